Context: an optimization exercise on an open-source flow, tuned for small area. The choices shown serve that exercise and are no tape-out recipe.
Where RTL was checked, it was by simulation tests only, not by an equivalence proof against the original.
Order is by start time. A run may have started before the one above it ended, and the first run may already hold edits.
Some runs may be left out. An edit can pass the tests and still lose a function that they never use.
Function not checked in runs 3 to 7: the RTL went through the layout flow alone.
Power and IR drop assume default switching activity.

==> design.v <==
`timescale 1ns / 1ps
module act_n_weight_ctrlr #(
    parameter ADDR_IN           = 20,            
    parameter ADDR_W            = 18,            
    parameter ACT_PER_CORE      = 11,
    parameter WEIGHT_PER_CORE   = 9,
    parameter NUM_DENSE_CORE    = 8,
    parameter NUM_SPARSE_CORE   = 4,
    parameter INPUT_BW          = 8,             
    parameter OUTPUT_BW         = 8              
)(
    input                       clk,
    input                       resetn,
    input  wire start,           
    output wire done,            
    input  wire [9:0] TOTAL_IC,
    input  wire [5:0] OC,
    input  wire [5:0] IMG_H,
    input  wire [5:0] IMG_W,
    input  wire [2:0] K,
    input  wire signed [INPUT_BW-1:0]   input_mem_data,
    output wire [ADDR_IN-1:0]           input_mem_addr,
    output                              input_mem_en,
    input  wire signed [INPUT_BW-1:0]   weight_mem_data,
    output wire [ADDR_W-1:0]            weight_mem_addr,
    output                              weight_mem_en,
    output wire signed [INPUT_BW-1:0]   act_row_mem_data,
    output wire [ACT_PER_CORE-1:0]      act_row_mem_addr,
    output wire signed [INPUT_BW-1:0]       weight_row_mem_data,
    output wire [WEIGHT_PER_CORE-1:0]       weight_row_mem_addr,
    input wire [NUM_DENSE_CORE-1:0]     which_dense_core_done,
    input wire [NUM_SPARSE_CORE-1:0]    which_sparse_core_done,
    output wire [NUM_DENSE_CORE-1:0]        which_dense_core_start,
    output wire [NUM_SPARSE_CORE-1:0]       which_sparse_core_start
    );
    wire [5:0] input_img_h        = IMG_H + K - 1;
    wire [5:0] input_img_w        = IMG_W + K - 1;
    wire [ADDR_IN-1:0] max_elems_input_mem    = input_img_h * input_img_w * TOTAL_IC; 
    wire [ADDR_W-1:0]  max_elems_weight_mem   = K * K * TOTAL_IC * OC; 
    wire [12:0] weight_ic_offset   = K * K * (TOTAL_IC);
    wire [10:0] act_per_core       = (input_img_h * input_img_w);  
    wire [8:0]  weight_per_core    = (K * K * OC);                 
    reg [1:0] ic_per_core_cnt;
    reg       was_dense_core_q;   
    localparam LOG2_NUM_DENSE_CORE  = $clog2(NUM_DENSE_CORE);
    localparam LOG2_NUM_SPARSE_CORE = $clog2(NUM_SPARSE_CORE);
    reg [NUM_DENSE_CORE-1:0]        dense_core_ready;
    reg [NUM_SPARSE_CORE-1:0]       sparse_core_ready;
    reg [LOG2_NUM_DENSE_CORE-1:0]   dense_core_check_cnt;
    reg [LOG2_NUM_SPARSE_CORE-1:0]  sparse_core_check_cnt;
    reg get_core;
    reg [5:0] sparsity_cnt;
    reg [5:0] sparse_amount;
    reg [ADDR_IN-1:0] input_mem_addr_reg;
    reg [ADDR_W-1:0]  weight_mem_addr_reg;
    reg [10:0]  input_per_core_cnt;
    reg [10:0]  weight_per_core_cnt;
    reg [2:0] state, n_state;
    localparam IDLE                 = 3'd0;
    localparam SPARSE_CHECK         = 3'd1;
    localparam DENSE_CORE_CHECK     = 3'd2;
    localparam SPARSE_CORE_CHECK    = 3'd3;
    localparam LOAD_DENSE_DATA      = 3'd4;
    localparam LOAD_SPARSE_DATA     = 3'd5;
    localparam IS_DONE              = 3'd6;
    localparam DONE                 = 3'd7;
    wire was_dense_core = (state == LOAD_DENSE_DATA)  ? 1'b1 :
                          (state == LOAD_SPARSE_DATA) ? 1'b0 : was_dense_core_q;
    always @(posedge clk or negedge resetn) begin
        if(~resetn) was_dense_core_q <= 1'b0;
        else        was_dense_core_q <= was_dense_core;
    end
    assign input_mem_addr   = (state == SPARSE_CHECK) ? (input_mem_addr_reg + sparsity_cnt) : input_mem_addr_reg;
    assign input_mem_en     = (state != IDLE);
    reg [8:0]     weight_oc_iter;     
    reg [9:0]     weight_current_ic;
    reg [3:0]     weight_ic_cnt;
    assign weight_mem_addr  = weight_oc_iter * weight_ic_offset + weight_current_ic * K * K + weight_ic_cnt;
    assign weight_mem_en    = (state != IDLE);
    reg [10:0]  input_per_core_cnt_delay;
    reg [10:0]  weight_per_core_cnt_delay;
    always @(posedge clk or negedge resetn) begin
        if(~resetn) begin
            input_per_core_cnt_delay    <= 0;
            weight_per_core_cnt_delay   <= 0;
        end
        else begin 
            input_per_core_cnt_delay    <= input_per_core_cnt;
            weight_per_core_cnt_delay   <= weight_per_core_cnt;
        end
    end
    assign act_row_mem_data = input_mem_data;
    assign act_row_mem_addr = input_per_core_cnt_delay;
    assign weight_row_mem_data  = weight_mem_data;
    assign weight_row_mem_addr  = weight_per_core_cnt_delay;
    assign done = (state==DONE);
    always @(posedge clk or negedge resetn) begin
        if(~resetn) state <= IDLE;
        else state <= n_state;
    end
     always @(*) begin
        case (state)
        IDLE : begin 
            if(start) begin
                n_state = SPARSE_CHECK;
            end               
            else n_state = IDLE;
        end
        SPARSE_CHECK : begin
            if(ic_per_core_cnt > 0) begin
                if(was_dense_core)  n_state = LOAD_DENSE_DATA;
                else                n_state = LOAD_SPARSE_DATA;
            end
            else if(sparsity_cnt >= (input_img_w-1)) begin
                if(2*sparse_amount >= (input_img_w-1))   n_state = SPARSE_CORE_CHECK;    
                else                                     n_state = DENSE_CORE_CHECK;
            end
            else                                         n_state = SPARSE_CHECK;
        end
        DENSE_CORE_CHECK : begin
            if(get_core == 1)                              n_state = LOAD_DENSE_DATA;
            else                                           n_state = DENSE_CORE_CHECK;
        end
        SPARSE_CORE_CHECK : begin
            if(get_core == 1)                              n_state = LOAD_SPARSE_DATA;
            else                                           n_state = SPARSE_CORE_CHECK;
        end
        LOAD_DENSE_DATA : begin
            if(input_per_core_cnt >= (act_per_core - 1) && weight_per_core_cnt >= (weight_per_core - 1)) n_state = IS_DONE;
            else n_state = LOAD_DENSE_DATA;
        end
        LOAD_SPARSE_DATA : begin
            if(input_per_core_cnt >= (act_per_core - 1) && weight_per_core_cnt >= (weight_per_core - 1)) n_state = IS_DONE;
            else n_state = LOAD_SPARSE_DATA;
        end
        IS_DONE : begin
            if(input_mem_addr_reg >= (max_elems_input_mem-1) && weight_mem_addr_reg >=( max_elems_weight_mem-1))    n_state = DONE;
            else                                                                                                    n_state = SPARSE_CHECK;
        end
        DONE : begin
            n_state = IDLE;
        end
        default :  n_state = IDLE;
        endcase
    end
    always @(posedge clk or negedge resetn) begin
        if(~resetn) begin
            sparsity_cnt    <= 0;
            sparse_amount   <= 0;
        end
        else begin
            case (state)
                IDLE : begin
                    sparsity_cnt    <= 0;
                    sparse_amount   <= 0;      
                end
                SPARSE_CHECK : begin
                    sparsity_cnt    <= sparsity_cnt + 1;
                    if (input_mem_data == 0) begin
                        sparse_amount <= sparse_amount + 1;
                    end
                end
                default :  begin
                    sparsity_cnt    <= 0;
                    sparse_amount   <= 0;
                end
            endcase
        end
    end
    always @(posedge clk or negedge resetn) begin
        if(~resetn) begin
            dense_core_ready        <= 0;
            sparse_core_ready       <= 0;
            get_core                <= 0;
        end
        else begin
            case (state)
                IDLE : begin
                    dense_core_ready        <= dense_core_ready;
                    sparse_core_ready       <= sparse_core_ready;
                    get_core                <= 0;
                end
                DENSE_CORE_CHECK : begin
                    if(which_dense_core_done[dense_core_check_cnt] == 1) begin
                        dense_core_ready[dense_core_check_cnt] <= 0;
                    end
                    if(dense_core_ready[dense_core_check_cnt] == 0 && get_core == 0) begin
                        get_core    <= 1;
                        dense_core_ready[dense_core_check_cnt] <= 1;
                    end
                    else get_core    <= 0;
                end
                SPARSE_CORE_CHECK : begin
                    if(which_sparse_core_done[sparse_core_check_cnt] == 1) begin
                        sparse_core_ready[sparse_core_check_cnt] <= 0;
                    end
                    if(sparse_core_ready[sparse_core_check_cnt] == 0 && get_core == 0) begin
                        get_core    <= 1;
                        sparse_core_ready[sparse_core_check_cnt] <= 1;
                    end
                    else get_core    <= 0;
                end
                default :  begin
                    dense_core_ready        <= dense_core_ready;
                    sparse_core_ready       <= sparse_core_ready;
                    get_core                <= 0;
                end
            endcase
        end
    end
    always @(posedge clk or negedge resetn) begin
        if(~resetn) begin
            dense_core_check_cnt    <= 0;
            sparse_core_check_cnt   <= 0;
        end
        else begin
            case (state)
                IDLE : begin
                    dense_core_check_cnt    <= 0;
                    sparse_core_check_cnt   <= 0;        
                end
                DENSE_CORE_CHECK : begin
                    if(dense_core_check_cnt >= NUM_DENSE_CORE-1)    dense_core_check_cnt    <= 0;
                    else if (get_core == 1)                         dense_core_check_cnt    <= dense_core_check_cnt;
                    else                                            dense_core_check_cnt    <= dense_core_check_cnt + 1;
                end
                SPARSE_CORE_CHECK : begin
                    if(sparse_core_check_cnt >= NUM_SPARSE_CORE-1)  sparse_core_check_cnt    <= 0;
                    else if (get_core == 1)                         dense_core_check_cnt    <= dense_core_check_cnt;
                    else                                            sparse_core_check_cnt    <= sparse_core_check_cnt + 1;
                end
                default :  begin
                    dense_core_check_cnt    <= dense_core_check_cnt;
                    sparse_core_check_cnt   <= sparse_core_check_cnt;
                end
            endcase
        end
    end
    always @(posedge clk or negedge resetn) begin
        if(~resetn) begin
            input_mem_addr_reg    <= 0;
            input_per_core_cnt    <= 0;
            weight_mem_addr_reg   <= 0;
            weight_per_core_cnt   <= 0;
            weight_ic_cnt         <= 0;
            weight_oc_iter        <= 0;
        end
        else begin
            case (state)
                IDLE : begin
                    input_mem_addr_reg     <= 0;
                    weight_mem_addr_reg    <= 0;
                    input_per_core_cnt     <= 0;
                    weight_per_core_cnt    <= 0;
                    weight_ic_cnt          <= 0;
                    weight_oc_iter  <= 0;
                end
                LOAD_DENSE_DATA : begin
                    input_mem_addr_reg   <= input_mem_addr_reg + 1;
                    input_per_core_cnt   <= input_per_core_cnt + 1;
                    if(weight_per_core_cnt == weight_per_core) begin
                        weight_mem_addr_reg  <= weight_mem_addr_reg;
                        weight_per_core_cnt  <= weight_per_core_cnt; 
                    end
                    else begin
                        weight_mem_addr_reg  <= weight_mem_addr_reg + 1;
                        weight_per_core_cnt  <= weight_per_core_cnt + 1;
                        if(weight_ic_cnt == K*K-1) begin
                            weight_ic_cnt           <= 0;
                            weight_oc_iter   <= weight_oc_iter + 1;
                        end
                        else begin
                            weight_ic_cnt <= weight_ic_cnt + 1;
                        end
                    end
                end
                LOAD_SPARSE_DATA : begin
                    input_mem_addr_reg   <= input_mem_addr_reg + 1;
                    input_per_core_cnt   <= input_per_core_cnt + 1;
                    if(weight_per_core_cnt == weight_per_core) begin
                        weight_mem_addr_reg  <= weight_mem_addr_reg;
                        weight_per_core_cnt  <= weight_per_core_cnt; 
                    end
                    else begin
                        weight_mem_addr_reg  <= weight_mem_addr_reg + 1;
                        weight_per_core_cnt  <= weight_per_core_cnt + 1;
                        if(weight_ic_cnt == K*K-1) begin
                            weight_ic_cnt           <= 0;
                            weight_oc_iter   <= weight_oc_iter + 1;
                        end
                        else begin
                            weight_ic_cnt <= weight_ic_cnt + 1;
                        end
                    end
                end
                default :  begin
                    input_mem_addr_reg     <= input_mem_addr_reg;
                    input_per_core_cnt     <= 0;
                    weight_mem_addr_reg    <= weight_mem_addr_reg;
                    weight_per_core_cnt    <= 0;
                    weight_ic_cnt          <= 0;
                    weight_oc_iter  <= 0;
                end
            endcase
        end
    end
    always @(posedge clk or negedge resetn) begin
        if(~resetn) begin
            weight_current_ic    <= 0;
            ic_per_core_cnt      <= 0;
        end
        else begin
            case (state)
                IDLE : begin
                    weight_current_ic      <= 0;
                    ic_per_core_cnt        <= 0;
                end
                IS_DONE : begin
                    weight_current_ic    <= weight_current_ic + 1;
                    if(K!=3 && (ic_per_core_cnt < 2)) ic_per_core_cnt <= ic_per_core_cnt + 1;
                    else                              ic_per_core_cnt <= 0;
                end
                default :  begin
                    weight_current_ic    <= weight_current_ic;
                    ic_per_core_cnt      <= ic_per_core_cnt;
                end
            endcase
        end
    end
    reg [NUM_DENSE_CORE-1:0]        which_dense_core_start_reg;
    reg [NUM_SPARSE_CORE-1:0]       which_sparse_core_start_reg;
    assign which_dense_core_start   = which_dense_core_start_reg;
    assign which_sparse_core_start  = which_sparse_core_start_reg;
    reg get_core_delay;
    reg [LOG2_NUM_DENSE_CORE-1:0]   dense_core_check_cnt_delay, dense_core_check_cnt_delay2;
    reg [LOG2_NUM_SPARSE_CORE-1:0]  sparse_core_check_cnt_delay, sparse_core_check_cnt_delay2;
    always @(posedge clk or negedge resetn) begin
        if(~resetn) begin
            get_core_delay <= 0;
            dense_core_check_cnt_delay  <= 0; dense_core_check_cnt_delay2  <= 0;
            sparse_core_check_cnt_delay <= 0; sparse_core_check_cnt_delay2 <= 0;
        end
        else begin
            get_core_delay <= get_core;
            dense_core_check_cnt_delay  <= dense_core_check_cnt;  dense_core_check_cnt_delay2  <= dense_core_check_cnt_delay;
            sparse_core_check_cnt_delay <= sparse_core_check_cnt; sparse_core_check_cnt_delay2 <= sparse_core_check_cnt_delay;
        end
    end
    always @(posedge clk or negedge resetn) begin
        if(~resetn) begin
            which_dense_core_start_reg        <= 0;
            which_sparse_core_start_reg       <= 0;
        end
        else begin
            if(get_core_delay && was_dense_core) begin
                which_dense_core_start_reg[dense_core_check_cnt_delay2] <= 1;  
            end
            else if(get_core_delay && !was_dense_core) begin
                which_sparse_core_start_reg[sparse_core_check_cnt_delay2] <= 1;  
            end
            else begin
                which_dense_core_start_reg  <= 0;
                which_sparse_core_start_reg <= 0;
            end
        end
    end
endmodule
==> run.sh <==
#!/bin/bash
# synth_recipe.tcl (not shown) runs the flow's synth.tcl, then flattens the netlist and writes it again
# the make line also repeats each setting of config.mk as NAME=value (left out here)
make -C /OpenROAD-flow-scripts/flow DESIGN_CONFIG=/design/flow/config.mk WORK_HOME=/design/flow/orfs CLKGATE_MAP_FILE= SYNTH_SCRIPT=/design/flow/synth_recipe.tcl finish
==> config.mk <==
export PLATFORM = sky130hd
export DESIGN_NAME = act_n_weight_ctrlr
export DESIGN_NICKNAME = act_n_weight_ctrlr
export VERILOG_FILES = /design/flow/design.v
export SDC_FILE = /design/flow/constraint.sdc
export NUM_CORES = 4
export LEC_CHECK = 0
export CAP_MARGIN = 20
export CORE_MARGIN = 2
export CORE_UTILIZATION = 40
export SLEW_MARGIN = 20
==> constraint.sdc <==
create_clock -name core_clock -period 15.0 [get_ports {clk}]
set_input_delay 3.0000 -clock core_clock [delete_from_list [all_inputs] [get_ports {clk}]]
set_output_delay 3.0000 -clock core_clock [all_outputs]
set_load 0.01 [all_outputs]
==> results.txt, run 1 <==
outcome - complete, no violations
vias per cell - 5.087
Worst Setup End Kind - output pin
endpoints failing hold - 0
Mapped Area - 0.02624 sq mm
Max Slew Vio Count - 0
# IOs - 151
Worst-Margin Slew - 941.6 ps
hold depth - 0
drt pass-1 iters - 5
Post-route DRC - 0
number of antenna violations at the first check in global routing - 2
Slowest-stage cell, CP - fa_1
Starting Density - 40.55%
HPWL after detailed placement - 50760 um
Worst Hold Endpoint - dense_core_check_cnt_delay2[0]
Max Fanout on Critical Path - 10
CTS sink cnt - 162
crit path launch type - primary input
Hold Crit Class - flop to flop
synthesized instance count - 2998
final WL - 63060 um
RSZ-0062 raised after global routing - false
Setup TNS - 0 ps
WL/cell - 15.84 um
vias in the first global route - 21220
Avg Inst Size Synth - 8.752 sq um
die width - 260.1 um
CTS tree - yes
FFs w/ async S/R, synth - 100.0%
via count - 20250
yosys warns - 1
Area growth, synth to finish - 12.19%
Site Rows - 93
most numerous cell on the critical path - fa_1
crit path time final - 14510 ps
Crit path arrival time - 11510 ps
Final GP Congestion - 0.8173
number of flops mapped to enable cells by yosys - 0
first-pass GRT wire length - 108900 um
r2r startpoint - weight_per_core_cnt[0]
Die H - 260.1 um
register area - 0.004054 sq mm
Clock Path Buffers - 2
Worst Setup SP - K[2]
starting DRC count in detailed routing - 969
min-delay src - dense_core_check_cnt_delay[0]
sequential area share after synthesis - 15.45%
Clock transition at path regs - 80 ps
WP data required - 12000 ps
H-tree depth - 4
Post-DRT Antenna Nets - 0
syn_nets - 3681
Port Buffer Count - 134
Core Footprint - 0.06470 sq mm
Tcrit/Tclk final - 96.73%
worst setup path class - primary input to output pin
Reg2Reg Setup Slack - 11820 ps
Rel. slew slack - 37.22%
Die ar. - 0.06766 sq mm
# fillers - 6417
Clock Latency Late Sink - 490 ps
GR Overflow Total - 0
R2R depth - 10
layout cell share with drive strength beyond 1 - 5.760%
Unique masters post-synth - 92
reg-to-reg endpoint - weight_mem_addr_reg[5]
FMAX - 68.92 MHz
endpoints failing setup - 0
max reg flops - 20
Max-Cap Viols - 0
CP peak stage delay - 560 ps
multi-input logic area - 0.02002 sq mm
clk_skew - 12.58 ps
Root Driver - clkbuf_16
Num CTS Buffers - 17
largest net degree at the start of global routing - 94
Final #Nets - 3795
Top FF cell, synth - dfrtp_1
total track usage - 20.02%
Synth Register Bits - 162
-- per-stage QoR --
step           std cells  hold WS (ps)  setup WS [ps]  cell area (sq um)  utilization (%)
4_1_cts             3971         353.8          68.52              29320            45.31
2_1_floorplan       2998         331.2          714.6              26240                -
5_1_grt             3981         359.8          22.17              29440            45.50
3_5_place_dp        3939         334.7          16.32              28690            44.34
6_report            3981         351.9          490.8              29440            45.50
3_3_place_gp        3939         333.0          88.31              28690            44.34
-- worst max-delay path: cells and delay by family --
family | cells | cell delay, ps
and+or+nand+nor | 5 | 770
xor gates and xnor gates | 2 | 350
AOI/OAI and AO/OA | 6 | 910
adders and majority gates | 11 | 4990
buffers and inverters | 7 | 1480
-- kinds of logic after synthesis --
family / synth area share [%]
AND/OR/NAND/NOR: 19.49
XOR/XNOR: 7.701
buffers and inverters: 8.503
multiplexers: 0.9967
adder cells (fa/ha/maj): 38.34
AO/OA/AOI/OAI: 9.514
flip-flops: 15.45
-- worst max-delay path by stage --
stage / endpoint / slack, ps / cells past startpoint
after global routing: weight_mem_addr[16] / 20 / 31
final: weight_mem_addr[16] / 490 / 31
after global placement: weight_mem_addr[17] / 90 / 33
after detailed placement: weight_mem_addr[17] / 20 / 33
after floorplan: weight_mem_addr[17] / 710 / 35
after CTS: weight_mem_addr[17] / 70 / 32
-- cell usage after synthesis (all sizes together), types with 9 or more instances --
library cell | number | area (sq um)
nand2b | 29 | 188.9
nor4 | 14 | 106.4
and3 | 76 | 475.5
inv | 450 | 1689
buf | 23 | 155.2
a22o | 14 | 122.6
nand3 | 64 | 320.3
a21o | 49 | 367.9
clkbuf | 101 | 379.1
fa | 305 | 6106
a21oi | 79 | 421.7
nor3 | 34 | 180.2
a31oi | 21 | 131.4
nand4 | 27 | 168.9
xor2 | 88 | 770.7
o31ai | 14 | 105.1
xnor2 | 128 | 1136
o21a | 13 | 97.59
nor2b | 42 | 270.3
o211ai | 15 | 117.6
a211oi | 9 | 77.57
and2 | 152 | 952.2
o21ai | 94 | 474.2
nor3b | 10 | 85.08
ha | 316 | 3954
nand2 | 379 | 1423
nor2 | 153 | 574.3
or3 | 18 | 112.6
o2111ai | 9 | 85.08
dfrtp | 162 | 4054
-- layer usage --
| layer | wire length (um) | track usage (%) | share of wire, % |
|---|---|---|---|
| met1 | 29900 | 27.37 | 47 |
| met3 | 2106 | 2.710 | 3.3 |
| met2 | 29920 | 33.53 | 47 |
| met4 | 1116 | 4.825 | 1.8 |
| met5 | 13 | 0 | 0.021 |
-- cell usage in the layout (no fill, tap or decap), drive strengths merged, types with 7 or more instances in the layout --
master,n
a21oi,79
a21o,49
o31ai,14
a22o,14
and2,152
o211ai,15
dfrtp,162
clkdlybuf4s50,130
nand3,64
or3,18
xor2,88
nor2,153
a211oi,9
nor4,14
nand2b,29
o21ai,94
xnor2,128
nor3,34
nand2,379
clkinv,11
a31oi,21
o21a,13
mux2i,7
clkbuf,17
buf,86
ha,316
inv,456
and3,76
o21bai,8
nor3b,10
fa,305
o2111ai,9
nand4,27
nor2b,42
-- repair_timing --
action | 4_1_cts | 5_1_grt
endpoints found under the setup margin | 1 | 8
pin swaps | 0 | 3
hold endpoints to repair | 0 | 0
resized for setup | 2 | 13
cloned | 0 | 1
hold buffers | 0 | 0
buffers inserted | 0 | 8
-- layout make-up --
class	instances	share of cell area, %
well taps	855	3.634
multi-input cells	2260	68.01
repair buffers	219	6.741
clock inverters	15	0.6248
inverters	452	5.764
flip-flops and latches	162	13.77
diodes	1	0.008501
clock buffers	17	1.445
Power of run 1 is left out: the tool's default activity adds up to more than one toggle a clock period on the data nets, which glitch-free logic cannot reach.
==> run 2: changes to the inputs <==
==> design.v (replaced) <==
`timescale 1ns / 1ps
module act_n_weight_ctrlr #(
    parameter ADDR_IN           = 20,
    parameter ADDR_W            = 18,
    parameter ACT_PER_CORE      = 11,
    parameter WEIGHT_PER_CORE   = 9,
    parameter NUM_DENSE_CORE    = 8,
    parameter NUM_SPARSE_CORE   = 4,
    parameter INPUT_BW          = 8,
    parameter OUTPUT_BW         = 8
)(
    input                       clk,
    input                       resetn,
    input  wire start,
    output wire done,
    input  wire [9:0] TOTAL_IC,
    input  wire [5:0] OC,
    input  wire [5:0] IMG_H,
    input  wire [5:0] IMG_W,
    input  wire [2:0] K,
    input  wire signed [INPUT_BW-1:0]   input_mem_data,
    output wire [ADDR_IN-1:0]           input_mem_addr,
    output                              input_mem_en,
    input  wire signed [INPUT_BW-1:0]   weight_mem_data,
    output wire [ADDR_W-1:0]            weight_mem_addr,
    output                              weight_mem_en,
    output wire signed [INPUT_BW-1:0]   act_row_mem_data,
    output wire [ACT_PER_CORE-1:0]      act_row_mem_addr,
    output wire signed [INPUT_BW-1:0]       weight_row_mem_data,
    output wire [WEIGHT_PER_CORE-1:0]       weight_row_mem_addr,
    input wire [NUM_DENSE_CORE-1:0]     which_dense_core_done,
    input wire [NUM_SPARSE_CORE-1:0]    which_sparse_core_done,
    output wire [NUM_DENSE_CORE-1:0]        which_dense_core_start,
    output wire [NUM_SPARSE_CORE-1:0]       which_sparse_core_start
    );
    localparam IDLE                 = 3'd0;
    localparam SPARSE_CHECK         = 3'd1;
    localparam DENSE_CORE_CHECK     = 3'd2;
    localparam SPARSE_CORE_CHECK    = 3'd3;
    localparam LOAD_DENSE_DATA      = 3'd4;
    localparam LOAD_SPARSE_DATA     = 3'd5;
    localparam IS_DONE              = 3'd6;
    localparam DONE                 = 3'd7;
    reg [2:0] state;
    wire st_idle  = (state == IDLE);
    wire st_sc    = (state == SPARSE_CHECK);
    wire st_dcc   = (state == DENSE_CORE_CHECK);
    wire st_scc   = (state == SPARSE_CORE_CHECK);
    wire st_load  = (state == LOAD_DENSE_DATA) || (state == LOAD_SPARSE_DATA);
    wire st_isd   = (state == IS_DONE);
    wire        k3   = K[1];
    wire [5:0]  wm1  = IMG_W + {{5{~k3}}, 1'b1};            
    wire [5:0]  hm1  = IMG_H + {{5{~k3}}, 1'b1};            
    wire [9:0]  tm1  = TOTAL_IC - 1'b1;
    wire [12:0] kkt1 = {3'b0, tm1} + (k3 ? {tm1, 3'b0} : 13'd0);    
    wire [8:0]  wpc  = {3'b0, OC} + (k3 ? {OC, 3'b0} : 9'd0);       
    wire        one_one = ~k3 & (OC == 6'd1) & (IMG_H == 6'd1) & (IMG_W == 6'd1);
    reg        was_dense_core_q;
    reg [1:0]  ic_per_core_cnt;
    reg [5:0]  sparsity_cnt;         
    reg [5:0]  sparse_amount;        
    reg [19:0] input_mem_addr_reg;
    reg [17:0] weight_addr;
    reg [12:0] weight_base;          
    reg [3:0]  weight_ic_cnt;
    reg [8:0]  weight_per_core_cnt;
    reg        weight_full;          
    reg        load_q;               
    reg [10:0] input_per_core_cnt_delay;
    reg [8:0]  weight_per_core_cnt_delay;
    reg [NUM_DENSE_CORE-1:0]   dense_core_ready;
    reg [NUM_SPARSE_CORE-1:0]  sparse_core_ready;
    reg [2:0]  dense_core_check_cnt;
    reg [1:0]  sparse_core_check_cnt;
    reg        get_core, get_core_delay, start_pulse;
    reg [2:0]  granted_core;
    wire col_last = (sparsity_cnt == wm1);
    wire row_last = (sparse_amount == hm1);
    wire act_last = col_last & row_last;
    wire [8:0] wpc_inc   = weight_per_core_cnt + 1'b1;
    wire       w_last    = weight_full | (wpc_inc == wpc);
    wire       w_step    = st_load & ~weight_full;
    wire       ic_wrap   = ~k3 | weight_ic_cnt[3];
    wire [12:0] base_next = weight_base + {k3, 2'b00, 1'b1};
    wire        tile_last = (weight_base == kkt1) | (one_one & (base_next == kkt1));
    wire [10:0] input_per_core_cnt = load_q ? input_per_core_cnt_delay + 1'b1 : 11'd0;
    assign done             = (state == DONE);
    assign input_mem_en     = ~st_idle;
    assign weight_mem_en    = ~st_idle;
    assign input_mem_addr   = st_sc ? (input_mem_addr_reg + sparsity_cnt) : input_mem_addr_reg;
    assign weight_mem_addr  = weight_addr;
    assign act_row_mem_data    = input_mem_data;
    assign act_row_mem_addr    = input_per_core_cnt_delay;
    assign weight_row_mem_data = weight_mem_data;
    assign weight_row_mem_addr = weight_per_core_cnt_delay;
    assign which_dense_core_start  = (start_pulse &  was_dense_core_q) ? (8'd1 << granted_core) : 8'd0;
    assign which_sparse_core_start = (start_pulse & ~was_dense_core_q) ? (4'd1 << granted_core[1:0]) : 4'd0;
    reg [2:0] n_state;
    always @(*) begin
        case (state)
        IDLE              : n_state = start ? SPARSE_CHECK : IDLE;
        SPARSE_CHECK      : begin
            if (ic_per_core_cnt != 2'd0)
                n_state = was_dense_core_q ? LOAD_DENSE_DATA : LOAD_SPARSE_DATA;
            else if (col_last)
                n_state = ({sparse_amount, 1'b0} >= {1'b0, wm1}) ? SPARSE_CORE_CHECK : DENSE_CORE_CHECK;
            else
                n_state = SPARSE_CHECK;
        end
        DENSE_CORE_CHECK  : n_state = get_core ? LOAD_DENSE_DATA : DENSE_CORE_CHECK;
        SPARSE_CORE_CHECK : n_state = get_core ? LOAD_SPARSE_DATA : SPARSE_CORE_CHECK;
        LOAD_DENSE_DATA   : n_state = (act_last & w_last) ? IS_DONE : LOAD_DENSE_DATA;
        LOAD_SPARSE_DATA  : n_state = (act_last & w_last) ? IS_DONE : LOAD_SPARSE_DATA;
        IS_DONE           : n_state = tile_last ? DONE : SPARSE_CHECK;
        default           : n_state = IDLE;
        endcase
    end
    always @(posedge clk or negedge resetn) begin
        if (~resetn) state <= IDLE;
        else         state <= n_state;
    end
    always @(posedge clk) begin
        if (st_sc & (ic_per_core_cnt == 2'd0)) begin
            sparsity_cnt  <= sparsity_cnt + 1'b1;
            sparse_amount <= sparse_amount + (input_mem_data == 0);
        end
        else if (st_load) begin
            if (~col_last)
                sparsity_cnt <= sparsity_cnt + 1'b1;
            else if (~row_last) begin
                sparsity_cnt  <= 6'd0;
                sparse_amount <= sparse_amount + 1'b1;
            end
        end
        else begin
            sparsity_cnt  <= 6'd0;
            sparse_amount <= 6'd0;
        end
    end
    always @(posedge clk) begin
        if (st_idle) begin
            input_mem_addr_reg <= 20'd0;
            weight_addr        <= 18'd0;
            weight_base        <= 13'd0;
        end
        else begin
            if (st_load) input_mem_addr_reg <= input_mem_addr_reg + 1'b1;
            if (w_step)
                weight_addr <= weight_addr + (ic_wrap ? {5'd0, kkt1} : 18'd0) + 1'b1;
            else if (st_isd)
                weight_addr <= {5'd0, base_next};
            if (st_isd) weight_base <= base_next;
        end
        weight_ic_cnt <= (w_step & ~ic_wrap) ? weight_ic_cnt + 1'b1 : 4'd0;
    end
    always @(posedge clk or negedge resetn) begin
        if (~resetn) begin
            weight_per_core_cnt       <= 9'd0;
            weight_full               <= 1'b0;
            load_q                    <= 1'b0;
            input_per_core_cnt_delay  <= 11'd0;
            weight_per_core_cnt_delay <= 9'd0;
        end
        else begin
            weight_per_core_cnt       <= st_load ? (weight_full ? weight_per_core_cnt : wpc_inc) : 9'd0;
            weight_full               <= st_load & w_last;
            load_q                    <= st_load;
            input_per_core_cnt_delay  <= input_per_core_cnt;
            weight_per_core_cnt_delay <= weight_per_core_cnt;
        end
    end
    always @(posedge clk) begin
        if (state == LOAD_DENSE_DATA)       was_dense_core_q <= 1'b1;
        else if (state == LOAD_SPARSE_DATA) was_dense_core_q <= 1'b0;
        if (st_idle)     ic_per_core_cnt <= 2'd0;
        else if (st_isd) ic_per_core_cnt <= (~k3 & ~ic_per_core_cnt[1]) ? ic_per_core_cnt + 1'b1 : 2'd0;
    end
    wire dense_busy  = dense_core_ready[dense_core_check_cnt];
    wire sparse_busy = sparse_core_ready[sparse_core_check_cnt];
    always @(posedge clk or negedge resetn) begin
        if (~resetn) begin
            dense_core_ready  <= 0;
            sparse_core_ready <= 0;
            get_core          <= 1'b0;
            get_core_delay    <= 1'b0;
            start_pulse       <= 1'b0;
        end
        else begin
            get_core_delay <= get_core;
            start_pulse    <= get_core_delay;
            if (st_dcc) begin
                if (which_dense_core_done[dense_core_check_cnt])
                    dense_core_ready[dense_core_check_cnt] <= 1'b0;
                if (~dense_busy & ~get_core) begin
                    get_core <= 1'b1;
                    dense_core_ready[dense_core_check_cnt] <= 1'b1;
                end
                else get_core <= 1'b0;
            end
            else if (st_scc) begin
                if (which_sparse_core_done[sparse_core_check_cnt])
                    sparse_core_ready[sparse_core_check_cnt] <= 1'b0;
                if (~sparse_busy & ~get_core) begin
                    get_core <= 1'b1;
                    sparse_core_ready[sparse_core_check_cnt] <= 1'b1;
                end
                else get_core <= 1'b0;
            end
            else get_core <= 1'b0;
        end
    end
    always @(posedge clk) begin
        if (st_idle) begin
            dense_core_check_cnt  <= 3'd0;
            sparse_core_check_cnt <= 2'd0;
        end
        else if (st_dcc) begin
            if (~get_core | (dense_core_check_cnt == 3'd7))
                dense_core_check_cnt <= dense_core_check_cnt + 1'b1;
        end
        else if (st_scc) begin
            if (~get_core | (sparse_core_check_cnt == 2'd3))
                sparse_core_check_cnt <= sparse_core_check_cnt + 1'b1;
        end
        if ((st_dcc & ~dense_busy & ~get_core) | (st_scc & ~sparse_busy & ~get_core))
            granted_core <= st_dcc ? dense_core_check_cnt : {1'b0, sparse_core_check_cnt};
    end
endmodule
==> run 2 against run 1 <==
Still clean on timing, DRC and antenna. Global-route usage decreased by 0.53 points. Sequential cell count decreased by 35. Worst setup slack improved by 6500 ps. Hold slack got worse by 3.6 ps. Fmax increased by 80%. Synthesized area decreased by 64%. Synthesized cell count decreased by 63%. Core utilization increased by 4.5 points. Register-to-register slack got worse by 320 ps. Non-clock buffer count decreased by 81.
==> results.txt, run 2 <==
Psw - 0.5397 mW
Final GP Congestion - 0.8726 (+6.8%)
top cell type's share of synthesized area - 13.46% (-9.8 points)
endpoints failing hold - 0 (unchanged)
most frequent cells in the layout - 131 x clkdlybuf4s50_1, 120 x nor2_1, 80 x xnor2_1
Rel. slew slack - 37.78% (+0.55 points)
Pint - 0.8927 mW
Clk pwr share - 28.7%
RSZ-0062 raised after global routing - false
CTS tree - yes
Core Footprint - 0.02285 sq mm (-65%)
vias per cell - 5.267 (+3.5%)
Setup TNS - 0 ps (unchanged)
max reg flops - 20 (unchanged)
r2r startpoint - weight_ic_cnt[3]
Yosys top cell by area - dfxtp_1
Top FF cell, synth - dfxtp_1
post-CTS setup buffer count - 0 (unchanged)
Synth area leaders - dfxtp_1 13%, dfrtp_1 13%, ha_1 8.5%
sequential area share after synthesis - 31.36% (+16 points)
R2R depth - 12 (+2)
Clock Latency Late Sink - 430 ps (-60 ps)
Post-route DRC - 0 (unchanged)
crit path launch type - primary input
# hold bufs at CTS - 0 (unchanged)
Sequential Power Share - 33.7%
Post-DRT Antenna Nets - 0 (unchanged)
Starting Density - 41.00% (+0.45 points)
number of antenna violations at the first check in global routing - 0 (-2)
total track usage - 19.49% (-0.53 points)
Hold Crit Class - flop to flop
Mapped Area - 0.009368 sq mm (-64%)
drt pass-1 iters - 5 (unchanged)
starting DRC count in detailed routing - 303 (-69%)
reg-to-reg endpoint - weight_addr[16]
most frequent cells after synthesis - 120 x nor2_1, 80 x xnor2_1, 77 x nand2_1
Max-Cap Viols - 0 (unchanged)
CTS sink cnt - 127 (-22%)
yosys warns - 1 (unchanged)
Area growth, synth to finish - 21.82%
via count - 8022 (-60%)
Clock transition at path regs - 60 ps (-20 ps)
power density of the placed cells - 125.5 mW/mm^2
# fillers - 2205 (-66%)
clk_skew - 8.815 ps (-3.762 ps)
H-tree depth - 4 (unchanged)
outcome - complete, no violations
Port Buffer Count - 132 (-1.5%)
FFs w/ async S/R, synth - 38.58% (-61 points)
Worst-Margin Slew - 923.6 ps (-18.08 ps)
WL/cell - 15.36 um (-3.0%)
WP data required - 15360 ps (+3360 ps)
number of flops mapped to enable cells by yosys - 15 (+15)
Clock Path Buffers - 2 (unchanged)
VDD IR max - 0.08343 mV
most common cell after layout, fill and taps aside - clkdlybuf4s50_1
hold depth - 0 (unchanged)
combinational cell fraction of total power - 37.6%
Worst Setup End Kind - flop
Root Driver - clkbuf_16
Site Rows - 55 (-41%)
Max Fanout on Critical Path - 19 (+9)
die width - 157.0 um (-40%)
setup ws final - 6941 ps (+6450 ps)
Num CTS Buffers - 17 (unchanged)
Die ar. - 0.02466 sq mm (-64%)
Crit path arrival time - 8420 ps (-3090 ps)
leakage - 4.556 nW
GR Overflow Total - 0 (unchanged)
final WL - 23390 um (-63%)
first-pass GRT wire length - 38520 um (-65%)
switching part of the total - 37.68%
Avg Inst Size Synth - 8.508 sq um (-2.8%)
Final #Nets - 1329 (-65%)
HPWL after detailed placement - 17410 um (-66%)
Max Slew Vio Count - 0 (unchanged)
endpoints failing setup - 0 (unchanged)
# IOs - 151 (unchanged)
vias in the first global route - 7699 (-64%)
FMAX - 124.1 MHz (+80%)
Tcrit/Tclk final - 53.73% (-43 points)
crit path time final - 8059 ps (-6450 ps)
Reg2Reg Setup Slack - 11500 ps (-320 ps)
largest net degree at the start of global routing - 50 (-47%)
post-place setup slack - 6624 ps (+6607 ps)
worst setup path class - primary input to flop
number of diodes - 0 (-1)
Unique masters post-synth - 78 (-15%)
synthesized instance count - 1101 (-63%)
Worst Setup SP - K[1]
Post-CTS Resized - 0 (-2)
layout cell share with drive strength beyond 1 - 5.537% (-0.22 points)
CP endpoint - weight_addr[16]
Die H - 157.0 um (-40%)
syn_nets - 1233 (-67%)
most common cell in the netlist - nor2_1
Synth Register Bits - 127 (-22%)
==> run 2: metrics by stage <==
| step | cells | total power, mW | hold slack, ps | instance area (sq um) | utilization (%) |
|---|---|---|---|---|---|
| 3_5_place_dp | 1491 | 1.028 | 337.0 | 10830 | 47.41 |
| 5_1_grt | 1523 | 1.532 | 361.4 | 11410 | 49.95 |
| 4_1_cts | 1523 | 1.447 | 350.2 | 11410 | 49.95 |
| 2_1_floorplan | 1101 | 0.8448 | 331.2 | 9368 | - |
| 3_3_place_gp | 1491 | 1.023 | 333.9 | 10830 | 47.41 |
| 6_report | 1523 | 1.432 | 348.3 | 11410 | 49.95 |
==> run 2: kinds of logic (layout without fill, tap and decap cells) <==
logic type                 Yosys count  after routing  share of synthesized area [%]
xor gates and xnor gates           145            145                          14.01
and+or+nand+nor                    415            415                          21.98
DFF                                127            127                          31.36
AOI/OAI and AO/OA                  226            226                          15.77
muxes                               12             12                          2.097
adders and majority gates           70             70                          9.830
buffers and inverters              106            215                          4.942
==> run 2: power groups by stage <==
stage | Sequential, mW | Combinational (mW) | Clock [mW]
after detailed placement | 0.489 | 0.539 | 0
after global placement | 0.488 | 0.535 | 0
after CTS | 0.483 | 0.544 | 0.420
after floorplan | 0.462 | 0.383 | 0
final | 0.483 | 0.539 | 0.410
after global routing | 0.494 | 0.603 | 0.435
==> run 2: critical path, cell delays in order <==
cell and delay, ps:
clkdlybuf4s50_1 940, inv_1 550, nor2_1 270, ha_1 260, a211oi_1 370, nor2_1 190
o21ai_0 380, xor2_1 440, nor2b_1 220, ha_1 280, and3_1 190, a31o_2 260
o41ai_1 650, o21a_1 180, o21ai_0 70, a21oi_1 150
==> run 2: per-layer routing <==
layer	vias to the layer above	routed length (um)	GRT usage, %
met5	-	0	0
met4	0	311	5.152
met3	25	881	3.607
met2	141	11600	34.31
met1	3786	10600	24.50
li1	4070	-	-
==> run 2: area by class of cell <==
class	count	area (sq um)	area share [%]
timing repair buffer	138	1361	11.93
tap	313	391.6	3.432
clock inverter	14	130.1	1.140
multi-input combinational	868	5972	52.33
clock buffer	18	450.4	3.947
sequential	127	2938	25.74
inverter	45	168.9	1.480
==> run 2: worst min-delay path by stage <==
stage,end,slack [ps],startpoint
final,start_pulse,350,get_core_delay
after global routing,start_pulse,360,get_core_delay
after CTS,start_pulse,350,get_core_delay
after detailed placement,start_pulse,340,get_core_delay
after global placement,start_pulse,330,get_core_delay
after floorplan,start_pulse,330,get_core_delay
==> run 3: changes to the inputs <==
--- a/design.v
+++ b/design.v
@@ -35,2 +35,17 @@
     );
+    function [20:0] radd;
+        input [19:0] a;
+        input [19:0] b;
+        input        ci;
+        integer i;
+        reg c;
+        begin
+            c = ci;
+            for (i = 0; i < 20; i = i + 1) begin
+                radd[i] = a[i] ^ b[i] ^ c;
+                c = (a[i] & b[i]) | (c & (a[i] ^ b[i]));
+            end
+            radd[20] = c;
+        end
+    endfunction
     localparam IDLE                 = 3'd0;
@@ -51,7 +66,12 @@
     wire        k3   = K[1];
-    wire [5:0]  wm1  = IMG_W + {{5{~k3}}, 1'b1};            
-    wire [5:0]  hm1  = IMG_H + {{5{~k3}}, 1'b1};            
-    wire [9:0]  tm1  = TOTAL_IC - 1'b1;
-    wire [12:0] kkt1 = {3'b0, tm1} + (k3 ? {tm1, 3'b0} : 13'd0);    
-    wire [8:0]  wpc  = {3'b0, OC} + (k3 ? {OC, 3'b0} : 9'd0);       
+    wire [20:0] wm1_s  = radd({14'd0, IMG_W}, {14'd0, {5{~k3}}, 1'b1}, 1'b0);
+    wire [20:0] hm1_s  = radd({14'd0, IMG_H}, {14'd0, {5{~k3}}, 1'b1}, 1'b0);
+    wire [5:0]  wm1  = wm1_s[5:0];                                   
+    wire [5:0]  hm1  = hm1_s[5:0];                                   
+    wire [20:0] tm1_s  = radd({10'd0, TOTAL_IC}, {10'd0, 10'h3ff}, 1'b0);
+    wire [9:0]  tm1  = tm1_s[9:0];                                   
+    wire [20:0] kkt1_s = radd({10'd0, tm1}, {7'd0, k3 ? {tm1, 3'b0} : 13'd0}, 1'b0);
+    wire [12:0] kkt1 = kkt1_s[12:0];                                 
+    wire [20:0] wpc_s  = radd({14'd0, OC}, {11'd0, k3 ? {OC, 3'b0} : 9'd0}, 1'b0);
+    wire [8:0]  wpc  = wpc_s[8:0];                                   
     wire        one_one = ~k3 & (OC == 6'd1) & (IMG_H == 6'd1) & (IMG_W == 6'd1);
@@ -79,3 +99,10 @@
     wire act_last = col_last & row_last;
-    wire [8:0] wpc_inc   = weight_per_core_cnt + 1'b1;
+    wire [20:0] scnt_inc_s = radd({14'd0, sparsity_cnt}, 20'd0, 1'b1);
+    wire [5:0]  scnt_inc   = scnt_inc_s[5:0];
+    wire [20:0] amt_inc_s  = radd({14'd0, sparse_amount}, 20'd0, st_load | (input_mem_data == 0));
+    wire [5:0]  amt_inc    = amt_inc_s[5:0];
+    wire [20:0] dec_s      = radd({13'd0, sparse_amount, 1'b0}, {13'd0, 1'b1, ~wm1}, 1'b1);
+    wire        go_sparse  = dec_s[7];
+    wire [20:0] wpc_inc_s = radd({11'd0, weight_per_core_cnt}, 20'd0, 1'b1);
+    wire [8:0]  wpc_inc   = wpc_inc_s[8:0];
     wire       w_last    = weight_full | (wpc_inc == wpc);
@@ -83,5 +110,13 @@
     wire       ic_wrap   = ~k3 | weight_ic_cnt[3];
-    wire [12:0] base_next = weight_base + {k3, 2'b00, 1'b1};
-    wire        tile_last = (weight_base == kkt1) | (one_one & (base_next == kkt1));
-    wire [10:0] input_per_core_cnt = load_q ? input_per_core_cnt_delay + 1'b1 : 11'd0;
+    wire [20:0] ic_inc_s = radd({16'd0, weight_ic_cnt}, 20'd0, 1'b1);
+    wire [20:0] base_next_s = radd({7'd0, weight_base}, {16'd0, k3, 3'b001}, 1'b0);
+    wire [12:0] base_next   = base_next_s[12:0];
+    wire        tile_last   = (weight_base == kkt1) | (one_one & (base_next == kkt1));
+    wire [20:0] wa_s = radd({2'd0, weight_addr}, {7'd0, ic_wrap ? kkt1 : 13'd0}, 1'b1);
+    wire sc_count  = st_sc & (ic_per_core_cnt == 2'd0);
+    wire in_rewind = sc_count & col_last;
+    wire in_step   = st_load | (sc_count & ~col_last);
+    wire [20:0] in_s = radd(input_mem_addr_reg, in_rewind ? {14'h3fff, ~wm1} : 20'd0, in_step | in_rewind);
+    wire [20:0] ipc_s = radd({9'd0, input_per_core_cnt_delay}, 20'd0, 1'b1);
+    wire [10:0] input_per_core_cnt = load_q ? ipc_s[10:0] : 11'd0;
     assign done             = (state == DONE);
@@ -89,3 +124,3 @@
     assign weight_mem_en    = ~st_idle;
-    assign input_mem_addr   = st_sc ? (input_mem_addr_reg + sparsity_cnt) : input_mem_addr_reg;
+    assign input_mem_addr   = input_mem_addr_reg;
     assign weight_mem_addr  = weight_addr;
@@ -105,3 +140,3 @@
             else if (col_last)
-                n_state = ({sparse_amount, 1'b0} >= {1'b0, wm1}) ? SPARSE_CORE_CHECK : DENSE_CORE_CHECK;
+                n_state = go_sparse ? SPARSE_CORE_CHECK : DENSE_CORE_CHECK;
             else
@@ -122,5 +157,5 @@
     always @(posedge clk) begin
-        if (st_sc & (ic_per_core_cnt == 2'd0)) begin
-            sparsity_cnt  <= sparsity_cnt + 1'b1;
-            sparse_amount <= sparse_amount + (input_mem_data == 0);
+        if (sc_count) begin
+            sparsity_cnt  <= scnt_inc;
+            sparse_amount <= amt_inc;
         end
@@ -128,6 +163,6 @@
             if (~col_last)
-                sparsity_cnt <= sparsity_cnt + 1'b1;
+                sparsity_cnt <= scnt_inc;
             else if (~row_last) begin
                 sparsity_cnt  <= 6'd0;
-                sparse_amount <= sparse_amount + 1'b1;
+                sparse_amount <= amt_inc;
             end
@@ -146,5 +181,5 @@
         else begin
-            if (st_load) input_mem_addr_reg <= input_mem_addr_reg + 1'b1;
+            input_mem_addr_reg <= in_s[19:0];
             if (w_step)
-                weight_addr <= weight_addr + (ic_wrap ? {5'd0, kkt1} : 18'd0) + 1'b1;
+                weight_addr <= wa_s[17:0];
             else if (st_isd)
@@ -153,3 +188,3 @@
         end
-        weight_ic_cnt <= (w_step & ~ic_wrap) ? weight_ic_cnt + 1'b1 : 4'd0;
+        weight_ic_cnt <= (w_step & ~ic_wrap) ? ic_inc_s[3:0] : 4'd0;
     end
@@ -175,3 +210,3 @@
         if (st_idle)     ic_per_core_cnt <= 2'd0;
-        else if (st_isd) ic_per_core_cnt <= (~k3 & ~ic_per_core_cnt[1]) ? ic_per_core_cnt + 1'b1 : 2'd0;
+        else if (st_isd) ic_per_core_cnt <= (~k3 & ~ic_per_core_cnt[1]) ? {ic_per_core_cnt[0], ~ic_per_core_cnt[0]} : 2'd0;
     end
@@ -211,2 +246,4 @@
     end
+    wire [20:0] dcnt_inc = radd({17'd0, dense_core_check_cnt}, 20'd0, 1'b1);
+    wire [20:0] scnt2_inc = radd({18'd0, sparse_core_check_cnt}, 20'd0, 1'b1);
     always @(posedge clk) begin
@@ -218,3 +255,3 @@
             if (~get_core | (dense_core_check_cnt == 3'd7))
-                dense_core_check_cnt <= dense_core_check_cnt + 1'b1;
+                dense_core_check_cnt <= dcnt_inc[2:0];
         end
@@ -222,3 +259,3 @@
             if (~get_core | (sparse_core_check_cnt == 2'd3))
-                sparse_core_check_cnt <= sparse_core_check_cnt + 1'b1;
+                sparse_core_check_cnt <= scnt2_inc[1:0];
         end
==> run 3 against run 2 <==
Fmax decreased by 35%. Global-route usage decreased by 2.2 points. Clock skew increased by 5.9 ps. First-iteration DRC count decreased by 7.6%. Largest power group is now sequential cells.
==> results.txt, run 3 <==
sequential area share after synthesis - 36.93% (+5.6 points)
endpoints failing hold - 0 (unchanged)
setup ws final - 2560 ps (-4381 ps)
number of flops mapped to enable cells by yosys - 15 (unchanged)
# IOs - 151 (unchanged)
Clock transition at path regs - 60 ps (about the same)
CP peak stage delay - 570 ps (-370 ps)
vias in the first global route - 5814 (-24%)
outcome - complete, no violations
max reg flops - 20 (unchanged)
r2r startpoint - state[1]
Site Rows - 51 (-7.3%)
R2R depth - 38 (+26)
Max Slew Vio Count - 0 (unchanged)
Top FF cell, synth - dfxtp_1
Root Driver - clkbuf_16
Worst Hold Endpoint - start_pulse
total power - 1.367 mW (-4.5%)
starting DRC count in detailed routing - 280 (-7.6%)
leakage - 4.742 nW (+4.1%)
Final #Nets - 1076 (-19%)
Yosys top cell by area - dfxtp_1
Hold Crit Class - flop to flop
Unique masters post-synth - 54 (-31%)
Final Util - 51.75% (+1.8 points)
Max-Cap Viols - 0 (unchanged)
power density of the placed cells - 135.8 mW/mm^2 (+8.2%)
most common cell in the netlist - ha_1
min-delay src - get_core_delay
yosys warns - 1 (unchanged)
vias per cell - 4.907 (-6.8%)
Setup TNS - 0 ps (unchanged)
most numerous cell on the critical path - ha_1
largest net degree at the start of global routing - 57 (+14%)
Avg Inst Size Synth - 10.21 sq um (+20%)
CTS sink cnt - 127 (unchanged)
Starting Density - 40.87% (-0.13 points)
Worst Setup End Kind - flop
Worst Setup SP - K[1]
layout cell share with drive strength beyond 1 - 6.167% (+0.63 points)
Pint - 0.9003 mW (+0.84%)
number of antenna violations at the first check in global routing - 0 (unchanged)
RSZ-0062 raised after global routing - false
top routing layer used - met4
Rel. slew slack - 42.15% (+4.4 points)
GR Overflow Total - 0 (unchanged)
post-CTS setup buffer count - 0 (unchanged)
most frequent cells in the layout - 131 x clkdlybuf4s50_1, 84 x ha_1, 75 x nand2_1
switching part of the total - 34.16% (-3.5 points)
die width - 145.0 um (-7.6%)
reg-to-reg endpoint - input_mem_addr_reg[19]
top cell type's share of synthesized area - 15.85% (+2.4 points)
Die ar. - 0.02103 sq mm (-15%)
syn_nets - 960 (-22%)
most common cell after layout, fill and taps aside - clkdlybuf4s50_1
Max Fanout on Critical Path - 15 (-4)
Die H - 145.0 um (-7.6%)
Num CTS Buffers - 17 (unchanged)
HPWL after detailed placement - 12880 um (-26%)
Post-DRT Antenna Nets - 0 (unchanged)
final WL - 17370 um (-26%)
Sequential Power Share - 35.9% (+2.2 points)
first-pass GRT wire length - 29430 um (-24%)
Tcrit/Tclk final - 82.93% (+29 points)
number of diodes - 0 (unchanged)
M1 wire length - 8375 um (-21%)
Clk pwr share - 31.8% (+3.1 points)
drt pass-1 iters - 4 (-1)
Worst-Margin Slew - 858.7 ps (-64.85 ps)
met3 WL - 810 um (-8.1%)
VDD IR max - 0.09594 mV (+15%)
hold depth - 0 (unchanged)
Synth Register Bits - 127 (unchanged)
H-tree depth - 4 (unchanged)
WP data required - 15280 ps (-80 ps)
combinational cell fraction of total power - 32.4% (-5.2 points)
post-place setup slack - 2040 ps (-4584 ps)
Final GP Congestion - 0.8302 (-4.9%)
total track usage - 17.28% (-2.2 points)
synthesized instance count - 779 (-29%)
Post-CTS Resized - 0 (unchanged)
Port Buffer Count - 132 (unchanged)
FFs w/ async S/R, synth - 38.58% (unchanged)
most frequent cells after synthesis - 84 x ha_1, 75 x nand2_1, 63 x dfxtp_1, 63 x nor2_1, 49 x dfrtp_1
endpoints failing setup - 0 (unchanged)
WL/cell - 14.80 um (-3.6%)
Clock Path Buffers - 2 (unchanged)
clk_skew - 14.74 ps (+5.927 ps)
CTS tree - yes
worst setup path class - primary input to flop
via count - 5756 (-28%)
Mapped Area - 0.007955 sq mm (-15%)
Slowest-stage cell, CP - clkdlybuf4s50_1
Synth area leaders - dfxtp_1 16%, dfrtp_1 15%, ha_1 13%
crit path launch type - primary input
# hold bufs at CTS - 0 (unchanged)
Post-route DRC - 0 (unchanged)
Clock Latency Late Sink - 420 ps (about the same)
Core Footprint - 0.01946 sq mm (-15%)
met2 WL - 7832 um (-33%)
Reg2Reg Setup Slack - 5800 ps (-5700 ps)
FMAX - 80.39 MHz (-35%)
Area growth, synth to finish - 26.60%
Psw - 0.4671 mW (-13%)
crit path time final - 12440 ps (+4381 ps)
Crit path arrival time - 12720 ps (+4300 ps)
run 3: through the flow:
stage	hold slack (ps)	cells	area, sq um
after floorplan	331.2	779	7955
after global placement	358.6	1141	9439
after detailed placement	360.1	1141	9439
after CTS	373.9	1173	10070
after global routing	379.2	1173	10070
final	371.6	1173	10070
run 3: layout make-up:
cell class              count  area [sq um]
flip-flops and latches    127          2938
well taps                 265         331.6
inverters                  40         150.1
clock buffers              23         543.0
clock inverters             9         88.84
fillers                  1842          9392
repair buffers            141          1384
multi-input cells         568          4636
run 3: worst max-delay path, delay by kind of cell:
kind | cells | cell delay [ps]
buf+inv | 3 | 900
mux | 1 | 160
compound gates | 12 | 1820
xor+xnor | 3 | 610
fa+ha+maj | 23 | 5940
simple gates | 3 | 280
run 3: worst max-delay path by stage:
stage / end / slack, ps / cells after the start
final: input_mem_addr_reg[19] / 2560 / 45
after global placement: input_mem_addr_reg[19] / 2140 / 45
after CTS: input_mem_addr_reg[19] / 2480 / 45
after detailed placement: input_mem_addr_reg[19] / 2040 / 45
after floorplan: input_mem_addr_reg[19] / 2800 / 45
after global routing: input_mem_addr_reg[19] / 1960 / 46
run 3: metal layers:
layer  up-vias  GRT usage, %
li1       2859             -
met1      2731         23.62
met2       138         27.10
met3        28         3.553
met4         0         6.436
met5         -             0
run 3: kinds of logic (layout without fill, tap and decap cells):
logic type	count (synthesis)	after routing	share of synthesized area, %
buf+inv	84	213	4.860
mux	19	19	3.350
xor+xnor	78	78	9.044
fa+ha+maj	119	119	22.02
compound gates	87	87	7.157
simple gates	265	265	16.64
flops	127	127	36.93
run 3: power groups by stage:
stage | registers, mW | logic [mW] | clock network (mW)
floorplan | 0.484 | 0.280 | 0
global placement | 0.498 | 0.439 | 0
detailed placement | 0.498 | 0.445 | 0
CTS | 0.492 | 0.449 | 0.444
global route | 0.503 | 0.494 | 0.459
finish | 0.490 | 0.442 | 0.435
==> run 4: changes to the inputs <==
--- a/config.mk
+++ b/config.mk
@@ -10,2 +10,4 @@
 export CORE_UTILIZATION = 40
+export CTS_BUF_LIST = sky130_fd_sc_hd__clkbuf_4 sky130_fd_sc_hd__clkbuf_8
+export CTS_CLUSTER_SIZE = 10
 export SLEW_MARGIN = 20
==> run 4 against run 3 <==
Still clean. First-iteration DRC count increased by 9.3%. Hold slack improved by 7.4 ps. Final area fell by 1.7%. Sequential share of layout area grew 0.49 points. Count of clock-buffer cells in the layout down 4. Sequential power is essentially flat. Routed wire length shrank 0.56%.
==> results.txt, run 4 <==
vias in the first global route - 5784 (-0.52%)
drt pass-1 iters - 4 (unchanged)
Starting Density - 40.87% (unchanged)
synthesized instance count - 779 (unchanged)
first-pass GRT wire length - 29300 um (-0.42%)
Yosys top cell by area - dfxtp_1
top cell type's share of synthesized area - 15.85% (unchanged)
Top delay family on crit path - adder cells
most frequent cells in the layout - 131 x clkdlybuf4s50_1, 84 x ha_1, 75 x nand2_1
Post-Synth Simple-Gate Area - 16.64% (unchanged)
crit path time final - 12430 ps (-7.530 ps)
most frequent cells after synthesis - 84 x ha_1, 75 x nand2_1, 63 x dfxtp_1, 63 x nor2_1, 49 x dfrtp_1
WL/cell - 14.72 um (-0.56%)
die width - 145.0 um (unchanged)
Site Rows - 51 (unchanged)
FFs w/ async S/R, synth - 38.58% (unchanged)
Port Buffer Count - 132 (unchanged)
Slowest-stage cell, CP - clkdlybuf4s50_1
Clock transition at path regs - 80 ps (+20 ps)
Final #Nets - 1076 (unchanged)
post-synthesis mux area share - 3.350% (unchanged)
power density of the placed cells - 129.5 mW/mm^2 (-4.6%)
CTS tree - yes
crit path launch type - primary input
final instance area - 0.009903 sq mm (-1.7%)
HPWL after detailed placement - 12880 um (unchanged)
Synth area leaders - dfxtp_1 16%, dfrtp_1 15%, ha_1 13%
Max-Cap Viols - 0 (unchanged)
most common cell after layout, fill and taps aside - clkdlybuf4s50_1
VDD IR max - 0.07095 mV (-26%)
worst setup path class - primary input to flop
outcome - complete, no violations
starting DRC count in detailed routing - 306 (+9.3%)
endpoints failing hold - 0 (unchanged)
most numerous cell on the critical path - ha_1
Synth Area in Adders - 22.02% (unchanged)
r2r startpoint - state[1]
Root Driver - clkbuf_8
vias per cell - 4.881 (-0.54%)
clk_skew - 19.17 ps (+4.425 ps)
Area growth, synth to finish - 24.49%
Worst Setup End Kind - flop
hold depth - 0 (unchanged)
H-tree depth - 4 (unchanged)
Hold Crit Class - flop to flop
final WL - 17270 um (-0.56%)
yosys warns - 1 (unchanged)
largest family of logic cells by synthesized area - adder cells
post-CTS setup buffer count - 0 (unchanged)
via count - 5725 (-0.54%)
Worst-Margin Slew - 850.5 ps (-8.233 ps)
leakage - 4.666 nW (-1.6%)
Rel. slew slack - 42.70% (+0.55 points)
endpoints failing setup - 0 (unchanged)
number of antenna violations at the first check in global routing - 0 (unchanged)
Tcrit/Tclk final - 82.88% (about the same)
Post-route DRC - 0 (unchanged)
most common cell in the netlist - ha_1
Synth Register Bits - 127 (unchanged)
# fillers - 1852 (+0.54%)
CP peak stage delay - 570 ps (about the same)
max reg flops - 20 (unchanged)
CTS sink cnt - 127 (unchanged)
area post-placement - 0.009439 sq mm (unchanged)
Post-DRT Antenna Nets - 0 (unchanged)
WP buf/inv - 3 (unchanged)
Avg Inst Size Synth - 10.21 sq um (unchanged)
GR Overflow Total - 0 (unchanged)
WP data required - 15310 ps (+30 ps)
Fin Hold WS - 379.0 ps (+7.400 ps)
Max Slew Vio Count - 0 (unchanged)
Worst Setup SP - K[1]
# IOs - 151 (unchanged)
XOR/XNOR share of the synthesized area - 9.044% (unchanged)
Top FF cell, synth - dfxtp_1
syn_nets - 960 (unchanged)
Mapped Area - 0.007955 sq mm (unchanged)
RSZ-0062 raised after global routing - false
Unique masters post-synth - 54 (unchanged)
# hold bufs at CTS - 0 (unchanged)
Core Footprint - 0.01946 sq mm (unchanged)
WP depth - 45 (unchanged)
Post-CTS Resized - 0 (unchanged)
Clock Latency Late Sink - 450 ps (+30 ps)
min-delay src - get_core_delay
Clock Path Buffers - 2 (unchanged)
layout cell share with drive strength beyond 1 - 6.278% (+0.11 points)
Final GP Congestion - 0.8302 (unchanged)
compound-cell area share of the yosys netlist - 7.156% (unchanged)
R2R depth - 38 (unchanged)
sequential area share after synthesis - 36.93% (unchanged)
Die ar. - 0.02103 sq mm (unchanged)
Crit path arrival time - 12740 ps (+20 ps)
Max Fanout on Critical Path - 15 (unchanged)
Die H - 145.0 um (unchanged)
FMAX - 80.44 MHz (about the same)
Num CTS Buffers - 17 (unchanged)
largest net degree at the start of global routing - 57 (unchanged)
number of diodes - 0 (unchanged)
number of flops mapped to enable cells by yosys - 15 (unchanged)
Setup TNS - 0 ps (unchanged)
Final Util - 50.88% (-0.86 points)
total track usage - 17.24% (-0.034 points)
==> run 4: cell counts after synthesis <==
No cell type changed its count.
==> run 4: area by class of cell <==
class	instances	area (sq um)	area share (%)
inverters	40	150.1	1.516
multi-input cells	568	4636	46.81
flip-flops and latches	127	2938	29.67
repair buffers	141	1384	13.97
clock inverters	13	209.0	2.110
clock buffers	19	255.2	2.577
well taps	265	331.6	3.348
==> run 4: power by group <==
group          internal, mW  switching (mW)
clock                 0.205           0.146
combinational         0.210           0.232
sequential            0.416          0.0736
total                 0.831           0.451
==> run 4: layer usage <==
| metal | track usage [%] | routed length, um |
|---|---|---|
| met5 | 0 | 0 |
| met4 | 5.842 | 316 |
| met3 | 3.774 | 677 |
| met2 | 27.10 | 7708 |
| met1 | 23.62 | 8566 |
==> run 4: path summary, 6_finish.rpt <==
kind / slack, ps / to
setup reg to reg: 5840 / input_mem_addr_reg[19]
hold / removal: 380 / start_pulse
max in group asynchronous: 11940 / sparse_core_ready[3]
min in group asynchronous: 2640 / weight_per_core_cnt_delay[7]
hold reg to reg: 380 / start_pulse
setup / recovery: 2570 / input_mem_addr_reg[19]
==> run 4: worst register-to-register path, delay by kind of cell, from the launching register on <==
| kind | cells | cell delay, ps |
|---|---|---|
| XOR/XNOR | 1 | 150 |
| multiplexers | 1 | 160 |
| buffers and inverters | 2 | 570 |
| AND/OR/NAND/NOR | 3 | 1140 |
| AO/OA/AOI/OAI | 12 | 1820 |
| flip-flops | 1 | 620 |
| adder cells (fa/ha/maj) | 19 | 4560 |
==> run 4: logic make-up (layout without fill, tap and decap cells) <==
group                    after synthesis  in the layout
AND/OR/NAND/NOR                      265            265
flip-flops                           127            127
adder cells (fa/ha/maj)              119            119
AO/OA/AOI/OAI                         87             87
buffers and inverters                 84            213
XOR/XNOR                              78             78
multiplexers                          19             19
==> run 4: per-stage QoR <==
step | std cells | total power, mW | worst slack [ps]
finish | 1173 | 1.282 | 2568
global route | 1173 | 1.372 | 2006
CTS | 1173 | 1.300 | 2516
detailed placement | 1141 | 0.9429 | 2040
global placement | 1141 | 0.9376 | 2138
floorplan | 779 | 0.7641 | 2797
==> run 5: changes to the inputs <==
--- a/config.mk
+++ b/config.mk
@@ -10,4 +10,3 @@
 export CORE_UTILIZATION = 40
-export CTS_BUF_LIST = sky130_fd_sc_hd__clkbuf_4 sky130_fd_sc_hd__clkbuf_8
-export CTS_CLUSTER_SIZE = 10
+export CTS_BUF_LIST = sky130_fd_sc_hd__clkbuf_8
 export SLEW_MARGIN = 20
==> run 5 against run 4 <==
Synthesized cell count unchanged. Clock skew about the same. Clock power is essentially flat. Via count hardly changed. Cell count unchanged. Worst setup slack better by 2.5 ps. Critical path depth did not move. Non-clock buffer count is the same. Critical path type unchanged. Critical endpoint unchanged. Largest power group unchanged. Highest routed layer unchanged.
==> results.txt, run 5 <==
Tcrit/Tclk final - 82.86% (about the same)
Post-DRT Antenna Nets - 0 (unchanged)
most numerous cell on the critical path - ha_1
vias in the first global route - 5784 (unchanged)
layout cell share with drive strength beyond 1 - 6.167% (-0.11 points)
final WL - 17260 um (about the same)
Root Driver - clkbuf_8
Hold Crit Class - flop to flop
number of antenna violations at the first check in global routing - 0 (unchanged)
Die ar. - 0.02103 sq mm (unchanged)
Clock Latency Late Sink - 450 ps (about the same)
# IOs - 151 (unchanged)
CTS sink cnt - 127 (unchanged)
VDD IR max - 0.07100 mV (about the same)
# hold bufs at CTS - 0 (unchanged)
most common cell after layout, fill and taps aside - clkdlybuf4s50_1
post-CTS setup buffer count - 0 (unchanged)
power density of the placed cells - 129.3 mW/mm^2 (-0.17%)
worst setup path class - primary input to flop
Num CTS Buffers - 17 (unchanged)
syn_nets - 960 (unchanged)
Final GP Congestion - 0.8302 (unchanged)
Unique masters post-synth - 54 (unchanged)
clk_skew - 19.10 ps (-0.06270 ps)
H-tree depth - 4 (unchanged)
WL/cell - 14.72 um (about the same)
CP peak stage delay - 580 ps (about the same)
yosys warns - 1 (unchanged)
Area growth, synth to finish - 24.44% (about the same)
Starting Density - 40.87% (unchanged)
Crit path arrival time - 12740 ps (about the same)
via count - 5730 (+0.087%)
FMAX - 80.45 MHz (about the same)
Clock transition at path regs - 80 ps (about the same)
synthesized instance count - 779 (unchanged)
endpoints failing hold - 0 (unchanged)
Slowest-stage cell, CP - clkdlybuf4s50_1
leakage - 4.666 nW (about the same)
Setup TNS - 0 ps (unchanged)
HPWL after detailed placement - 12880 um (unchanged)
Clock Path Buffers - 2 (unchanged)
FFs w/ async S/R, synth - 38.58% (unchanged)
Avg Inst Size Synth - 10.21 sq um (unchanged)
Final #Nets - 1076 (unchanged)
crit path launch type - primary input
Port Buffer Count - 132 (unchanged)
Core Footprint - 0.01946 sq mm (unchanged)
Top FF cell, synth - dfxtp_1
CTS tree - yes
drt pass-1 iters - 4 (unchanged)
Post-CTS Resized - 0 (unchanged)
largest net degree at the start of global routing - 57 (unchanged)
die width - 145.0 um (unchanged)
Worst-Margin Slew - 855.1 ps (+4.607 ps)
crit path time final - 12430 ps (-2.490 ps)
Yosys top cell by area - dfxtp_1
Site Rows - 51 (unchanged)
max reg flops - 20 (unchanged)
WP data required - 15310 ps (about the same)
endpoints failing setup - 0 (unchanged)
outcome - complete, no violations
most frequent cells after synthesis - 84 x ha_1, 75 x nand2_1, 63 x dfxtp_1, 63 x nor2_1, 49 x dfrtp_1
Die H - 145.0 um (unchanged)
Synth Register Bits - 127 (unchanged)
met1 usage - 23.62% (unchanged)
Max-Cap Viols - 0 (unchanged)
grt met2 use - 27.10% (unchanged)
number of diodes - 0 (unchanged)
RSZ-0062 raised after global routing - false
total power - 1.280 mW (-0.20%)
Max Fanout on Critical Path - 15 (unchanged)
first-pass GRT wire length - 29300 um (unchanged)
Post-route DRC - 0 (unchanged)
starting DRC count in detailed routing - 307 (+0.33%)
number of flops mapped to enable cells by yosys - 15 (unchanged)
top cell type's share of synthesized area - 15.85% (unchanged)
Rel. slew slack - 42.39% (-0.31 points)
total track usage - 17.24% (unchanged)
gr busiest metal - met2
most frequent cells in the layout - 131 x clkdlybuf4s50_1, 84 x ha_1, 75 x nand2_1
Worst Setup End Kind - flop
GR Overflow Total - 0 (unchanged)
vias per cell - 4.885 (about the same)
Max Slew Vio Count - 0 (unchanged)
Synth area leaders - dfxtp_1 16%, dfrtp_1 15%, ha_1 13%
Mapped Area - 0.007955 sq mm (unchanged)
sequential area share after synthesis - 36.93% (unchanged)
most common cell in the netlist - ha_1
routing usage on met3 - 3.774% (unchanged)
-- run 5: final timing paths --
path	from	end	slack (ps)	depth (start not counted)
worst max-delay path	K[1]	input_mem_addr_reg[19]	2570	45
worst min register to register	get_core_delay	start_pulse	380	0
max in group asynchronous	resetn	input_per_core_cnt_delay[7]	11940	2
min in group asynchronous	resetn	weight_per_core_cnt_delay[7]	2640	2
worst min-delay path	get_core_delay	start_pulse	380	0
worst max register to register	state[1]	input_mem_addr_reg[19]	5810	38
-- run 5: where the power goes --
| group | switching (mW) | leakage, nW | internal [mW] |
|---|---|---|---|
| logic | 0.231 | 3.10 | 0.210 |
| clock network | 0.146 | 0.231 | 0.202 |
| registers | 0.0736 | 1.34 | 0.416 |
| total | 0.451 | 4.67 | 0.829 |
-- run 5: cell families after synthesis --
kind of cell	after synthesis	share of synthesized area [%]
mux	19	3.350
flops	127	36.93
simple gates	265	16.64
xor+xnor	78	9.044
buf+inv	84	4.860
compound gates	87	7.157
fa+ha+maj	119	22.02
-- run 5: cell type report --
type                            instances  area (sq um)
Multi-Input combinational cell        568          4636
Tap cell                              265         331.6
Sequential cell                       127          2938
Fill cell                            1854          9563
Timing Repair Buffer                  141          1384
Clock inverter                         14         212.7
Clock buffer                           18         247.7
Inverter                               40         150.1
-- run 5: layer usage --
layer | vias up | wire length, um | part of all wire [%]
li1 | 2857 | - | -
met3 | 25 | 685 | 4.0
met4 | 0 | 316 | 1.8
met2 | 125 | 7680 | 44
met1 | 2723 | 8580 | 50
met5 | - | 0 | 0
-- run 5: worst max-delay path: cells and delay by family --
family,cells,cell delay (ps)
compound gates,12,1820
xor+xnor,3,610
fa+ha+maj,23,5950
buf+inv,3,910
mux,1,160
simple gates,3,280
-- run 5: through the flow --
step	cell area, sq um	worst slack (ps)	utilization [%]	hold WS [ps]	cells
3_3_place_gp	9439	2138	48.50	358.6	1141
5_1_grt	9899	2006	50.86	386.4	1173
3_5_place_dp	9439	2040	48.50	360.1	1141
4_1_cts	9899	2516	50.86	379.0	1173
6_report	9899	2571	50.86	378.7	1173
2_1_floorplan	7955	2797	-	331.2	779
==> run 6: changes to the inputs <==
--- a/design.v
+++ b/design.v
@@ -67,3 +67,2 @@
     wire [20:0] wm1_s  = radd({14'd0, IMG_W}, {14'd0, {5{~k3}}, 1'b1}, 1'b0);
-    wire [20:0] hm1_s  = radd({14'd0, IMG_H}, {14'd0, {5{~k3}}, 1'b1}, 1'b0);
     wire [5:0]  wm1  = wm1_s[5:0];                                   
@@ -94,6 +93,6 @@
     reg [1:0]  sparse_core_check_cnt;
-    reg        get_core, get_core_delay, start_pulse;
+    reg        get_core;
     reg [2:0]  granted_core;
     wire col_last = (sparsity_cnt == wm1);
-    wire row_last = (sparse_amount == hm1);
+    wire row_last = (sparse_amount == IMG_H);
     wire act_last = col_last & row_last;
@@ -109,4 +108,4 @@
     wire       w_step    = st_load & ~weight_full;
-    wire       ic_wrap   = ~k3 | weight_ic_cnt[3];
-    wire [20:0] ic_inc_s = radd({16'd0, weight_ic_cnt}, 20'd0, 1'b1);
+    wire       ic_wrap   = ~k3 | (weight_ic_cnt[3] & ~weight_ic_cnt[1] & ~weight_ic_cnt[0]);
+    wire [3:0] ic_inc_s  = {weight_ic_cnt[2:0], ~(weight_ic_cnt[3] ^ weight_ic_cnt[2])};
     wire [20:0] base_next_s = radd({7'd0, weight_base}, {16'd0, k3, 3'b001}, 1'b0);
@@ -121,2 +120,3 @@
     wire [10:0] input_per_core_cnt = load_q ? ipc_s[10:0] : 11'd0;
+    wire start_pulse = load_q & (input_per_core_cnt_delay == 11'd0) & (ic_per_core_cnt == 2'd0);
     assign done             = (state == DONE);
@@ -171,3 +171,3 @@
             sparsity_cnt  <= 6'd0;
-            sparse_amount <= 6'd0;
+            sparse_amount <= (st_dcc | st_scc | st_sc) ? {{5{k3}}, 1'b1} : 6'd0;
         end
@@ -219,8 +219,4 @@
             get_core          <= 1'b0;
-            get_core_delay    <= 1'b0;
-            start_pulse       <= 1'b0;
-        end
-        else begin
-            get_core_delay <= get_core;
-            start_pulse    <= get_core_delay;
+        end
+        else begin
             if (st_dcc) begin
==> flow/run.sh (new file) <==
#!/bin/bash
set -euo pipefail
export BUFFER_PORTS_ARGS="-buffer_cell sky130_fd_sc_hd__buf_1"
export CTS_ARGS="-sink_clustering_enable -repair_clock_nets -buf_list sky130_fd_sc_hd__clkbuf_8 -dont_use_dummy_load"
bash standard.sh > flow_make.log 2>&1
==> standard.sh (new file) <==
#!/bin/bash
# synth_recipe.tcl (not shown) runs the flow's synth.tcl, then flattens the netlist and writes it again
# the make line also repeats each setting of config.mk as NAME=value (left out here)
make -C /OpenROAD-flow-scripts/flow DESIGN_CONFIG=/design/flow/config.mk WORK_HOME=/design/flow/orfs CLKGATE_MAP_FILE= SYNTH_SCRIPT=/design/flow/synth_recipe.tcl "${@:-finish}"
--- a/config.mk
+++ b/config.mk
@@ -10,3 +10,2 @@
 export CORE_UTILIZATION = 40
-export CTS_BUF_LIST = sky130_fd_sc_hd__clkbuf_8
 export SLEW_MARGIN = 20
removed: run.sh
==> run 6 against run 5 <==
Non-clock buffer count fell by 2. Final area fell by 12%. Combinational power is 11% lower. Largest cell class unchanged. Largest power group unchanged. Highest routed layer unchanged.
==> results.txt, run 6 <==
CP peak stage delay - 510 ps (-70 ps)
Starting Density - 40.56% (-0.32 points)
Final GP Congestion - 0.7966 (-4.0%)
via count - 5586 (-2.5%)
Slowest-stage cell, CP - fa_1
number of diodes - 0 (unchanged)
Worst Setup End Kind - flop
Unique masters post-synth - 49 (-9.3%)
first-pass GRT wire length - 27530 um (-6.1%)
WP data required - 15310 ps (about the same)
Avg Inst Size Synth - 10.37 sq um (+1.6%)
clk_skew - 19.10 ps (-0.005300 ps)
Worst-Margin Slew - 1059 ps (+203.7 ps)
Root Driver - clkbuf_8
FFs w/ async S/R, synth - 37.60% (-0.98 points)
R2R depth - 37 (-2.6%)
outcome - complete, no violations
FMAX - 83.08 MHz (+3.3%)
max reg flops - 20 (unchanged)
most frequent cells after synthesis - 83 x ha_1, 63 x dfxtp_1, 61 x nor2_1
area post-placement - 0.008469 sq mm (-10%)
Synth area leaders - dfxtp_1 16%, dfrtp_1 15%, ha_1 13%
synthesized instance count - 756 (-3.0%)
crit path launch type - primary input
Die ar. - 0.02074 sq mm (-1.4%)
Port Buffer Count - 132 (unchanged)
drt pass-1 iters - 4 (unchanged)
Mapped Area - 0.007841 sq mm (-1.4%)
final WL - 16910 um (-2.0%)
# IOs - 151 (unchanged)
fin cells - 1131 (-3.6%)
power density of the placed cells - 127.2 mW/mm^2 (-1.6%)
most common cell in the netlist - ha_1
CTS sink cnt - 125 (-1.6%)
starting DRC count in detailed routing - 345 (+12%)
Setup TNS - 0 ps (unchanged)
Yosys top cell by area - dfxtp_1
crit path time final - 12040 ps (-392.8 ps)
RSZ-0062 raised after global routing - false
largest net degree at the start of global routing - 48 (-16%)
Post-DRT Antenna Nets - 0 (unchanged)
VDD IR max - 0.08515 mV (+20%)
Post-route DRC - 0 (unchanged)
Hold Crit Class - flop to flop
most numerous cell on the critical path - ha_1
Crit path arrival time - 12350 ps (-390 ps)
Tcrit/Tclk final - 80.24% (-2.6 points)
Top delay family on crit path - adder cells
Die H - 144.0 um (-0.70%)
H-tree depth - 4 (unchanged)
leakage - 4.080 nW (-13%)
Core Footprint - 0.01933 sq mm (-0.66%)
total track usage - 17.15% (-0.094 points)
syn_nets - 932 (-2.9%)
grt met2 use - 26.12% (-0.98 points)
Max-Cap Viols - 0 (unchanged)
HPWL after detailed placement - 12900 um (+0.16%)
worst setup path class - primary input to flop
top cell type's share of synthesized area - 16.08% (+0.23 points)
sequential area share after synthesis - 36.83% (-0.10 points)
Clock transition at path regs - 60 ps (-20 ps)
number of flops mapped to enable cells by yosys - 15 (unchanged)
Reg2Reg Setup Slack - 6940 ps (+1130 ps)
WL/cell - 14.95 um (+1.6%)
routing usage on met3 - 4.437% (+0.66 points)
most frequent cells in the layout - 131 x buf_1, 83 x ha_1, 63 x dfxtp_1
Top FF cell, synth - dfxtp_1
gr busiest metal - met2
# hold bufs at CTS - 0 (unchanged)
Rel. slew slack - 29.15% (-13 points)
met1 usage - 24.04% (+0.42 points)
endpoints failing hold - 0 (unchanged)
Final #Nets - 1044 (-3.0%)
vias in the first global route - 5409 (-6.5%)
hold depth - 0 (unchanged)
final instance area - 0.008703 sq mm (-12%)
vias per cell - 4.939 (+1.1%)
Clock Path Buffers - 2 (unchanged)
Post-CTS Resized - 0 (unchanged)
Num CTS Buffers - 17 (unchanged)
post-CTS setup buffer count - 0 (unchanged)
placed cell count - 1114 (-2.4%)
Site Rows - 51 (unchanged)
number of antenna violations at the first check in global routing - 0 (unchanged)
Clock Latency Late Sink - 440 ps (about the same)
yosys warns - 3 (+2)
Max Fanout on Critical Path - 16 (+1)
CTS tree - yes
layout cell share with drive strength beyond 1 - 4.503% (-1.7 points)
# fillers - 1893 (+2.1%)
most common cell after layout, fill and taps aside - buf_1
Area growth, synth to finish - 10.99%
WP depth - 44 (-2.2%)
GR Overflow Total - 0 (unchanged)
endpoints failing setup - 0 (unchanged)
post-place setup slack - 2457 ps (+416.8 ps)
die width - 144.0 um (-0.70%)
Synth Register Bits - 125 (-1.6%)
WP buf/inv - 3 (unchanged)
setup ws final - 2963 ps (+392.8 ps)
Max Slew Vio Count - 0 (unchanged)
==> run 6: area by class of cell <==
cell class | instances | area, sq um | share of cell area (%)
clock buffer | 17 | 234.0 | 2.688
inverter | 41 | 153.9 | 1.768
multi-input combinational | 544 | 4547 | 52.24
sequential | 125 | 2888 | 33.18
tap | 265 | 331.6 | 3.810
timing repair buffer | 139 | 549.3 | 6.311
==> run 6: stage by stage <==
step	power (mW)	util (%)	hold WS (ps)
after floorplan	0.7871	-	377.3
after global placement	0.9033	43.80	396.6
after detailed placement	0.9072	43.80	393.2
after CTS	1.127	45.01	402.9
after global routing	1.213	45.01	410.9
final	1.107	45.01	399.3
==> run 6: final timing paths <==
kind                                              from                      endpoint
worst max register to register                state[0]        input_mem_addr_reg[19]
worst max-delay path                              K[1]        input_mem_addr_reg[19]
worst min register to register  weight_per_core_cnt[1]  weight_per_core_cnt_delay[1]
min in group asynchronous                       resetn          sparse_core_ready[1]
worst min-delay path            weight_per_core_cnt[1]  weight_per_core_cnt_delay[1]
max in group asynchronous                       resetn        weight_per_core_cnt[1]
==> run 6: power breakdown <==
group          switching, mW  total, mW  leakage, nW  internal (mW)
clock                  0.114      0.213        0.122         0.0994
sequential            0.0741      0.502         1.26          0.428
combinational          0.206      0.392         2.70          0.187
==> run 6: logic make-up after synthesis <==
logic type               share of synthesized area, %
AND/OR/NAND/NOR                                 14.92
flip-flops                                      36.83
adder cells (fa/ha/maj)                         21.16
AO/OA/AOI/OAI                                   8.984
buffers and inverters                           5.313
XOR/XNOR                                        9.127
multiplexers                                    3.670
==> run 6: metal layers <==
layer	vias to the layer above	share of wire [%]	wire, um
li1	2790	-	-
met1	2649	49	8363
met2	131	43	7322
met3	16	5.8	977
met4	0	1.5	249
met5	-	0	0
==> run 6: worst register-to-register path: cells and delay by family, from the launching register on <==
| kind | cells | cell delay [ps] |
|---|---|---|
| mux | 1 | 160 |
| compound gates | 12 | 1820 |
| flops | 1 | 580 |
| simple gates | 4 | 600 |
| fa+ha+maj | 19 | 4610 |
| xor+xnor | 1 | 160 |
==> run 7: changes to the inputs <==
==> run.sh (new file) <==
#!/bin/bash
# synth_recipe.tcl (not shown) runs the flow's synth.tcl, then flattens the netlist and writes it again
# the make line also repeats each setting of config.mk as NAME=value (left out here)
make -C /OpenROAD-flow-scripts/flow DESIGN_CONFIG=/design/flow/config.mk WORK_HOME=/design/flow/orfs CLKGATE_MAP_FILE= SYNTH_SCRIPT=/design/flow/synth_recipe.tcl finish
--- a/config.mk
+++ b/config.mk
@@ -10,2 +10,3 @@
 export CORE_UTILIZATION = 40
+export CTS_BUF_LIST = sky130_fd_sc_hd__clkbuf_8
 export SLEW_MARGIN = 20
removed: flow/run.sh
removed: standard.sh
==> run 7 against run 6 <==
Still clean on timing, DRC and antenna. Power is 12% higher. Routed wire length rose by 1.4%. Sequential power is essentially flat. Critical endpoint unchanged. Largest cell class unchanged.
==> results.txt, run 7 <==
starting DRC count in detailed routing - 292 (-15%)
met2 WL - 7153 um (-2.3%)
Final GP Congestion - 0.8166 (+2.5%)
Clock Path Buffers - 2 (unchanged)
first-pass GRT wire length - 28150 um (+2.2%)
R2R depth - 37 (unchanged)
reg-to-reg endpoint - input_mem_addr_reg[19]
most frequent cells in the layout - 131 x clkdlybuf4s50_1, 83 x ha_1, 63 x dfxtp_1
clk_skew - 8.835 ps (-10.26 ps)
vias in the first global route - 5462 (+0.98%)
placed cell count - 1114 (unchanged)
most common cell in the netlist - ha_1
# IOs - 151 (unchanged)
H-tree depth - 4 (unchanged)
power density of the placed cells - 128.3 mW/mm^2 (+0.82%)
via count - 5653 (+1.2%)
WP data required - 15310 ps (about the same)
Reg2Reg Setup Slack - 6970 ps (+30 ps)
total power - 1.236 mW (+12%)
post-CTS setup buffer count - 0 (unchanged)
Top FF cell, synth - dfxtp_1
most common cell after layout, fill and taps aside - clkdlybuf4s50_1
FFs w/ async S/R, synth - 37.60% (unchanged)
Post-route DRC - 0 (unchanged)
CP endpoint - input_mem_addr_reg[19]
Site Rows - 51 (unchanged)
Post-CTS Resized - 0 (unchanged)
Max Fanout on Critical Path - 16 (unchanged)
WL/cell - 14.99 um (+0.21%)
syn_nets - 932 (unchanged)
largest net degree at the start of global routing - 48 (unchanged)
Worst Setup SP - K[1]
GR Overflow Total - 0 (unchanged)
Num CTS Buffers - 17 (unchanged)
most numerous cell on the critical path - ha_1
Final #Nets - 1044 (unchanged)
fin cells - 1144 (+1.1%)
Clock transition at path regs - 70 ps (about the same)
number of antenna violations at the first check in global routing - 0 (unchanged)
total track usage - 17.55% (+0.40 points)
Worst Setup End Kind - flop
crit path launch type - primary input
vias per cell - 4.941 (about the same)
endpoints failing setup - 0 (unchanged)
CP peak stage delay - 520 ps (about the same)
met3 WL - 1123 um (+15%)
sequential area share after synthesis - 36.83% (unchanged)
yosys warns - 3 (unchanged)
Clock Latency Late Sink - 440 ps (about the same)
max reg flops - 20 (unchanged)
RSZ-0062 raised after global routing - false
Port Buffer Count - 132 (unchanged)
Synth Register Bits - 125 (unchanged)
VDD IR max - 0.09669 mV (+14%)
Die H - 144.0 um (unchanged)
Worst-Margin Slew - 914.0 ps (-144.8 ps)
FMAX - 80.59 MHz (-3.0%)
Tcrit/Tclk final - 82.72% (+2.5 points)
number of flops mapped to enable cells by yosys - 15 (unchanged)
Rel. slew slack - 38.84% (+9.7 points)
Max-Cap Viols - 0 (unchanged)
drt pass-1 iters - 5 (+1)
final WL - 17140 um (+1.4%)
Mapped Area - 0.007841 sq mm (unchanged)
# hold bufs at CTS - 0 (unchanged)
crit path time final - 12410 ps (+371.3 ps)
HPWL after detailed placement - 12970 um (+0.51%)
Final Util - 49.84% (+4.8 points)
CTS sink cnt - 125 (unchanged)
Die ar. - 0.02074 sq mm (unchanged)
endpoints failing hold - 0 (unchanged)
number of diodes - 0 (unchanged)
M1 wire length - 8548 um (+2.2%)
Max Slew Vio Count - 0 (unchanged)
Root Driver - clkbuf_8
leakage - 4.496 nW (+10%)
top routing layer used - met4
Synth area leaders - dfxtp_1 16%, dfrtp_1 15%, ha_1 13%
r2r startpoint - state[0]
top cell type's share of synthesized area - 16.08% (unchanged)
# fillers - 1818 (-4.0%)
Core Footprint - 0.01933 sq mm (unchanged)
outcome - complete, no violations
Crit path arrival time - 12720 ps (+370 ps)
Slowest-stage cell, CP - fa_1
most frequent cells after synthesis - 83 x ha_1, 63 x dfxtp_1, 61 x nor2_1
Hold Crit Class - flop to flop
worst setup path class - primary input to flop
Post-DRT Antenna Nets - 0 (unchanged)
layout cell share with drive strength beyond 1 - 5.461% (+0.96 points)
Avg Inst Size Synth - 10.37 sq um (unchanged)
Starting Density - 40.56% (unchanged)
Unique masters post-synth - 49 (unchanged)
Setup TNS - 0 ps (unchanged)
CTS tree - yes
min-delay src - weight_per_core_cnt[1]
synthesized instance count - 756 (unchanged)
Area growth, synth to finish - 22.90%
die width - 144.0 um (unchanged)
Yosys top cell by area - dfxtp_1
==> run 7: cell counts after synthesis <==
No cell type changed its count.
==> run 7: how the worst min path moves through the flow <==
stage                                    to  cells past startpoint
2_1_floorplan  weight_per_core_cnt_delay[1]                      0
3_3_place_gp   weight_per_core_cnt_delay[1]                      0
3_5_place_dp   weight_per_core_cnt_delay[1]                      0
4_1_cts        weight_per_core_cnt_delay[1]                      0
5_1_grt        weight_per_core_cnt_delay[1]                      0
6_report       weight_per_core_cnt_delay[1]                      0
==> run 7: cell type report <==
class / instances / area [sq um] / share of cell area, %
Timing Repair Buffer: 139 / 1369 / 14.20
Multi-Input combinational cell: 544 / 4549 / 47.21
Inverter: 41 / 153.9 / 1.597
Sequential cell: 125 / 2888 / 29.97
Tap cell: 265 / 331.6 / 3.441
Clock buffer: 23 / 316.6 / 3.285
Clock inverter: 7 / 28.78 / 0.2986
==> run 7: where the power goes <==
group	internal [mW]	switching, mW	leakage [nW]
registers	0.427	0.0750	1.26
logic	0.262	0.208	3.03
clock network	0.135	0.129	0.200
==> run 7: kinds of logic after synthesis <==
family	synth area share (%)
simple gates	14.92
flops	36.83
fa+ha+maj	21.16
compound gates	8.984
buf+inv	5.313
xor+xnor	9.127
mux	3.670
==> run 7: per-stage QoR <==
step	worst slack, ps	hold slack, ps	instance area, sq um
2_1_floorplan	3142	377.3	7841
3_3_place_gp	2176	395.1	9289
3_5_place_dp	2028	395.6	9289
4_1_cts	2539	410.6	9634
5_1_grt	2113	424.1	9637
6_report	2592	414.3	9637
==> run 7: worst max-delay path, delay by kind of cell <==
kind	cells	cell delay (ps)
adder cells (fa/ha/maj)	22	5860
AO/OA/AOI/OAI	12	1820
buffers and inverters	3	970
XOR/XNOR	3	590
AND/OR/NAND/NOR	3	320
multiplexers	1	160
==> run 7: metal layers <==
layer | GRT usage [%] | vias up
li1 | - | 2801
met3 | 4.934 | 24
met1 | 25.54 | 2690
met4 | 5.986 | 0
met2 | 24.96 | 138
met5 | 0 | -
==> run 8: changes to the inputs <==
--- a/design.v
+++ b/design.v
@@ -68,3 +68,2 @@
     wire [5:0]  wm1  = wm1_s[5:0];                                   
-    wire [5:0]  hm1  = hm1_s[5:0];                                   
     wire [20:0] tm1_s  = radd({10'd0, TOTAL_IC}, {10'd0, 10'h3ff}, 1'b0);
@@ -73,4 +72,5 @@
     wire [12:0] kkt1 = kkt1_s[12:0];                                 
-    wire [20:0] wpc_s  = radd({14'd0, OC}, {11'd0, k3 ? {OC, 3'b0} : 9'd0}, 1'b0);
-    wire [8:0]  wpc  = wpc_s[8:0];                                   
+    wire [20:0] ocm1_s = radd({14'd0, OC}, {14'd0, 6'h3f}, 1'b0);
+    wire [20:0] wpcm1_s = radd({14'd0, ocm1_s[5:0]}, {11'd0, k3 ? {OC, 3'b0} : 9'd0}, 1'b0);
+    wire [8:0]  wpcm1  = wpcm1_s[8:0];                               
     wire        one_one = ~k3 & (OC == 6'd1) & (IMG_H == 6'd1) & (IMG_W == 6'd1);
@@ -84,4 +84,4 @@
     reg [3:0]  weight_ic_cnt;
-    reg [8:0]  weight_per_core_cnt;
     reg        weight_full;          
+    reg        weight_full_q;
     reg        load_q;               
@@ -94,3 +94,3 @@
     reg        get_core;
-    reg [2:0]  granted_core;
+    reg        granted_last;         
     wire col_last = (sparsity_cnt == wm1);
@@ -104,5 +104,5 @@
     wire        go_sparse  = dec_s[7];
-    wire [20:0] wpc_inc_s = radd({11'd0, weight_per_core_cnt}, 20'd0, 1'b1);
-    wire [8:0]  wpc_inc   = wpc_inc_s[8:0];
-    wire       w_last    = weight_full | (wpc_inc == wpc);
+    wire [20:0] wpc_inc_s = radd({11'd0, weight_per_core_cnt_delay}, 20'd0, 1'b1);
+    wire [8:0]  weight_per_core_cnt = ~load_q ? 9'd0 : weight_full_q ? weight_per_core_cnt_delay : wpc_inc_s[8:0];
+    wire       w_last    = weight_full | (weight_per_core_cnt == wpcm1);
     wire       w_step    = st_load & ~weight_full;
@@ -130,4 +130,8 @@
     assign weight_row_mem_addr = weight_per_core_cnt_delay;
-    assign which_dense_core_start  = (start_pulse &  was_dense_core_q) ? (8'd1 << granted_core) : 8'd0;
-    assign which_sparse_core_start = (start_pulse & ~was_dense_core_q) ? (4'd1 << granted_core[1:0]) : 4'd0;
+    wire [7:0] dcnt_hot = 8'd1 << dense_core_check_cnt;
+    wire [3:0] scnt_hot = 4'd1 << sparse_core_check_cnt;
+    assign which_dense_core_start  = (start_pulse &  was_dense_core_q) ?
+        {dcnt_hot[0] & granted_last, dcnt_hot[0] & ~granted_last, dcnt_hot[6:1]} : 8'd0;
+    assign which_sparse_core_start = (start_pulse & ~was_dense_core_q) ?
+        {scnt_hot[0] & granted_last, scnt_hot[0] & ~granted_last, scnt_hot[2:1]} : 4'd0;
     reg [2:0] n_state;
@@ -192,4 +196,2 @@
         if (~resetn) begin
-            weight_per_core_cnt       <= 9'd0;
-            weight_full               <= 1'b0;
             load_q                    <= 1'b0;
@@ -199,4 +201,2 @@
         else begin
-            weight_per_core_cnt       <= st_load ? (weight_full ? weight_per_core_cnt : wpc_inc) : 9'd0;
-            weight_full               <= st_load & w_last;
             load_q                    <= st_load;
@@ -205,2 +205,6 @@
         end
+    end
+    always @(posedge clk) begin
+        weight_full   <= st_load & w_last;
+        weight_full_q <= weight_full;
     end
@@ -218,26 +222,18 @@
             sparse_core_ready <= 0;
-            get_core          <= 1'b0;
-        end
-        else begin
-            if (st_dcc) begin
-                if (which_dense_core_done[dense_core_check_cnt])
-                    dense_core_ready[dense_core_check_cnt] <= 1'b0;
-                if (~dense_busy & ~get_core) begin
-                    get_core <= 1'b1;
-                    dense_core_ready[dense_core_check_cnt] <= 1'b1;
-                end
-                else get_core <= 1'b0;
-            end
-            else if (st_scc) begin
-                if (which_sparse_core_done[sparse_core_check_cnt])
-                    sparse_core_ready[sparse_core_check_cnt] <= 1'b0;
-                if (~sparse_busy & ~get_core) begin
-                    get_core <= 1'b1;
-                    sparse_core_ready[sparse_core_check_cnt] <= 1'b1;
-                end
-                else get_core <= 1'b0;
-            end
-            else get_core <= 1'b0;
-        end
-    end
+        end
+        else if (st_dcc) begin
+            if (which_dense_core_done[dense_core_check_cnt])
+                dense_core_ready[dense_core_check_cnt] <= 1'b0;
+            if (~dense_busy & ~get_core)
+                dense_core_ready[dense_core_check_cnt] <= 1'b1;
+        end
+        else if (st_scc) begin
+            if (which_sparse_core_done[sparse_core_check_cnt])
+                sparse_core_ready[sparse_core_check_cnt] <= 1'b0;
+            if (~sparse_busy & ~get_core)
+                sparse_core_ready[sparse_core_check_cnt] <= 1'b1;
+        end
+    end
+    always @(posedge clk)
+        get_core <= ~get_core & ((st_dcc & ~dense_busy) | (st_scc & ~sparse_busy));
     wire [20:0] dcnt_inc = radd({17'd0, dense_core_check_cnt}, 20'd0, 1'b1);
@@ -257,4 +253,4 @@
         end
-        if ((st_dcc & ~dense_busy & ~get_core) | (st_scc & ~sparse_busy & ~get_core))
-            granted_core <= st_dcc ? dense_core_check_cnt : {1'b0, sparse_core_check_cnt};
+        if (get_core)
+            granted_last <= st_dcc ? (dense_core_check_cnt == 3'd0) : (sparse_core_check_cnt == 2'd0);
     end
==> flow/run.sh (new file) <==
#!/bin/bash
set -euo pipefail
export BUFFER_PORTS_ARGS="-buffer_cell sky130_fd_sc_hd__buf_1"
export CTS_ARGS="-sink_clustering_enable -repair_clock_nets -buf_list sky130_fd_sc_hd__clkbuf_8 -dont_use_dummy_load"
bash standard.sh > flow_make.log 2>&1
==> standard.sh (new file) <==
#!/bin/bash
# synth_recipe.tcl (not shown) runs the flow's synth.tcl, then flattens the netlist and writes it again
# the make line also repeats each setting of config.mk as NAME=value (left out here)
make -C /OpenROAD-flow-scripts/flow DESIGN_CONFIG=/design/flow/config.mk WORK_HOME=/design/flow/orfs CLKGATE_MAP_FILE= SYNTH_SCRIPT=/design/flow/synth_recipe.tcl "${@:-finish}"
--- a/config.mk
+++ b/config.mk
@@ -10,3 +10,2 @@
 export CORE_UTILIZATION = 40
-export CTS_BUF_LIST = sky130_fd_sc_hd__clkbuf_8
 export SLEW_MARGIN = 20
removed: run.sh
==> run 8 against run 7 <==
Still clean on timing, DRC and antenna. Sequential share of layout area up 0.72 points. Synthesized area decreased by 2.0%. Count of clock-buffer cells in the layout fell by 6. Largest cell class unchanged. Highest routed layer unchanged.
==> results.txt, run 8 <==
vias in the first global route - 5667 (+3.8%)
clk_skew - 22.23 ps (+13.40 ps)
Post-route DRC - 0 (unchanged)
largest net degree at the start of global routing - 46 (-4.2%)
Clock transition at path regs - 60 ps (about the same)
Rel. slew slack - 28.76% (-10 points)
Tcrit/Tclk final - 84.03% (+1.3 points)
H-tree depth - 4 (unchanged)
post-place setup slack - 1883 ps (-144.9 ps)
FFs w/ async S/R, synth - 31.30% (-6.3 points)
# fillers - 1854 (+2.0%)
max reg flops - 20 (unchanged)
CP peak stage delay - 490 ps (-30 ps)
Num CTS Buffers - 17 (unchanged)
number of antenna violations at the first check in global routing - 0 (unchanged)
starting DRC count in detailed routing - 244 (-16%)
Clk pwr share - 19.7% (-1.7 points)
Psw - 0.3886 mW (-5.5%)
Worst Hold Endpoint - weight_full_q
Avg Inst Size Synth - 10.13 sq um (-2.4%)
Starting Density - 40.96% (+0.40 points)
first-pass GRT wire length - 28880 um (+2.6%)
layout cell share with drive strength beyond 1 - 4.954% (-0.51 points)
Synth area leaders - dfxtp_1 17%, ha_1 15%, dfrtp_1 12%
crit path time final - 12610 ps (+197.2 ps)
total track usage - 18.32% (+0.76 points)
Root Driver - clkbuf_8
vias per cell - 5.124 (+3.7%)
Final Util - 45.37% (-4.5 points)
via count - 5647 (-0.11%)
# hold bufs at CTS - 0 (unchanged)
WP depth - 44 (unchanged)
Sequential Power Share - 43.0% (+2.4 points)
Post-CTS Resized - 0 (unchanged)
die width - 142.6 um (-0.96%)
Clock Path Buffers - 2 (unchanged)
Mapped Area - 0.007687 sq mm (-2.0%)
HPWL after detailed placement - 13460 um (+3.8%)
multi-input logic area - 0.004646 sq mm (+2.1%)
Crit path arrival time - 12910 ps (+190 ps)
min-delay src - weight_full
r2r startpoint - sparsity_cnt[5]
most common cell in the netlist - ha_1
number of diodes - 0 (unchanged)
post-CTS setup buffer count - 0 (unchanged)
worst setup path class - primary input to flop
outcome - complete, no violations
syn_nets - 943 (+1.2%)
drt pass-1 iters - 4 (-1)
routing usage on met3 - 4.863% (-0.071 points)
leakage - 4.087 nW (-9.1%)
Synth Register Bits - 115 (-8.0%)
Max-Cap Viols - 0 (unchanged)
endpoints failing setup - 0 (unchanged)
WP data required - 15300 ps (about the same)
Post-DRT Antenna Nets - 0 (unchanged)
Die H - 142.6 um (-0.96%)
reg-to-reg endpoint - input_mem_addr_reg[19]
most common cell after layout, fill and taps aside - buf_1
register area - 0.002613 sq mm (-9.5%)
WL/cell - 16.10 um (+7.4%)
Reg2Reg Setup Slack - 6800 ps (-170 ps)
Unique masters post-synth - 56 (+14%)
VDD IR max - 0.05656 mV (-42%)
most frequent cells after synthesis - 91 x ha_1, 66 x dfxtp_1, 60 x nor2_1
FMAX - 79.33 MHz (-1.6%)
Worst Setup End Kind - flop
Max Slew Vio Count - 0 (unchanged)
Yosys top cell by area - dfxtp_1
RSZ-0062 raised after global routing - false
Final #Nets - 1054 (+0.96%)
Port Buffer Count - 132 (unchanged)
combinational cell fraction of total power - 37.3% (-0.7 points)
Top FF cell, synth - dfxtp_1
CTS tree - yes
Area growth, synth to finish - 10.76%
CTS sink cnt - 115 (-8.0%)
Slowest-stage cell, CP - buf_1
Clock Latency Late Sink - 430 ps (about the same)
most numerous cell on the critical path - ha_1
Hold Crit Class - flop to flop
Worst-Margin Slew - 1065 ps (+150.7 ps)
most frequent cells in the layout - 131 x buf_1, 91 x ha_1, 66 x dfxtp_1
GR Overflow Total - 0 (unchanged)
Final GP Congestion - 0.8128 (-0.47%)
Die ar. - 0.02034 sq mm (-1.9%)
endpoints failing hold - 0 (unchanged)
Max Fanout on Critical Path - 11 (-5)
setup ws final - 2395 ps (-197.2 ps)
final WL - 17740 um (+3.5%)
Setup TNS - 0 ps (unchanged)
R2R depth - 37 (unchanged)
WP buf/inv - 2 (-1)
hold depth - 0 (unchanged)
# IOs - 151 (unchanged)
yosys warns - 1 (-2)
Core Footprint - 0.01877 sq mm (-2.9%)
synthesized instance count - 759 (+0.40%)
Top delay family on crit path - adder cells
crit path launch type - primary input
met1 usage - 25.65% (+0.10 points)
switching part of the total - 36.61% (+3.3 points)
sequential area share after synthesis - 33.98% (-2.8 points)
power density of the placed cells - 124.7 mW/mm^2 (-2.8%)
Site Rows - 50 (-2.0%)
grt met2 use - 27.53% (+2.6 points)
top cell type's share of synthesized area - 17.19% (+1.1 points)
gr busiest metal - met2
number of flops mapped to enable cells by yosys - 13 (-2)
Pint - 0.6730 mW (-18%)
==> run 8: changes by cell type after synthesis, sizes merged, moves of 5 or more <==
cell,previous run,this run
inv,40,50
ha,83,91
and3,7,13
nor3,24,18
xnor2,33,28
dfrtp,47,36
==> run 8: cell families after synthesis <==
logic type / synth area share, %
mux: 3.499
fa+ha+maj: 22.88
xor+xnor: 8.577
simple gates: 15.37
flops: 33.98
buf+inv: 5.827
compound gates: 9.864
==> run 8: through the flow <==
stage,area (sq um),instances,power (mW),hold slack (ps)
3_5_place_dp,8280,1085,0.8617,454.0
4_1_cts,8514,1102,1.077,449.7
6_report,8514,1102,1.062,450.1
3_3_place_gp,8278,1085,0.8513,452.7
5_1_grt,8514,1102,1.162,464.9
2_1_floorplan,7687,759,0.7365,376.3
==> run 8: routing by layer <==
layer | part of all wire (%) | wire (um) | vias to the layer above
li1 | - | - | 2787
met1 | 49 | 8639 | 2697
met2 | 44 | 7829 | 145
met3 | 5.7 | 1020 | 18
met4 | 1.4 | 255 | 0
met5 | 0 | 0 | -
==> run 8: worst max path at each step <==
stage,from,slack [ps],endpoint
6_report,K[1],2390,input_mem_addr_reg[19]
5_1_grt,K[1],1790,input_mem_addr_reg[19]
4_1_cts,K[1],2320,input_mem_addr_reg[19]
3_5_place_dp,K[1],1880,input_mem_addr_reg[19]
3_3_place_gp,K[1],2070,input_mem_addr_reg[19]
2_1_floorplan,K[1],2830,input_mem_addr_reg[19]
==> run 8: worst reg2reg max path: cells and delay by family (launching register included) <==
kind / cells / cell delay [ps]
XOR/XNOR: 2 / 470
AND/OR/NAND/NOR: 3 / 600
AO/OA/AOI/OAI: 12 / 1810
adder cells (fa/ha/maj): 19 / 4620
multiplexers: 1 / 160
flip-flops: 1 / 430
==> run 8: power groups by stage <==
stage                     registers [mW]  clock network (mW)  logic, mW
after global routing               0.468               0.231      0.462
after detailed placement           0.464                   0      0.398
after floorplan                    0.473                   0      0.263
final                              0.456               0.209      0.396
after CTS                          0.458               0.217      0.402
after global placement             0.461                   0      0.390
==> run 8: final cells by class <==
class,count,area share (%)
Clock buffer,17,2.748
Timing Repair Buffer,138,6.363
Sequential cell,115,30.68
Tap cell,234,3.439
Multi-Input combinational cell,548,54.56
Inverter,50,2.204
==> run 9: changes to the inputs <==
--- a/design.v
+++ b/design.v
@@ -110,6 +110,7 @@
     wire [3:0] ic_inc_s  = {weight_ic_cnt[2:0], ~(weight_ic_cnt[3] ^ weight_ic_cnt[2])};
-    wire [20:0] base_next_s = radd({7'd0, weight_base}, {16'd0, k3, 3'b001}, 1'b0);
-    wire [12:0] base_next   = base_next_s[12:0];
+    wire [20:0] wa_s = radd(st_isd ? {7'd0, weight_base} : {2'd0, weight_addr},
+                            st_isd ? {16'd0, k3, 3'b000} : (w_step & ic_wrap) ? {7'd0, kkt1} : 20'd0,
+                            st_isd | w_step);
+    wire [12:0] base_next   = wa_s[12:0];
     wire        tile_last   = (weight_base == kkt1) | (one_one & (base_next == kkt1));
-    wire [20:0] wa_s = radd({2'd0, weight_addr}, {7'd0, ic_wrap ? kkt1 : 13'd0}, 1'b1);
     wire sc_count  = st_sc & (ic_per_core_cnt == 2'd0);
@@ -186,6 +187,3 @@
             input_mem_addr_reg <= in_s[19:0];
-            if (w_step)
-                weight_addr <= wa_s[17:0];
-            else if (st_isd)
-                weight_addr <= {5'd0, base_next};
+            weight_addr        <= wa_s[17:0];
             if (st_isd) weight_base <= base_next;
@@ -218,2 +216,4 @@
     wire sparse_busy = sparse_core_ready[sparse_core_check_cnt];
+    wire [7:0] dense_sel  = st_dcc ? (8'd1 << dense_core_check_cnt) : 8'd0;
+    wire [3:0] sparse_sel = st_scc ? (4'd1 << sparse_core_check_cnt) : 4'd0;
     always @(posedge clk or negedge resetn) begin
@@ -223,13 +223,7 @@
         end
-        else if (st_dcc) begin
-            if (which_dense_core_done[dense_core_check_cnt])
-                dense_core_ready[dense_core_check_cnt] <= 1'b0;
-            if (~dense_busy & ~get_core)
-                dense_core_ready[dense_core_check_cnt] <= 1'b1;
-        end
-        else if (st_scc) begin
-            if (which_sparse_core_done[sparse_core_check_cnt])
-                sparse_core_ready[sparse_core_check_cnt] <= 1'b0;
-            if (~sparse_busy & ~get_core)
-                sparse_core_ready[sparse_core_check_cnt] <= 1'b1;
+        else begin
+            dense_core_ready  <= (dense_core_ready & ~(dense_sel & which_dense_core_done)) |
+                                 (~dense_core_ready & dense_sel & {8{~get_core}});
+            sparse_core_ready <= (sparse_core_ready & ~(sparse_sel & which_sparse_core_done)) |
+                                 (~sparse_core_ready & sparse_sel & {4{~get_core}});
         end
==> run 9 against run 8 <==
Final area shrank 2.6%. Cell count is 1.0% higher. Synthesized area down 3.0%. Register-to-register slack got worse by 260 ps. Via count shrank 1.3%. Clock power is essentially flat. Core utilization rose by 0.34 points. Critical endpoint unchanged. Sequential power rose by 4.8%. Global-route usage down 0.76 points.
==> results.txt, run 9 <==
Max-Cap Viols - 0 (unchanged)
total power - 1.208 mW (+14%)
top cell type's share of synthesized area - 17.72% (+0.53 points)
die width - 140.5 um (-1.5%)
Worst-Margin Slew - 932.9 ps (-131.7 ps)
clk_skew - 21.05 ps (-1.183 ps)
most frequent cells after synthesis - 83 x nand2_1, 77 x ha_1, 66 x dfxtp_1
FFs w/ async S/R, synth - 31.30% (unchanged)
Max Fanout on Critical Path - 19 (+8)
Final Util - 45.70% (+0.34 points)
starting DRC count in detailed routing - 257 (+5.3%)
Fin Hold WS - 450.2 ps (+0.1470 ps)
Mapped Area - 0.007457 sq mm (-3.0%)
Crit path arrival time - 12540 ps (-370 ps)
RSZ-0062 raised after global routing - false
post-CTS setup buffer count - 0 (unchanged)
Unique masters post-synth - 54 (-3.6%)
sequential area share after synthesis - 35.03% (+1.0 points)
Synth area leaders - dfxtp_1 18%, ha_1 13%, dfrtp_1 12%
most common cell in the netlist - nand2_1
Rel. slew slack - 37.80% (+9.0 points)
crit path launch type - primary input
most frequent cells in the layout - 131 x buf_1, 83 x nand2_1, 77 x ha_1
Avg Inst Size Synth - 9.672 sq um (-4.5%)
Die ar. - 0.01975 sq mm (-2.9%)
GR Overflow Total - 0 (unchanged)
Synth Register Bits - 115 (unchanged)
worst setup path class - primary input to flop
outcome - complete, no violations
max reg flops - 20 (unchanged)
fin cells - 1113 (+1.0%)
yosys warns - 1 (unchanged)
Max Slew Vio Count - 0 (unchanged)
CP peak stage delay - 550 ps (+60 ps)
WL/cell - 14.72 um (-8.6%)
Slowest-stage cell, CP - fa_1
layout cell share with drive strength beyond 1 - 4.525% (-0.43 points)
largest net degree at the start of global routing - 60 (+30%)
total track usage - 17.56% (-0.76 points)
Final #Nets - 1056 (+0.19%)
number of antenna violations at the first check in global routing - 0 (unchanged)
syn_nets - 941 (-0.21%)
Setup TNS - 0 ps (unchanged)
Post-route DRC - 0 (unchanged)
crit path time final - 12240 ps (-362.7 ps)
Port Buffer Count - 132 (unchanged)
Final GP Congestion - 0.7931 (-2.4%)
Area growth, synth to finish - 11.22%
H-tree depth - 4 (unchanged)
most numerous cell on the critical path - ha_1
vias in the first global route - 5605 (-1.1%)
Core Footprint - 0.01815 sq mm (-3.3%)
Post-DRT Antenna Nets - 0 (unchanged)
Tcrit/Tclk final - 81.62% (-2.4 points)
final WL - 16390 um (-7.6%)
leakage - 4.075 nW (-0.27%)
synthesized instance count - 771 (+1.6%)
HPWL after detailed placement - 12380 um (-8.0%)
setup ws final - 2758 ps (+362.7 ps)
Root Driver - clkbuf_8
Clock Path Buffers - 2 (unchanged)
CTS tree - yes
endpoints failing hold - 0 (unchanged)
first-pass GRT wire length - 27830 um (-3.6%)
Die H - 140.5 um (-1.5%)
placed cell count - 1096 (+1.0%)
final instance area - 0.008294 sq mm (-2.6%)
FMAX - 81.68 MHz (+3.0%)
Clock Latency Late Sink - 430 ps (about the same)
drt pass-1 iters - 4 (unchanged)
VDD IR max - 0.08599 mV (+52%)
# fillers - 1767 (-4.7%)
number of diodes - 0 (unchanged)
area post-placement - 0.008060 sq mm (-2.7%)
Yosys top cell by area - dfxtp_1
WP data required - 15300 ps (about the same)
Worst Setup End Kind - flop
Top FF cell, synth - dfxtp_1
Num CTS Buffers - 17 (unchanged)
most common cell after layout, fill and taps aside - buf_1
# IOs - 151 (unchanged)
power density of the placed cells - 145.6 mW/mm^2 (+17%)
Site Rows - 49 (-2.0%)
vias per cell - 5.007 (-2.3%)
Post-CTS Resized - 0 (unchanged)
number of flops mapped to enable cells by yosys - 13 (unchanged)
Clock transition at path regs - 70 ps (about the same)
endpoints failing setup - 0 (unchanged)
Hold Crit Class - flop to flop
CTS sink cnt - 115 (unchanged)
# hold bufs at CTS - 0 (unchanged)
Starting Density - 41.09% (+0.13 points)
via count - 5573 (-1.3%)
post-place setup slack - 2280 ps (+396.9 ps)
[run 9: logic make-up after synthesis]
family	count (synthesis)	share of synthesized area (%)
AND/OR/NAND/NOR	272	18.52
flip-flops	115	35.03
adder cells (fa/ha/maj)	108	21.24
buffers and inverters	103	6.208
AO/OA/AOI/OAI	84	7.383
XOR/XNOR	72	8.742
multiplexers	17	2.869
[run 9: power by group]
group / switching (mW) / total (mW) / internal (mW)
registers: 0.0714 / 0.478 / 0.406
logic: 0.278 / 0.522 / 0.244
clock network: 0.108 / 0.207 / 0.0993
total: 0.458 / 1.21 / 0.750
[run 9: layout make-up]
| class | count | area (sq um) | area share, % |
|---|---|---|---|
| Sequential cell | 115 | 2613 | 31.50 |
| Multi-Input combinational cell | 553 | 4387 | 52.89 |
| Clock buffer | 17 | 234.0 | 2.821 |
| Timing Repair Buffer | 139 | 549.3 | 6.622 |
| Inverter | 60 | 225.2 | 2.715 |
| Tap cell | 229 | 286.5 | 3.455 |
[run 9: path summary, 6_finish.rpt]
path / start / end / slack [ps] / cells past startpoint
max: K[1] / input_mem_addr_reg[19] / 2760 / 44
min: weight_full / weight_full_q / 450 / 0
max reg2reg: state[2] / input_mem_addr_reg[19] / 6540 / 37
min reg2reg: weight_full / weight_full_q / 450 / 0
max in group asynchronous: resetn / input_per_core_cnt_delay[5] / 11710 / 1
min in group asynchronous: resetn / dense_core_ready[4] / 2700 / 1
[run 9: per-layer routing]
metal	routed length (um)	share of wire, %	track usage [%]	up-vias
met5	0	0	0	-
met4	140	0.85	3.684	0
met3	890	5.4	4.684	16
met2	7423	45	28.43	128
met1	7931	48	23.81	2637
li1	-	-	-	2792
[run 9: critical path: cells and delay by family]
family	cells	cell delay (ps)
compound gates	12	1810
simple gates	3	290
mux	1	160
fa+ha+maj	22	6000
buf+inv	3	660
xor+xnor	3	600

-- re-timing with driven ports --
Ports are ideal in the flow. The routed layouts listed here were re-timed in OpenROAD. Step 1 sets driving cells, clkbuf_16 on the clock port and buf_2 on the other inputs (assumed; they add their load-dependent delay and slew). Step 2 moves the port delays by t, midway between the first and last clock arrival at a register: inputs arrive t later, outputs are due t later. That takes back most of the time a late clock gives input paths. Slacks: no drivers / after step 1 / after step 2; pairs: no drivers / after step 1.
| run | shift t [ns] | slack for setup (ns) | clock arrival spread, ns |
|---|---|---|---|
| run 1 | 0.543 | 0.491 / 0.467 / 0.427 | 0.015 / 0.014 |
| run 2 | 0.472 | 6.941 / 6.959 / 6.488 | 0.009 / 0.009 |
| run 3 | 0.462 | 2.560 / 2.576 / 2.114 | 0.016 / 0.016 |
| run 4 | 0.485 | 2.568 / 2.581 / 2.096 | 0.020 / 0.019 |
| run 5 | 0.485 | 2.570 / 2.584 / 2.098 | 0.019 / 0.019 |
| run 6 | 0.471 | 2.963 / 2.974 / 2.503 | 0.022 / 0.022 |
| run 7 | 0.478 | 2.592 / 2.609 / 2.130 | 0.010 / 0.009 |
| run 8 | 0.464 | 2.395 / 2.409 / 1.945 | 0.030 / 0.030 |
| run 9 | 0.459 | 2.758 / 2.773 / 2.314 | 0.021 / 0.022 |
After both steps setup and hold are still met in every run listed.
